From an optimization exercise on the open Yosys and OpenROAD flow, aimed at small area; shortcuts taken in it are not production practice. The RTL was checked by simulation tests, not by an equivalence proof against the original design. Runs are listed by start time; runs that overlapped did not see each other's results, and the first one shown may already differ from the original design. Some runs may be left out. An edit can pass the tests and still lose a function that they never use. Power and IR drop assume default switching activity.

==> design.v <==
`timescale 1ns / 1ps
module crc (
    input wire [31:0]               crcIn,
    input wire [31:0]               data,
    output reg [31:0]               crcOut
);
    assign crcOut[0] = crcIn[0] ^ crcIn[1] ^ crcIn[2] ^ crcIn[3] ^ crcIn[4] ^ crcIn[6] ^ crcIn[7] ^ crcIn[8] ^ crcIn[16] ^ crcIn[20] ^ crcIn[22] ^ crcIn[23] ^ crcIn[26] ^ data[0] ^ data[1] ^ data[2] ^ data[3] ^ data[4] ^ data[6] ^ data[7] ^ data[8] ^ data[16] ^ data[20] ^ data[22] ^ data[23] ^ data[26];
    assign crcOut[1] = crcIn[1] ^ crcIn[2] ^ crcIn[3] ^ crcIn[4] ^ crcIn[5] ^ crcIn[7] ^ crcIn[8] ^ crcIn[9] ^ crcIn[17] ^ crcIn[21] ^ crcIn[23] ^ crcIn[24] ^ crcIn[27] ^ data[1] ^ data[2] ^ data[3] ^ data[4] ^ data[5] ^ data[7] ^ data[8] ^ data[9] ^ data[17] ^ data[21] ^ data[23] ^ data[24] ^ data[27];
    assign crcOut[2] = crcIn[0] ^ crcIn[2] ^ crcIn[3] ^ crcIn[4] ^ crcIn[5] ^ crcIn[6] ^ crcIn[8] ^ crcIn[9] ^ crcIn[10] ^ crcIn[18] ^ crcIn[22] ^ crcIn[24] ^ crcIn[25] ^ crcIn[28] ^ data[0] ^ data[2] ^ data[3] ^ data[4] ^ data[5] ^ data[6] ^ data[8] ^ data[9] ^ data[10] ^ data[18] ^ data[22] ^ data[24] ^ data[25] ^ data[28];
    assign crcOut[3] = crcIn[1] ^ crcIn[3] ^ crcIn[4] ^ crcIn[5] ^ crcIn[6] ^ crcIn[7] ^ crcIn[9] ^ crcIn[10] ^ crcIn[11] ^ crcIn[19] ^ crcIn[23] ^ crcIn[25] ^ crcIn[26] ^ crcIn[29] ^ data[1] ^ data[3] ^ data[4] ^ data[5] ^ data[6] ^ data[7] ^ data[9] ^ data[10] ^ data[11] ^ data[19] ^ data[23] ^ data[25] ^ data[26] ^ data[29];
    assign crcOut[4] = crcIn[2] ^ crcIn[4] ^ crcIn[5] ^ crcIn[6] ^ crcIn[7] ^ crcIn[8] ^ crcIn[10] ^ crcIn[11] ^ crcIn[12] ^ crcIn[20] ^ crcIn[24] ^ crcIn[26] ^ crcIn[27] ^ crcIn[30] ^ data[2] ^ data[4] ^ data[5] ^ data[6] ^ data[7] ^ data[8] ^ data[10] ^ data[11] ^ data[12] ^ data[20] ^ data[24] ^ data[26] ^ data[27] ^ data[30];
    assign crcOut[5] = crcIn[0] ^ crcIn[3] ^ crcIn[5] ^ crcIn[6] ^ crcIn[7] ^ crcIn[8] ^ crcIn[9] ^ crcIn[11] ^ crcIn[12] ^ crcIn[13] ^ crcIn[21] ^ crcIn[25] ^ crcIn[27] ^ crcIn[28] ^ crcIn[31] ^ data[0] ^ data[3] ^ data[5] ^ data[6] ^ data[7] ^ data[8] ^ data[9] ^ data[11] ^ data[12] ^ data[13] ^ data[21] ^ data[25] ^ data[27] ^ data[28] ^ data[31];
    assign crcOut[6] = crcIn[0] ^ crcIn[2] ^ crcIn[3] ^ crcIn[9] ^ crcIn[10] ^ crcIn[12] ^ crcIn[13] ^ crcIn[14] ^ crcIn[16] ^ crcIn[20] ^ crcIn[23] ^ crcIn[28] ^ crcIn[29] ^ data[0] ^ data[2] ^ data[3] ^ data[9] ^ data[10] ^ data[12] ^ data[13] ^ data[14] ^ data[16] ^ data[20] ^ data[23] ^ data[28] ^ data[29];
    assign crcOut[7] = crcIn[1] ^ crcIn[3] ^ crcIn[4] ^ crcIn[10] ^ crcIn[11] ^ crcIn[13] ^ crcIn[14] ^ crcIn[15] ^ crcIn[17] ^ crcIn[21] ^ crcIn[24] ^ crcIn[29] ^ crcIn[30] ^ data[1] ^ data[3] ^ data[4] ^ data[10] ^ data[11] ^ data[13] ^ data[14] ^ data[15] ^ data[17] ^ data[21] ^ data[24] ^ data[29] ^ data[30];
    assign crcOut[8] = crcIn[0] ^ crcIn[2] ^ crcIn[4] ^ crcIn[5] ^ crcIn[11] ^ crcIn[12] ^ crcIn[14] ^ crcIn[15] ^ crcIn[16] ^ crcIn[18] ^ crcIn[22] ^ crcIn[25] ^ crcIn[30] ^ crcIn[31] ^ data[0] ^ data[2] ^ data[4] ^ data[5] ^ data[11] ^ data[12] ^ data[14] ^ data[15] ^ data[16] ^ data[18] ^ data[22] ^ data[25] ^ data[30] ^ data[31];
    assign crcOut[9] = crcIn[0] ^ crcIn[2] ^ crcIn[4] ^ crcIn[5] ^ crcIn[7] ^ crcIn[8] ^ crcIn[12] ^ crcIn[13] ^ crcIn[15] ^ crcIn[17] ^ crcIn[19] ^ crcIn[20] ^ crcIn[22] ^ crcIn[31] ^ data[0] ^ data[2] ^ data[4] ^ data[5] ^ data[7] ^ data[8] ^ data[12] ^ data[13] ^ data[15] ^ data[17] ^ data[19] ^ data[20] ^ data[22] ^ data[31];
    assign crcOut[10] = crcIn[0] ^ crcIn[2] ^ crcIn[4] ^ crcIn[5] ^ crcIn[7] ^ crcIn[9] ^ crcIn[13] ^ crcIn[14] ^ crcIn[18] ^ crcIn[21] ^ crcIn[22] ^ crcIn[26] ^ data[0] ^ data[2] ^ data[4] ^ data[5] ^ data[7] ^ data[9] ^ data[13] ^ data[14] ^ data[18] ^ data[21] ^ data[22] ^ data[26];
    assign crcOut[11] = crcIn[1] ^ crcIn[3] ^ crcIn[5] ^ crcIn[6] ^ crcIn[8] ^ crcIn[10] ^ crcIn[14] ^ crcIn[15] ^ crcIn[19] ^ crcIn[22] ^ crcIn[23] ^ crcIn[27] ^ data[1] ^ data[3] ^ data[5] ^ data[6] ^ data[8] ^ data[10] ^ data[14] ^ data[15] ^ data[19] ^ data[22] ^ data[23] ^ data[27];
    assign crcOut[12] = crcIn[2] ^ crcIn[4] ^ crcIn[6] ^ crcIn[7] ^ crcIn[9] ^ crcIn[11] ^ crcIn[15] ^ crcIn[16] ^ crcIn[20] ^ crcIn[23] ^ crcIn[24] ^ crcIn[28] ^ data[2] ^ data[4] ^ data[6] ^ data[7] ^ data[9] ^ data[11] ^ data[15] ^ data[16] ^ data[20] ^ data[23] ^ data[24] ^ data[28];
    assign crcOut[13] = crcIn[0] ^ crcIn[3] ^ crcIn[5] ^ crcIn[7] ^ crcIn[8] ^ crcIn[10] ^ crcIn[12] ^ crcIn[16] ^ crcIn[17] ^ crcIn[21] ^ crcIn[24] ^ crcIn[25] ^ crcIn[29] ^ data[0] ^ data[3] ^ data[5] ^ data[7] ^ data[8] ^ data[10] ^ data[12] ^ data[16] ^ data[17] ^ data[21] ^ data[24] ^ data[25] ^ data[29];
    assign crcOut[14] = crcIn[0] ^ crcIn[1] ^ crcIn[4] ^ crcIn[6] ^ crcIn[8] ^ crcIn[9] ^ crcIn[11] ^ crcIn[13] ^ crcIn[17] ^ crcIn[18] ^ crcIn[22] ^ crcIn[25] ^ crcIn[26] ^ crcIn[30] ^ data[0] ^ data[1] ^ data[4] ^ data[6] ^ data[8] ^ data[9] ^ data[11] ^ data[13] ^ data[17] ^ data[18] ^ data[22] ^ data[25] ^ data[26] ^ data[30];
    assign crcOut[15] = crcIn[1] ^ crcIn[2] ^ crcIn[5] ^ crcIn[7] ^ crcIn[9] ^ crcIn[10] ^ crcIn[12] ^ crcIn[14] ^ crcIn[18] ^ crcIn[19] ^ crcIn[23] ^ crcIn[26] ^ crcIn[27] ^ crcIn[31] ^ data[1] ^ data[2] ^ data[5] ^ data[7] ^ data[9] ^ data[10] ^ data[12] ^ data[14] ^ data[18] ^ data[19] ^ data[23] ^ data[26] ^ data[27] ^ data[31];
    assign crcOut[16] = crcIn[1] ^ crcIn[4] ^ crcIn[7] ^ crcIn[10] ^ crcIn[11] ^ crcIn[13] ^ crcIn[15] ^ crcIn[16] ^ crcIn[19] ^ crcIn[22] ^ crcIn[23] ^ crcIn[24] ^ crcIn[26] ^ crcIn[27] ^ crcIn[28] ^ data[1] ^ data[4] ^ data[7] ^ data[10] ^ data[11] ^ data[13] ^ data[15] ^ data[16] ^ data[19] ^ data[22] ^ data[23] ^ data[24] ^ data[26] ^ data[27] ^ data[28];
    assign crcOut[17] = crcIn[2] ^ crcIn[5] ^ crcIn[8] ^ crcIn[11] ^ crcIn[12] ^ crcIn[14] ^ crcIn[16] ^ crcIn[17] ^ crcIn[20] ^ crcIn[23] ^ crcIn[24] ^ crcIn[25] ^ crcIn[27] ^ crcIn[28] ^ crcIn[29] ^ data[2] ^ data[5] ^ data[8] ^ data[11] ^ data[12] ^ data[14] ^ data[16] ^ data[17] ^ data[20] ^ data[23] ^ data[24] ^ data[25] ^ data[27] ^ data[28] ^ data[29];
    assign crcOut[18] = crcIn[0] ^ crcIn[3] ^ crcIn[6] ^ crcIn[9] ^ crcIn[12] ^ crcIn[13] ^ crcIn[15] ^ crcIn[17] ^ crcIn[18] ^ crcIn[21] ^ crcIn[24] ^ crcIn[25] ^ crcIn[26] ^ crcIn[28] ^ crcIn[29] ^ crcIn[30] ^ data[0] ^ data[3] ^ data[6] ^ data[9] ^ data[12] ^ data[13] ^ data[15] ^ data[17] ^ data[18] ^ data[21] ^ data[24] ^ data[25] ^ data[26] ^ data[28] ^ data[29] ^ data[30];
    assign crcOut[19] = crcIn[0] ^ crcIn[1] ^ crcIn[4] ^ crcIn[7] ^ crcIn[10] ^ crcIn[13] ^ crcIn[14] ^ crcIn[16] ^ crcIn[18] ^ crcIn[19] ^ crcIn[22] ^ crcIn[25] ^ crcIn[26] ^ crcIn[27] ^ crcIn[29] ^ crcIn[30] ^ crcIn[31] ^ data[0] ^ data[1] ^ data[4] ^ data[7] ^ data[10] ^ data[13] ^ data[14] ^ data[16] ^ data[18] ^ data[19] ^ data[22] ^ data[25] ^ data[26] ^ data[27] ^ data[29] ^ data[30] ^ data[31];
    assign crcOut[20] = crcIn[0] ^ crcIn[3] ^ crcIn[4] ^ crcIn[5] ^ crcIn[6] ^ crcIn[7] ^ crcIn[11] ^ crcIn[14] ^ crcIn[15] ^ crcIn[16] ^ crcIn[17] ^ crcIn[19] ^ crcIn[22] ^ crcIn[27] ^ crcIn[28] ^ crcIn[30] ^ crcIn[31] ^ data[0] ^ data[3] ^ data[4] ^ data[5] ^ data[6] ^ data[7] ^ data[11] ^ data[14] ^ data[15] ^ data[16] ^ data[17] ^ data[19] ^ data[22] ^ data[27] ^ data[28] ^ data[30] ^ data[31];
    assign crcOut[21] = crcIn[0] ^ crcIn[2] ^ crcIn[3] ^ crcIn[5] ^ crcIn[12] ^ crcIn[15] ^ crcIn[17] ^ crcIn[18] ^ crcIn[22] ^ crcIn[26] ^ crcIn[28] ^ crcIn[29] ^ crcIn[31] ^ data[0] ^ data[2] ^ data[3] ^ data[5] ^ data[12] ^ data[15] ^ data[17] ^ data[18] ^ data[22] ^ data[26] ^ data[28] ^ data[29] ^ data[31];
    assign crcOut[22] = crcIn[2] ^ crcIn[7] ^ crcIn[8] ^ crcIn[13] ^ crcIn[18] ^ crcIn[19] ^ crcIn[20] ^ crcIn[22] ^ crcIn[26] ^ crcIn[27] ^ crcIn[29] ^ crcIn[30] ^ data[2] ^ data[7] ^ data[8] ^ data[13] ^ data[18] ^ data[19] ^ data[20] ^ data[22] ^ data[26] ^ data[27] ^ data[29] ^ data[30];
    assign crcOut[23] = crcIn[0] ^ crcIn[3] ^ crcIn[8] ^ crcIn[9] ^ crcIn[14] ^ crcIn[19] ^ crcIn[20] ^ crcIn[21] ^ crcIn[23] ^ crcIn[27] ^ crcIn[28] ^ crcIn[30] ^ crcIn[31] ^ data[0] ^ data[3] ^ data[8] ^ data[9] ^ data[14] ^ data[19] ^ data[20] ^ data[21] ^ data[23] ^ data[27] ^ data[28] ^ data[30] ^ data[31];
    assign crcOut[24] = crcIn[2] ^ crcIn[3] ^ crcIn[6] ^ crcIn[7] ^ crcIn[8] ^ crcIn[9] ^ crcIn[10] ^ crcIn[15] ^ crcIn[16] ^ crcIn[21] ^ crcIn[23] ^ crcIn[24] ^ crcIn[26] ^ crcIn[28] ^ crcIn[29] ^ crcIn[31] ^ data[2] ^ data[3] ^ data[6] ^ data[7] ^ data[8] ^ data[9] ^ data[10] ^ data[15] ^ data[16] ^ data[21] ^ data[23] ^ data[24] ^ data[26] ^ data[28] ^ data[29] ^ data[31];
    assign crcOut[25] = crcIn[1] ^ crcIn[2] ^ crcIn[6] ^ crcIn[9] ^ crcIn[10] ^ crcIn[11] ^ crcIn[17] ^ crcIn[20] ^ crcIn[23] ^ crcIn[24] ^ crcIn[25] ^ crcIn[26] ^ crcIn[27] ^ crcIn[29] ^ crcIn[30] ^ data[1] ^ data[2] ^ data[6] ^ data[9] ^ data[10] ^ data[11] ^ data[17] ^ data[20] ^ data[23] ^ data[24] ^ data[25] ^ data[26] ^ data[27] ^ data[29] ^ data[30];
    assign crcOut[26] = crcIn[2] ^ crcIn[3] ^ crcIn[7] ^ crcIn[10] ^ crcIn[11] ^ crcIn[12] ^ crcIn[18] ^ crcIn[21] ^ crcIn[24] ^ crcIn[25] ^ crcIn[26] ^ crcIn[27] ^ crcIn[28] ^ crcIn[30] ^ crcIn[31] ^ data[2] ^ data[3] ^ data[7] ^ data[10] ^ data[11] ^ data[12] ^ data[18] ^ data[21] ^ data[24] ^ data[25] ^ data[26] ^ data[27] ^ data[28] ^ data[30] ^ data[31];
    assign crcOut[27] = crcIn[0] ^ crcIn[1] ^ crcIn[2] ^ crcIn[6] ^ crcIn[7] ^ crcIn[11] ^ crcIn[12] ^ crcIn[13] ^ crcIn[16] ^ crcIn[19] ^ crcIn[20] ^ crcIn[23] ^ crcIn[25] ^ crcIn[27] ^ crcIn[28] ^ crcIn[29] ^ crcIn[31] ^ data[0] ^ data[1] ^ data[2] ^ data[6] ^ data[7] ^ data[11] ^ data[12] ^ data[13] ^ data[16] ^ data[19] ^ data[20] ^ data[23] ^ data[25] ^ data[27] ^ data[28] ^ data[29] ^ data[31];
    assign crcOut[28] = crcIn[0] ^ crcIn[4] ^ crcIn[6] ^ crcIn[12] ^ crcIn[13] ^ crcIn[14] ^ crcIn[16] ^ crcIn[17] ^ crcIn[21] ^ crcIn[22] ^ crcIn[23] ^ crcIn[24] ^ crcIn[28] ^ crcIn[29] ^ crcIn[30] ^ data[0] ^ data[4] ^ data[6] ^ data[12] ^ data[13] ^ data[14] ^ data[16] ^ data[17] ^ data[21] ^ data[22] ^ data[23] ^ data[24] ^ data[28] ^ data[29] ^ data[30];
    assign crcOut[29] = crcIn[0] ^ crcIn[1] ^ crcIn[5] ^ crcIn[7] ^ crcIn[13] ^ crcIn[14] ^ crcIn[15] ^ crcIn[17] ^ crcIn[18] ^ crcIn[22] ^ crcIn[23] ^ crcIn[24] ^ crcIn[25] ^ crcIn[29] ^ crcIn[30] ^ crcIn[31] ^ data[0] ^ data[1] ^ data[5] ^ data[7] ^ data[13] ^ data[14] ^ data[15] ^ data[17] ^ data[18] ^ data[22] ^ data[23] ^ data[24] ^ data[25] ^ data[29] ^ data[30] ^ data[31];
    assign crcOut[30] = crcIn[3] ^ crcIn[4] ^ crcIn[7] ^ crcIn[14] ^ crcIn[15] ^ crcIn[18] ^ crcIn[19] ^ crcIn[20] ^ crcIn[22] ^ crcIn[24] ^ crcIn[25] ^ crcIn[30] ^ crcIn[31] ^ data[3] ^ data[4] ^ data[7] ^ data[14] ^ data[15] ^ data[18] ^ data[19] ^ data[20] ^ data[22] ^ data[24] ^ data[25] ^ data[30] ^ data[31];
    assign crcOut[31] = crcIn[0] ^ crcIn[1] ^ crcIn[2] ^ crcIn[3] ^ crcIn[5] ^ crcIn[6] ^ crcIn[7] ^ crcIn[15] ^ crcIn[19] ^ crcIn[21] ^ crcIn[22] ^ crcIn[25] ^ crcIn[31] ^ data[0] ^ data[1] ^ data[2] ^ data[3] ^ data[5] ^ data[6] ^ data[7] ^ data[15] ^ data[19] ^ data[21] ^ data[22] ^ data[25] ^ data[31];
endmodule
`timescale 1ns / 1ps
module SAL_FIFO #(
    parameter       DEPTH_LG2           = 4,
    parameter       DATA_WIDTH          = 32,
    parameter       AFULL_THRES         = ((1<<DEPTH_LG2)-1),
    parameter       AEMPTY_THRES        = 1
)
(
    input   wire                        clk,
    input   wire                        rst_n,
    output  wire                        full_o,
    output  wire                        afull_o,
    input   wire                        wren_i,
    input   wire    [DATA_WIDTH-1:0]    wdata_i,
    output  wire                        empty_o,
    output  wire                        aempty_o,
    input   wire                        rden_i,
    output  wire    [DATA_WIDTH-1:0]    rdata_o
);
    localparam  FIFO_DEPTH              = (1<<DEPTH_LG2);
    reg     [DATA_WIDTH-1:0]            data[FIFO_DEPTH];
    reg                                 full,       full_n,
                                        afull,      afull_n,
                                        empty,      empty_n,
                                        aempty,     aempty_n;
    reg     [DEPTH_LG2:0]               wrptr,      wrptr_n,
                                        rdptr,      rdptr_n;
    reg     [DEPTH_LG2-1:0]             cnt,        cnt_n;                                
    always_ff @(posedge clk)
        if (!rst_n) begin
            full                        <= 1'b0;
            afull                       <= 1'b0;
            empty                       <= 1'b1;     
            aempty                      <= 1'b1;
            wrptr                       <= {(DEPTH_LG2+1){1'b0}};
            rdptr                       <= {(DEPTH_LG2+1){1'b0}};
            cnt                         <= {DEPTH_LG2{1'b0}};
            for (int i=0; i<FIFO_DEPTH; i=i+1) begin
                data[i]                     <= {DATA_WIDTH{1'b0}};
            end
        end
        else begin
            full                        <= full_n;
            afull                       <= afull_n;
            empty                       <= empty_n;
            aempty                      <= aempty_n;
            wrptr                       <= wrptr_n;
            rdptr                       <= rdptr_n;
            cnt                         <= cnt_n;
            if (wren_i) begin
                data[wrptr[DEPTH_LG2-1:0]]  <= wdata_i;
            end
        end
    always_comb begin
        wrptr_n                     = wrptr;
        rdptr_n                     = rdptr;
        cnt_n                       = cnt;
        if (wren_i & ~full) begin
            wrptr_n                     = wrptr + 'd1;
        end
        if (rden_i & ~empty) begin
            rdptr_n                     = rdptr + 'd1;
        end
        if (wren_i & ~rden_i) begin
            cnt_n                       = cnt + 'd1;
        end
        else if (~wren_i & rden_i) begin
            cnt_n                       = cnt - 'd1;
        end
        full_n                      = (wrptr_n[DEPTH_LG2]!=rdptr_n[DEPTH_LG2])
                                     &(wrptr_n[DEPTH_LG2-1:0]==rdptr_n[DEPTH_LG2-1:0]);
        afull_n                     = (cnt_n >= AFULL_THRES);
        empty_n                     = (wrptr_n == rdptr_n);
        aempty_n                    = (cnt_n <= AEMPTY_THRES);
    end
    assign  full_o                      = full;
    assign  afull_o                     = afull;
    assign  empty_o                     = empty;
    assign  aempty_o                    = aempty;
    assign  rdata_o                     = data[rdptr[DEPTH_LG2-1:0]];
endmodule
`timescale 1ns / 1ps
module ARBITER
#(
    parameter N_MASTER          = 4,
    parameter DATA_SIZE         = 32
)
(
    input   wire                clk,
    input   wire                rst_n,   
    input   wire    [N_MASTER-1:0]      src_valid_i,
    output  reg     [N_MASTER-1:0]      src_ready_o,
    input   wire    [N_MASTER*DATA_SIZE-1:0] src_data_i,
    output  reg                 dst_valid_o,
    input   wire                dst_ready_i,
    output  reg     [DATA_SIZE-1:0] dst_data_o
);
    localparam  MASTER_CNT        = $clog2(N_MASTER);
    reg   [MASTER_CNT-1:0]        LRU,  LRU_n;
    reg                           valid,  valid_n;
    reg   [DATA_SIZE-1:0]         data,   data_n;
    reg                           cnt, cnt_n;
    always_ff @(posedge clk) begin
        if (!rst_n) begin
            valid           <= 1'b0;
            data            <= 'd0;
            LRU             <= 'd0;
            cnt             <= 'd0;
        end
        else begin
            valid           <= valid_n;
            data            <= data_n;
            LRU             <= LRU_n;
            cnt             <= cnt_n;
        end
    end
    always_comb begin
        valid_n           = valid;
        if (!valid | dst_ready_i) begin   
            if(src_valid_i[0]|src_valid_i[1]|src_valid_i[2]|src_valid_i[3]) begin
                valid_n = 1'b1;
            end
            else begin
                valid_n = 1'b0;
            end
        end
    end
    always_comb begin
        cnt_n            = cnt;
        if(!valid | dst_ready_i) cnt_n = cnt + 1'd1;
    end
    always_comb begin
        data_n                = data;
        LRU_n                 = LRU;
        {src_ready_o[0],src_ready_o[1],src_ready_o[2],src_ready_o[3]}        = 4'b0000;
        if (!valid | dst_ready_i) begin 
            if(cnt == 0) begin  
                case(LRU)
                'd0: begin
                    if (src_valid_i[1]) begin
                        data_n              = src_data_i[1*DATA_SIZE +: DATA_SIZE];
                        LRU_n               = 'd1;
                        src_ready_o[1]      = 1'b1;
                    end
                    else if (src_valid_i[2]) begin
                        data_n              = src_data_i[2*DATA_SIZE +: DATA_SIZE];
                        LRU_n               = 'd2;
                        src_ready_o[2]      = 1'b1;
                    end
                    else if (src_valid_i[3]) begin
                        data_n              = src_data_i[3*DATA_SIZE +: DATA_SIZE];
                        LRU_n               = 'd3;
                        src_ready_o[3]      = 1'b1;
                    end
                    else if (src_valid_i[0]) begin
                        data_n              = src_data_i[0*DATA_SIZE +: DATA_SIZE];
                        src_ready_o[0]      = 1'b1;
                    end
                end
                'd1 : begin
                    if (src_valid_i[2]) begin
                        data_n              = src_data_i[2*DATA_SIZE +: DATA_SIZE];
                        LRU_n               = 'd2;
                        src_ready_o[2]      = 1'b1;
                    end
                    else if (src_valid_i[3]) begin
                        data_n              = src_data_i[3*DATA_SIZE +: DATA_SIZE];
                        LRU_n               = 'd3;
                        src_ready_o[3]      = 1'b1;
                    end
                    else if (src_valid_i[0]) begin
                        data_n              = src_data_i[0*DATA_SIZE +: DATA_SIZE];
                        LRU_n               = 'd0;
                        src_ready_o[0]      = 1'b1;
                    end
                    else if (src_valid_i[1]) begin
                        data_n              = src_data_i[1*DATA_SIZE +: DATA_SIZE];
                        src_ready_o[1]      = 1'b1;
                    end
                end
                'd2 : begin
                    if (src_valid_i[3]) begin
                        data_n              = src_data_i[3*DATA_SIZE +: DATA_SIZE];
                        LRU_n               = 'd3;
                        src_ready_o[3]      = 1'b1;
                    end
                    else if (src_valid_i[0]) begin
                        data_n              = src_data_i[0*DATA_SIZE +: DATA_SIZE];
                        LRU_n               = 'd0;
                        src_ready_o[0]      = 1'b1;
                    end
                    else if (src_valid_i[1]) begin
                        data_n              = src_data_i[1*DATA_SIZE +: DATA_SIZE];
                        LRU_n               = 'd1;
                        src_ready_o[1]      = 1'b1;
                    end
                    else if (src_valid_i[2]) begin
                        data_n              = src_data_i[2*DATA_SIZE +: DATA_SIZE];
                        src_ready_o[2]      = 1'b1;
                    end
                end
                'd3 : begin
                    if (src_valid_i[0]) begin
                        data_n              = src_data_i[0*DATA_SIZE +: DATA_SIZE];
                        LRU_n               = 'd0;
                        src_ready_o[0]      = 1'b1;
                    end
                    else if (src_valid_i[1]) begin
                        data_n              = src_data_i[1*DATA_SIZE +: DATA_SIZE];
                        LRU_n               = 'd1;
                        src_ready_o[1]      = 1'b1;
                    end
                    else if (src_valid_i[2]) begin
                        data_n              = src_data_i[2*DATA_SIZE +: DATA_SIZE];
                        LRU_n               = 'd2;
                        src_ready_o[2]      = 1'b1;
                    end
                    else if (src_valid_i[3]) begin
                        data_n              = src_data_i[3*DATA_SIZE +: DATA_SIZE];
                        src_ready_o[3]      = 1'b1;
                    end
                end
                endcase
            end else begin  
                case(LRU)
                'd0: begin
                    if (src_valid_i[3]) begin
                        data_n              = src_data_i[3*DATA_SIZE +: DATA_SIZE];
                        LRU_n               = 'd1;
                        src_ready_o[3]      = 1'b1;
                    end
                    else if (src_valid_i[2]) begin
                        data_n              = src_data_i[2*DATA_SIZE +: DATA_SIZE];
                        LRU_n               = 'd2;
                        src_ready_o[2]      = 1'b1;
                    end
                    else if (src_valid_i[1]) begin
                        data_n              = src_data_i[1*DATA_SIZE +: DATA_SIZE];
                        LRU_n               = 'd3;
                        src_ready_o[1]      = 1'b1;
                    end
                    else if (src_valid_i[0]) begin
                        data_n              = src_data_i[0*DATA_SIZE +: DATA_SIZE];
                        src_ready_o[0]      = 1'b1;
                    end
                end
                'd1 : begin
                    if (src_valid_i[0]) begin
                        data_n              = src_data_i[0*DATA_SIZE +: DATA_SIZE];
                        LRU_n               = 'd2;
                        src_ready_o[0]      = 1'b1;
                    end
                    else if (src_valid_i[3]) begin
                        data_n              = src_data_i[3*DATA_SIZE +: DATA_SIZE];
                        LRU_n               = 'd3;
                        src_ready_o[3]      = 1'b1;
                    end
                    else if (src_valid_i[2]) begin
                        data_n              = src_data_i[2*DATA_SIZE +: DATA_SIZE];
                        LRU_n               = 'd0;
                        src_ready_o[2]      = 1'b1;
                    end
                    else if (src_valid_i[1]) begin
                        data_n              = src_data_i[1*DATA_SIZE +: DATA_SIZE];
                        src_ready_o[1]      = 1'b1;
                    end
                end
                'd2 : begin
                    if (src_valid_i[1]) begin
                        data_n              = src_data_i[1*DATA_SIZE +: DATA_SIZE];
                        LRU_n               = 'd3;
                        src_ready_o[1]      = 1'b1;
                    end
                    else if (src_valid_i[0]) begin
                        data_n              = src_data_i[0*DATA_SIZE +: DATA_SIZE];
                        LRU_n               = 'd0;
                        src_ready_o[0]      = 1'b1;
                    end
                    else if (src_valid_i[3]) begin
                        data_n              = src_data_i[3*DATA_SIZE +: DATA_SIZE];
                        LRU_n               = 'd1;
                        src_ready_o[3]      = 1'b1;
                    end
                    else if (src_valid_i[2]) begin
                        data_n              = src_data_i[2*DATA_SIZE +: DATA_SIZE];
                        src_ready_o[2]      = 1'b1;
                    end
                end
                'd3 : begin
                    if (src_valid_i[2]) begin
                        data_n              = src_data_i[2*DATA_SIZE +: DATA_SIZE];
                        LRU_n               = 'd0;
                        src_ready_o[2]      = 1'b1;
                    end
                    else if (src_valid_i[1]) begin
                        data_n              = src_data_i[1*DATA_SIZE +: DATA_SIZE];
                        LRU_n               = 'd1;
                        src_ready_o[1]      = 1'b1;
                    end
                    else if (src_valid_i[0]) begin
                        data_n              = src_data_i[0*DATA_SIZE +: DATA_SIZE];
                        LRU_n               = 'd2;
                        src_ready_o[0]      = 1'b1;
                    end
                    else if (src_valid_i[3]) begin
                        data_n              = src_data_i[3*DATA_SIZE +: DATA_SIZE];
                        src_ready_o[3]      = 1'b1;
                    end
                end
                endcase
            end
        end
    end
    assign  dst_valid_o             = valid;
    assign  dst_data_o              = data;
endmodule
`timescale 1ns / 1ps
module PCIE_TX_ARB (
    input   wire                clk,
    input   wire                rst_n,
    input   wire    [3:0]       in_valid,
    output  wire    [3:0]       in_ready,
    input   wire    [127:0]     in_data,
    output  wire                out_valid,
    input   wire                out_ready,
    output  wire    [31:0]      out_data,
    output  wire    [31:0]      out_crc
);
    wire    [3:0]               full;
    wire    [3:0]               empty;
    wire    [3:0]               grant;
    wire    [127:0]             q_data;
    genvar i;
    generate
        for (i = 0; i < 4; i = i + 1) begin : g_q
            SAL_FIFO #(
                .DEPTH_LG2      (4),
                .DATA_WIDTH     (32)
            ) u_fifo (
                .clk            (clk),
                .rst_n          (rst_n),
                .full_o         (full[i]),
                .afull_o        (),
                .wren_i         (in_valid[i] & ~full[i]),
                .wdata_i        (in_data[i*32 +: 32]),
                .empty_o        (empty[i]),
                .aempty_o       (),
                .rden_i         (grant[i]),
                .rdata_o        (q_data[i*32 +: 32])
            );
        end
    endgenerate
    assign  in_ready            = ~full;
    ARBITER #(
        .N_MASTER               (4),
        .DATA_SIZE              (32)
    ) u_arb (
        .clk                    (clk),
        .rst_n                  (rst_n),
        .src_valid_i            (~empty),
        .src_ready_o            (grant),
        .src_data_i             (q_data),
        .dst_valid_o            (out_valid),
        .dst_ready_i            (out_ready),
        .dst_data_o             (out_data)
    );
    reg     [31:0]              crc_q;
    wire    [31:0]              crc_next;
    crc u_crc (
        .crcIn                  (crc_q),
        .data                   (out_data),
        .crcOut                 (crc_next)
    );
    always @(posedge clk) begin
        if (!rst_n)
            crc_q               <= 32'hFFFF_FFFF;
        else if (out_valid & out_ready)
            crc_q               <= crc_next;
    end
    assign  out_crc             = crc_q;
endmodule
==> run.sh <==
#!/bin/bash
# synth_recipe.tcl (not shown) runs the flow's synth.tcl, then flattens the netlist and writes it again
# the make line also repeats each setting of config.mk as NAME=value (left out here)
make -C /OpenROAD-flow-scripts/flow DESIGN_CONFIG=/design/flow/config.mk WORK_HOME=/design/flow/orfs CLKGATE_MAP_FILE= SYNTH_SCRIPT=/design/flow/synth_recipe.tcl finish
==> config.mk <==
export PLATFORM = sky130hd
export DESIGN_NAME = PCIE_TX_ARB
export DESIGN_NICKNAME = PCIE_TX_ARB
export VERILOG_FILES = /design/flow/design.v
export SDC_FILE = /design/flow/constraint.sdc
export NUM_CORES = 4
export LEC_CHECK = 0
export CAP_MARGIN = 20
export CORE_MARGIN = 2
export CORE_UTILIZATION = 40
export SLEW_MARGIN = 20
==> constraint.sdc <==
create_clock -name core_clock -period 5.0 [get_ports {clk}]
set_input_delay 1.0000 -clock core_clock [delete_from_list [all_inputs] [get_ports {clk}]]
set_output_delay 1.0000 -clock core_clock [all_outputs]
set_load 0.01 [all_outputs]
==> results.txt, run 1 <==
status=timing/DRC/antenna clean; leading area contributor after synthesis=edfxtp_1; CP Max Fanout=29; Final Wtd Congestion=1.00; P_leak=43.6 nW; pin count of the biggest net entering global routing=62; DR vias=70,800; number of buffers created by CTS=235; initial antenna violation count=40; Least-Margin Pin Slew=about 1200 ps; dominant synthesized flop cell=edfxtp_1; Hold Crit Endpoint=crc_q[19]; Startpoint Class=flop; crit path DAT=about 4700 ps; DP Area=between 100,000 and 150,000 um2; Setup Buffers After CTS=0; Peak supply drop=0.657 mV; fin area=124,000 um2; critical path required time=between 5000 and 6000 ps; fmax=0.252 GHz; setup ws final=1030 ps; clk sink count=between 2,000 and 2,500; area grow syn2layout=14.7%; endpoints failing hold=0; setup_tns=0 ps; Starting Density=0.403; pre-CTS setup slack=~620 ps; Max Buffers Root-to-Sink=4; share of the synthesized area in the top cell type=0.569; register area share after synthesis=0.590; slew margin rel.=0.187; Final #Nets=around 8,000; worst hold path class=flop to flop; wl on met1=roughly 160,000 um; placed insts=~11,000; yosys warns=37; RSZ-0062 raised after global routing=false; All-Layer GR Usage=0.281; non-filler cells, final=about 12,000; vias in the first global route=between 70,000 and 80,000; global-route wire length before repair=about 550,000 um; Reg clk slew, reported paths=roughly 70 ps; reg2reg start=u_arb.LRU[0]; vias per std cell=5.99; ranking of synthesized cells by area=edfxtp_1 (57%), and2_1 (12%), mux4_2 (11%), xnor2_1 (2.4%), dfxtp_1 (2.1%); PwrDens=between 500 and 600 nW/um2; FF-to-FF End=u_arb.data[7]; clk_skew=109 ps; I/O Pins=between 200 and 250; 1st-pass router iterations=8; Die W=524 um; H-tree lvl count=4; Synth cell types=96; first-iteration detailed-routing DRC count=a little over 9,000; met2 wire length=roughly 180,000 um; core area=approximately 270,000 um2; period utilization=0.793; number of flops mapped to enable cells by yosys=about 2,000; FF+latch count, synth=around 2,200; IO Port Bufs=203; proportion of layout cells with a drive suffix above 1=0.180; CTS Hold Bufs=0; overall die height=~520 um; syn nets=slightly above 8,000; Clk Latency, worst-skew pair=970 ps; Routed Antenna Nets=0; Hold Path Cell Cnt=2; max cap viols=0; Total Wirelength=about 400,000 um; Util after Layout=0.462; DR WL met3=37,100 um; highest routed layer=met5; area of the mapped netlist=108,000 um2; worst reg-to-reg setup slack=between 1000 and 1500 ps; async set-reset flop share out of synthesis=0; routed len/inst=roughly 33 um; Die ar.=around 270,000 um2; R2R depth=8; Post-Syn Instances=slightly below 8,000; CTS tree=yes; Remaining DRCs=0; post-CTS sizing=0; Final HPWL DP=roughly 250,000 um; clk root buf=clkbuf_16; crit path time final=slightly below 4000 ps; CP Class=flop to flop; Slew Viols, Final=0; endpoints failing setup=0; row count=between 150 and 200; Syn Area/Cell=about 14 um2; fill count=23,400; CP startpoint=u_arb.LRU[0]; global route total overflow=0; min-delay src=crc_q[19]; endpoint class of the critical path=flop
==> cells in the mapped netlist (43+ instances only) <==
cell type  instances
nand2b_1          43
mux2_2            50
o21ai_0          192
clkbuf_1         517
nand2_1          323
mux4_2           516
xnor2_1          298
nor2_1           272
mux2i_1          161
nor3_1            46
nand3_1           63
dfxtp_1          116
o211ai_1          58
o22ai_1           48
xor2_1           109
a21oi_1          221
buf_2             57
and2_1          2088
edfxtp_1        2048
a211oi_1          47
==> routing by layer <==
layer	vias up	GRT usage
li1	29400	-
met1	36700	0.387
met2	3844	0.437
met3	831	0.0620
met4	34	0.106
met5	-	0
==> state kept, by name, summed over array words and instances (netlist names) <==
| name | count |
|---|---|
| crc_q | 32 |
| g_q.u_fifo.data | 2048 |
| g_q.u_fifo.empty | 4 |
| g_q.u_fifo.full | 4 |
| g_q.u_fifo.rdptr | 20 |
| g_q.u_fifo.wrptr | 20 |
| u_arb.LRU | 2 |
| u_arb.cnt | 1 |
| u_arb.data | 32 |
| u_arb.valid | 1 |
==> per-stage QoR <==
step	hold slack [ps]	total power, mW
after floorplan	485	39.3
after global placement	502	48.2
after detailed placement	511	48.2
after CTS	526	65.5
after global routing	555	67.8
final	520	65.7
==> power by group <==
| part | leakage (nW) | internal, mW | switching, mW |
|---|---|---|---|
| registers | 22.2 | 20.8 | 1.58 |
| clock network | 3.69 | 9.77 | 7.61 |
| logic | 17.7 | 10.9 | 15.1 |
==> critical path, cell delays in order (launching register included) <==
cell and delay [ps]:
dfxtp_2 940, and3b_1 790, nor2_1 180, nor2_1 800
o31ai_1 180, nand3_1 150, a2111oi_0 80, a2bb2oi_1 160
o22ai_1 480
==> placed cells by master, fill, tap and decap left out, drive strengths merged, types with 48 or more instances in the layout <==
cell type and instances:
a21oi 222, and2 2090, buf 387, clkbuf 295, clkdlybuf4s50 202, clkinv 115
dfxtp 116, edfxtp 2048, mux2 50, mux2i 161, mux4 540, nand2 326
nand3 63, nor2 272, o211ai 59, o21ai 200, o22ai 48, xnor2 298
xor2 109
==> worst max-delay path by stage <==
stage	cells after the start	endpoint	slack, ps
floorplan	4	g_q[2].u_fifo.data[13][0]	600
global placement	6	g_q[3].u_fifo.data[0][5]	620
detailed placement	6	g_q[3].u_fifo.data[1][7]	620
CTS	8	u_arb.data[24]	1100
global route	11	u_arb.data[7]	950
finish	8	u_arb.data[7]	1030
==> area by class of cell <==
type / instances / area (um2) / area share
diodes: 20 / 50.0 / 0.000404
well taps: 3552 / 4440 / 0.0358
clock inverters: 141 / 1420 / 0.0114
clock buffers: 294 / 6180 / 0.0499
inverters: 33 / 124 / 0.000999
flip-flops and latches: 2164 / 63900 / 0.515
multi-input cells: 5025 / 42100 / 0.340
repair buffers: 590 / 5770 / 0.0466
==> logic make-up after synthesis <==
kind of cell	share of synthesized area
multiplexers	0.133
flip-flops	0.590
AND/OR/NAND/NOR	0.157
adder cells (fa/ha/maj)	0.00241
AO/OA/AOI/OAI	0.0532
buffers and inverters	0.0300
XOR/XNOR	0.0334
==> run 2: changes to the inputs <==
==> design.v (replaced) <==
`timescale 1ns / 1ps
module crc (
    input wire [31:0]               crcIn,
    input wire [31:0]               data,
    output reg [31:0]               crcOut
);
    assign crcOut[0] = crcIn[0] ^ crcIn[1] ^ crcIn[2] ^ crcIn[3] ^ crcIn[4] ^ crcIn[6] ^ crcIn[7] ^ crcIn[8] ^ crcIn[16] ^ crcIn[20] ^ crcIn[22] ^ crcIn[23] ^ crcIn[26] ^ data[0] ^ data[1] ^ data[2] ^ data[3] ^ data[4] ^ data[6] ^ data[7] ^ data[8] ^ data[16] ^ data[20] ^ data[22] ^ data[23] ^ data[26];
    assign crcOut[1] = crcIn[1] ^ crcIn[2] ^ crcIn[3] ^ crcIn[4] ^ crcIn[5] ^ crcIn[7] ^ crcIn[8] ^ crcIn[9] ^ crcIn[17] ^ crcIn[21] ^ crcIn[23] ^ crcIn[24] ^ crcIn[27] ^ data[1] ^ data[2] ^ data[3] ^ data[4] ^ data[5] ^ data[7] ^ data[8] ^ data[9] ^ data[17] ^ data[21] ^ data[23] ^ data[24] ^ data[27];
    assign crcOut[2] = crcIn[0] ^ crcIn[2] ^ crcIn[3] ^ crcIn[4] ^ crcIn[5] ^ crcIn[6] ^ crcIn[8] ^ crcIn[9] ^ crcIn[10] ^ crcIn[18] ^ crcIn[22] ^ crcIn[24] ^ crcIn[25] ^ crcIn[28] ^ data[0] ^ data[2] ^ data[3] ^ data[4] ^ data[5] ^ data[6] ^ data[8] ^ data[9] ^ data[10] ^ data[18] ^ data[22] ^ data[24] ^ data[25] ^ data[28];
    assign crcOut[3] = crcIn[1] ^ crcIn[3] ^ crcIn[4] ^ crcIn[5] ^ crcIn[6] ^ crcIn[7] ^ crcIn[9] ^ crcIn[10] ^ crcIn[11] ^ crcIn[19] ^ crcIn[23] ^ crcIn[25] ^ crcIn[26] ^ crcIn[29] ^ data[1] ^ data[3] ^ data[4] ^ data[5] ^ data[6] ^ data[7] ^ data[9] ^ data[10] ^ data[11] ^ data[19] ^ data[23] ^ data[25] ^ data[26] ^ data[29];
    assign crcOut[4] = crcIn[2] ^ crcIn[4] ^ crcIn[5] ^ crcIn[6] ^ crcIn[7] ^ crcIn[8] ^ crcIn[10] ^ crcIn[11] ^ crcIn[12] ^ crcIn[20] ^ crcIn[24] ^ crcIn[26] ^ crcIn[27] ^ crcIn[30] ^ data[2] ^ data[4] ^ data[5] ^ data[6] ^ data[7] ^ data[8] ^ data[10] ^ data[11] ^ data[12] ^ data[20] ^ data[24] ^ data[26] ^ data[27] ^ data[30];
    assign crcOut[5] = crcIn[0] ^ crcIn[3] ^ crcIn[5] ^ crcIn[6] ^ crcIn[7] ^ crcIn[8] ^ crcIn[9] ^ crcIn[11] ^ crcIn[12] ^ crcIn[13] ^ crcIn[21] ^ crcIn[25] ^ crcIn[27] ^ crcIn[28] ^ crcIn[31] ^ data[0] ^ data[3] ^ data[5] ^ data[6] ^ data[7] ^ data[8] ^ data[9] ^ data[11] ^ data[12] ^ data[13] ^ data[21] ^ data[25] ^ data[27] ^ data[28] ^ data[31];
    assign crcOut[6] = crcIn[0] ^ crcIn[2] ^ crcIn[3] ^ crcIn[9] ^ crcIn[10] ^ crcIn[12] ^ crcIn[13] ^ crcIn[14] ^ crcIn[16] ^ crcIn[20] ^ crcIn[23] ^ crcIn[28] ^ crcIn[29] ^ data[0] ^ data[2] ^ data[3] ^ data[9] ^ data[10] ^ data[12] ^ data[13] ^ data[14] ^ data[16] ^ data[20] ^ data[23] ^ data[28] ^ data[29];
    assign crcOut[7] = crcIn[1] ^ crcIn[3] ^ crcIn[4] ^ crcIn[10] ^ crcIn[11] ^ crcIn[13] ^ crcIn[14] ^ crcIn[15] ^ crcIn[17] ^ crcIn[21] ^ crcIn[24] ^ crcIn[29] ^ crcIn[30] ^ data[1] ^ data[3] ^ data[4] ^ data[10] ^ data[11] ^ data[13] ^ data[14] ^ data[15] ^ data[17] ^ data[21] ^ data[24] ^ data[29] ^ data[30];
    assign crcOut[8] = crcIn[0] ^ crcIn[2] ^ crcIn[4] ^ crcIn[5] ^ crcIn[11] ^ crcIn[12] ^ crcIn[14] ^ crcIn[15] ^ crcIn[16] ^ crcIn[18] ^ crcIn[22] ^ crcIn[25] ^ crcIn[30] ^ crcIn[31] ^ data[0] ^ data[2] ^ data[4] ^ data[5] ^ data[11] ^ data[12] ^ data[14] ^ data[15] ^ data[16] ^ data[18] ^ data[22] ^ data[25] ^ data[30] ^ data[31];
    assign crcOut[9] = crcIn[0] ^ crcIn[2] ^ crcIn[4] ^ crcIn[5] ^ crcIn[7] ^ crcIn[8] ^ crcIn[12] ^ crcIn[13] ^ crcIn[15] ^ crcIn[17] ^ crcIn[19] ^ crcIn[20] ^ crcIn[22] ^ crcIn[31] ^ data[0] ^ data[2] ^ data[4] ^ data[5] ^ data[7] ^ data[8] ^ data[12] ^ data[13] ^ data[15] ^ data[17] ^ data[19] ^ data[20] ^ data[22] ^ data[31];
    assign crcOut[10] = crcIn[0] ^ crcIn[2] ^ crcIn[4] ^ crcIn[5] ^ crcIn[7] ^ crcIn[9] ^ crcIn[13] ^ crcIn[14] ^ crcIn[18] ^ crcIn[21] ^ crcIn[22] ^ crcIn[26] ^ data[0] ^ data[2] ^ data[4] ^ data[5] ^ data[7] ^ data[9] ^ data[13] ^ data[14] ^ data[18] ^ data[21] ^ data[22] ^ data[26];
    assign crcOut[11] = crcIn[1] ^ crcIn[3] ^ crcIn[5] ^ crcIn[6] ^ crcIn[8] ^ crcIn[10] ^ crcIn[14] ^ crcIn[15] ^ crcIn[19] ^ crcIn[22] ^ crcIn[23] ^ crcIn[27] ^ data[1] ^ data[3] ^ data[5] ^ data[6] ^ data[8] ^ data[10] ^ data[14] ^ data[15] ^ data[19] ^ data[22] ^ data[23] ^ data[27];
    assign crcOut[12] = crcIn[2] ^ crcIn[4] ^ crcIn[6] ^ crcIn[7] ^ crcIn[9] ^ crcIn[11] ^ crcIn[15] ^ crcIn[16] ^ crcIn[20] ^ crcIn[23] ^ crcIn[24] ^ crcIn[28] ^ data[2] ^ data[4] ^ data[6] ^ data[7] ^ data[9] ^ data[11] ^ data[15] ^ data[16] ^ data[20] ^ data[23] ^ data[24] ^ data[28];
    assign crcOut[13] = crcIn[0] ^ crcIn[3] ^ crcIn[5] ^ crcIn[7] ^ crcIn[8] ^ crcIn[10] ^ crcIn[12] ^ crcIn[16] ^ crcIn[17] ^ crcIn[21] ^ crcIn[24] ^ crcIn[25] ^ crcIn[29] ^ data[0] ^ data[3] ^ data[5] ^ data[7] ^ data[8] ^ data[10] ^ data[12] ^ data[16] ^ data[17] ^ data[21] ^ data[24] ^ data[25] ^ data[29];
    assign crcOut[14] = crcIn[0] ^ crcIn[1] ^ crcIn[4] ^ crcIn[6] ^ crcIn[8] ^ crcIn[9] ^ crcIn[11] ^ crcIn[13] ^ crcIn[17] ^ crcIn[18] ^ crcIn[22] ^ crcIn[25] ^ crcIn[26] ^ crcIn[30] ^ data[0] ^ data[1] ^ data[4] ^ data[6] ^ data[8] ^ data[9] ^ data[11] ^ data[13] ^ data[17] ^ data[18] ^ data[22] ^ data[25] ^ data[26] ^ data[30];
    assign crcOut[15] = crcIn[1] ^ crcIn[2] ^ crcIn[5] ^ crcIn[7] ^ crcIn[9] ^ crcIn[10] ^ crcIn[12] ^ crcIn[14] ^ crcIn[18] ^ crcIn[19] ^ crcIn[23] ^ crcIn[26] ^ crcIn[27] ^ crcIn[31] ^ data[1] ^ data[2] ^ data[5] ^ data[7] ^ data[9] ^ data[10] ^ data[12] ^ data[14] ^ data[18] ^ data[19] ^ data[23] ^ data[26] ^ data[27] ^ data[31];
    assign crcOut[16] = crcIn[1] ^ crcIn[4] ^ crcIn[7] ^ crcIn[10] ^ crcIn[11] ^ crcIn[13] ^ crcIn[15] ^ crcIn[16] ^ crcIn[19] ^ crcIn[22] ^ crcIn[23] ^ crcIn[24] ^ crcIn[26] ^ crcIn[27] ^ crcIn[28] ^ data[1] ^ data[4] ^ data[7] ^ data[10] ^ data[11] ^ data[13] ^ data[15] ^ data[16] ^ data[19] ^ data[22] ^ data[23] ^ data[24] ^ data[26] ^ data[27] ^ data[28];
    assign crcOut[17] = crcIn[2] ^ crcIn[5] ^ crcIn[8] ^ crcIn[11] ^ crcIn[12] ^ crcIn[14] ^ crcIn[16] ^ crcIn[17] ^ crcIn[20] ^ crcIn[23] ^ crcIn[24] ^ crcIn[25] ^ crcIn[27] ^ crcIn[28] ^ crcIn[29] ^ data[2] ^ data[5] ^ data[8] ^ data[11] ^ data[12] ^ data[14] ^ data[16] ^ data[17] ^ data[20] ^ data[23] ^ data[24] ^ data[25] ^ data[27] ^ data[28] ^ data[29];
    assign crcOut[18] = crcIn[0] ^ crcIn[3] ^ crcIn[6] ^ crcIn[9] ^ crcIn[12] ^ crcIn[13] ^ crcIn[15] ^ crcIn[17] ^ crcIn[18] ^ crcIn[21] ^ crcIn[24] ^ crcIn[25] ^ crcIn[26] ^ crcIn[28] ^ crcIn[29] ^ crcIn[30] ^ data[0] ^ data[3] ^ data[6] ^ data[9] ^ data[12] ^ data[13] ^ data[15] ^ data[17] ^ data[18] ^ data[21] ^ data[24] ^ data[25] ^ data[26] ^ data[28] ^ data[29] ^ data[30];
    assign crcOut[19] = crcIn[0] ^ crcIn[1] ^ crcIn[4] ^ crcIn[7] ^ crcIn[10] ^ crcIn[13] ^ crcIn[14] ^ crcIn[16] ^ crcIn[18] ^ crcIn[19] ^ crcIn[22] ^ crcIn[25] ^ crcIn[26] ^ crcIn[27] ^ crcIn[29] ^ crcIn[30] ^ crcIn[31] ^ data[0] ^ data[1] ^ data[4] ^ data[7] ^ data[10] ^ data[13] ^ data[14] ^ data[16] ^ data[18] ^ data[19] ^ data[22] ^ data[25] ^ data[26] ^ data[27] ^ data[29] ^ data[30] ^ data[31];
    assign crcOut[20] = crcIn[0] ^ crcIn[3] ^ crcIn[4] ^ crcIn[5] ^ crcIn[6] ^ crcIn[7] ^ crcIn[11] ^ crcIn[14] ^ crcIn[15] ^ crcIn[16] ^ crcIn[17] ^ crcIn[19] ^ crcIn[22] ^ crcIn[27] ^ crcIn[28] ^ crcIn[30] ^ crcIn[31] ^ data[0] ^ data[3] ^ data[4] ^ data[5] ^ data[6] ^ data[7] ^ data[11] ^ data[14] ^ data[15] ^ data[16] ^ data[17] ^ data[19] ^ data[22] ^ data[27] ^ data[28] ^ data[30] ^ data[31];
    assign crcOut[21] = crcIn[0] ^ crcIn[2] ^ crcIn[3] ^ crcIn[5] ^ crcIn[12] ^ crcIn[15] ^ crcIn[17] ^ crcIn[18] ^ crcIn[22] ^ crcIn[26] ^ crcIn[28] ^ crcIn[29] ^ crcIn[31] ^ data[0] ^ data[2] ^ data[3] ^ data[5] ^ data[12] ^ data[15] ^ data[17] ^ data[18] ^ data[22] ^ data[26] ^ data[28] ^ data[29] ^ data[31];
    assign crcOut[22] = crcIn[2] ^ crcIn[7] ^ crcIn[8] ^ crcIn[13] ^ crcIn[18] ^ crcIn[19] ^ crcIn[20] ^ crcIn[22] ^ crcIn[26] ^ crcIn[27] ^ crcIn[29] ^ crcIn[30] ^ data[2] ^ data[7] ^ data[8] ^ data[13] ^ data[18] ^ data[19] ^ data[20] ^ data[22] ^ data[26] ^ data[27] ^ data[29] ^ data[30];
    assign crcOut[23] = crcIn[0] ^ crcIn[3] ^ crcIn[8] ^ crcIn[9] ^ crcIn[14] ^ crcIn[19] ^ crcIn[20] ^ crcIn[21] ^ crcIn[23] ^ crcIn[27] ^ crcIn[28] ^ crcIn[30] ^ crcIn[31] ^ data[0] ^ data[3] ^ data[8] ^ data[9] ^ data[14] ^ data[19] ^ data[20] ^ data[21] ^ data[23] ^ data[27] ^ data[28] ^ data[30] ^ data[31];
    assign crcOut[24] = crcIn[2] ^ crcIn[3] ^ crcIn[6] ^ crcIn[7] ^ crcIn[8] ^ crcIn[9] ^ crcIn[10] ^ crcIn[15] ^ crcIn[16] ^ crcIn[21] ^ crcIn[23] ^ crcIn[24] ^ crcIn[26] ^ crcIn[28] ^ crcIn[29] ^ crcIn[31] ^ data[2] ^ data[3] ^ data[6] ^ data[7] ^ data[8] ^ data[9] ^ data[10] ^ data[15] ^ data[16] ^ data[21] ^ data[23] ^ data[24] ^ data[26] ^ data[28] ^ data[29] ^ data[31];
    assign crcOut[25] = crcIn[1] ^ crcIn[2] ^ crcIn[6] ^ crcIn[9] ^ crcIn[10] ^ crcIn[11] ^ crcIn[17] ^ crcIn[20] ^ crcIn[23] ^ crcIn[24] ^ crcIn[25] ^ crcIn[26] ^ crcIn[27] ^ crcIn[29] ^ crcIn[30] ^ data[1] ^ data[2] ^ data[6] ^ data[9] ^ data[10] ^ data[11] ^ data[17] ^ data[20] ^ data[23] ^ data[24] ^ data[25] ^ data[26] ^ data[27] ^ data[29] ^ data[30];
    assign crcOut[26] = crcIn[2] ^ crcIn[3] ^ crcIn[7] ^ crcIn[10] ^ crcIn[11] ^ crcIn[12] ^ crcIn[18] ^ crcIn[21] ^ crcIn[24] ^ crcIn[25] ^ crcIn[26] ^ crcIn[27] ^ crcIn[28] ^ crcIn[30] ^ crcIn[31] ^ data[2] ^ data[3] ^ data[7] ^ data[10] ^ data[11] ^ data[12] ^ data[18] ^ data[21] ^ data[24] ^ data[25] ^ data[26] ^ data[27] ^ data[28] ^ data[30] ^ data[31];
    assign crcOut[27] = crcIn[0] ^ crcIn[1] ^ crcIn[2] ^ crcIn[6] ^ crcIn[7] ^ crcIn[11] ^ crcIn[12] ^ crcIn[13] ^ crcIn[16] ^ crcIn[19] ^ crcIn[20] ^ crcIn[23] ^ crcIn[25] ^ crcIn[27] ^ crcIn[28] ^ crcIn[29] ^ crcIn[31] ^ data[0] ^ data[1] ^ data[2] ^ data[6] ^ data[7] ^ data[11] ^ data[12] ^ data[13] ^ data[16] ^ data[19] ^ data[20] ^ data[23] ^ data[25] ^ data[27] ^ data[28] ^ data[29] ^ data[31];
    assign crcOut[28] = crcIn[0] ^ crcIn[4] ^ crcIn[6] ^ crcIn[12] ^ crcIn[13] ^ crcIn[14] ^ crcIn[16] ^ crcIn[17] ^ crcIn[21] ^ crcIn[22] ^ crcIn[23] ^ crcIn[24] ^ crcIn[28] ^ crcIn[29] ^ crcIn[30] ^ data[0] ^ data[4] ^ data[6] ^ data[12] ^ data[13] ^ data[14] ^ data[16] ^ data[17] ^ data[21] ^ data[22] ^ data[23] ^ data[24] ^ data[28] ^ data[29] ^ data[30];
    assign crcOut[29] = crcIn[0] ^ crcIn[1] ^ crcIn[5] ^ crcIn[7] ^ crcIn[13] ^ crcIn[14] ^ crcIn[15] ^ crcIn[17] ^ crcIn[18] ^ crcIn[22] ^ crcIn[23] ^ crcIn[24] ^ crcIn[25] ^ crcIn[29] ^ crcIn[30] ^ crcIn[31] ^ data[0] ^ data[1] ^ data[5] ^ data[7] ^ data[13] ^ data[14] ^ data[15] ^ data[17] ^ data[18] ^ data[22] ^ data[23] ^ data[24] ^ data[25] ^ data[29] ^ data[30] ^ data[31];
    assign crcOut[30] = crcIn[3] ^ crcIn[4] ^ crcIn[7] ^ crcIn[14] ^ crcIn[15] ^ crcIn[18] ^ crcIn[19] ^ crcIn[20] ^ crcIn[22] ^ crcIn[24] ^ crcIn[25] ^ crcIn[30] ^ crcIn[31] ^ data[3] ^ data[4] ^ data[7] ^ data[14] ^ data[15] ^ data[18] ^ data[19] ^ data[20] ^ data[22] ^ data[24] ^ data[25] ^ data[30] ^ data[31];
    assign crcOut[31] = crcIn[0] ^ crcIn[1] ^ crcIn[2] ^ crcIn[3] ^ crcIn[5] ^ crcIn[6] ^ crcIn[7] ^ crcIn[15] ^ crcIn[19] ^ crcIn[21] ^ crcIn[22] ^ crcIn[25] ^ crcIn[31] ^ data[0] ^ data[1] ^ data[2] ^ data[3] ^ data[5] ^ data[6] ^ data[7] ^ data[15] ^ data[19] ^ data[21] ^ data[22] ^ data[25] ^ data[31];
endmodule
`timescale 1ns / 1ps
module PCIE_TX_ARB (
    input   wire                clk,
    input   wire                rst_n,
    input   wire    [3:0]       in_valid,
    output  wire    [3:0]       in_ready,
    input   wire    [127:0]     in_data,
    output  wire                out_valid,
    input   wire                out_ready,
    output  wire    [31:0]      out_data,
    output  wire    [31:0]      out_crc
);
    reg     [4:0]   wptr [0:3];
    reg     [4:0]   rptr [0:3];
    wire    [3:0]   full, empty, wen;
    wire    [3:0]   grant;
    genvar q, k;
    generate
        for (q = 0; q < 4; q = q + 1) begin : g_ptr
            wire [4:0] x = wptr[q] ^ rptr[q];
            assign empty[q] = ~|x;
            assign full[q]  = x[4] & ~|x[3:0];
            assign wen[q]   = in_valid[q] & ~full[q];
            always @(posedge clk) begin
                if (!rst_n) begin
                    wptr[q] <= 5'd0;
                    rptr[q] <= 5'd0;
                end else begin
                    wptr[q] <= wptr[q] + {4'd0, wen[q]};
                    rptr[q] <= rptr[q] + {4'd0, grant[q]};
                end
            end
        end
    endgenerate
    assign in_ready = ~full;
    reg             valid;
    reg     [1:0]   lru;
    reg             dir;
    reg     [31:0]  data;
    wire            load = ~valid | out_ready;
    wire    [3:0]   ne   = ~empty;
    wire            any  = |ne;
    wire    [1:0]   s1 = dir ? lru - 2'd1 : lru + 2'd1;
    wire    [1:0]   s2 = lru + 2'd2;
    wire    [1:0]   s3 = dir ? lru + 2'd1 : lru - 2'd1;
    wire            h1 = ne[s1];
    wire            h2 = ne[s2];
    wire            h3 = ne[s3];
    wire            h4 = ne[lru];
    reg     [1:0]   gidx;
    reg     [1:0]   step;
    always @(*) begin
        if (h1)      begin gidx = s1;  step = 2'd1; end
        else if (h2) begin gidx = s2;  step = 2'd2; end
        else if (h3) begin gidx = s3;  step = 2'd3; end
        else         begin gidx = lru; step = 2'd0; end
    end
    wire            take_new = load & any;
    assign grant[0] = take_new & (gidx == 2'd0);
    assign grant[1] = take_new & (gidx == 2'd1);
    assign grant[2] = take_new & (gidx == 2'd2);
    assign grant[3] = take_new & (gidx == 2'd3);
    wire    [31:0]  rd_term [0:64];
    generate
        for (q = 0; q < 4; q = q + 1) begin : g_q
            wire [31:0] wd = in_data[q*32 +: 32];
            for (k = 0; k < 16; k = k + 1) begin : g_e
                wire we  = wen[q] & rst_n & (wptr[q][3:0] == k);
                wire sel = grant[q] & (rptr[q][3:0] == k);
                wire hd  = ~sel & rst_n;
                reg  [31:0] m;
                always @(posedge clk)
                    m <= (m & {32{hd}}) | (wd & {32{we}});
                assign rd_term[q*16+k] = m & {32{sel}};
            end
        end
    endgenerate
    assign rd_term[64] = data & {32{~take_new}};
    reg     [31:0]  data_n;
    integer j;
    always @(*) begin
        data_n = 32'd0;
        for (j = 0; j < 65; j = j + 1)
            data_n = data_n | rd_term[j];
    end
    always @(posedge clk) begin
        data <= data_n;
        if (!rst_n) begin
            valid <= 1'b0;
            lru   <= 2'd0;
            dir   <= 1'b0;
        end else if (load) begin
            valid <= any;
            lru   <= lru + step;
            dir   <= ~dir;
        end
    end
    assign out_valid = valid;
    assign out_data  = data;
    reg     [31:0]  crc_q;
    wire    [31:0]  crc_next;
    crc u_crc (
        .crcIn  (crc_q),
        .data   (data),
        .crcOut (crc_next)
    );
    always @(posedge clk) begin
        if (!rst_n)
            crc_q <= 32'hFFFF_FFFF;
        else if (valid & out_ready)
            crc_q <= crc_next;
    end
    assign out_crc = crc_q;
endmodule
==> results.txt, run 2 <==
proportion of layout cells with a drive suffix above 1=0.153 (-0.0265); All-Layer GR Usage=0.432 (+0.150); IO Port Bufs=203 (unchanged); clk root buf=clkbuf_16; vias in the first global route=72,200 (+2.2%); Synth top cells by count=dfxtp_1 (2,156), a22o_1 (2,131), clkbuf_1 (619); number of buffers created by CTS=224 (-4.7%); Setup Buffers After CTS=0 (unchanged); DR vias=80,100 (+13%); endpoints failing setup=1 (+1); Post-Synth XOR/XNOR Area=0.0421 (+0.00871); worst hold path class=flop to flop; fmax=0.199 GHz (-21%); Starting Density=0.402 (-0.000973); simple-gate share of the synthesized area=0.0587 (-0.0984); 1st-pass router iterations=9 (+1); async set-reset flop share out of synthesis=0 (unchanged); initial antenna violation count=43 (+7.5%); leading area contributor after synthesis=dfxtp_1; Remaining DRCs=0 (unchanged); Top Registers=g_q.g_e.m: 2048 flops, crc_q: 32 flops, data: 32 flops; most frequent cell after synthesis=dfxtp_1; Synth cell types=86 (-10%); global-route wire length before repair=648,000 um (+18%); FF+latch count, synth=2,156 (-0.37%); CTS tree=yes; setup ws final=-21.4 ps (-1050 ps); max FFs per register=2,048 (unchanged); syn nets=8,074 (+0.14%); commonest non-fill, non-tap cells in the layout=dfxtp_1 (2,156), a22o_1 (2,131), buf_4 (526), xnor2_1 (305), a22oi_1 (305); CP Class=flop to flop; endpoints failing hold=0 (unchanged); clk_skew=39.6 ps (-69.3 ps); Peak supply drop=0.530 mV (-19%); endpoint class of the critical path=flop; global route total overflow=0 (unchanged); Startpoint Class=flop; Total Power Consumption=66.8 mW (+1.7%); fill count=18,800 (-20%); Die W=462 um (-12%); Final HPWL DP=325,000 um (+31%); crit path time final=5020 ps (+1050 ps); crit path DAT=5820 ps (+1120 ps); pre-CTS setup slack=-113 ps (-737 ps); register area share after synthesis=0.514 (-0.0768); fin area=101,000 um2 (-18%); critical path required time=5800 ps (+70 ps); dominant synthesized flop cell=dfxtp_1; share of the synthesized area in the top cell type=0.514 (-0.0553); yosys warns=35 (-5.4%); CP startpoint=wptr[3][1]; Top delay family on crit path=compound AO/OA/AOI/OAI gates; Syn Area/Cell=10.6 um2 (-22%); vias per std cell=7.27 (+21%); P_leak=37.5 nW (-14%); min-delay src=g_q[2].g_e[14].m[11]; Slowest-stage cell, CP=dfxtp_1; row count=168 (-12%); area of the mapped netlist=84,000 um2 (-22%); crit path buf inv count=3 (+3); area grow syn2layout=20.3%; most used cell, CP=buf_4; Least-Margin Pin Slew=1270 ps (+56.8 ps); slowest stage delay, CP=570 ps (-370 ps); CP Max Fanout=16 (-45%); routed len/inst=43.9 um (+33%); first-iteration detailed-routing DRC count=15,600 (+66%); compound-cell area share of the yosys netlist=0.332 (+0.278); Routed Antenna Nets=0 (unchanged); SO Viols=negative setup slack; PwrDens=661 nW/um2 (+25%); Final Wtd Congestion=1.03 (+2.4%); core area=209,000 um2 (-22%); CTS Hold Bufs=0 (unchanged); Clk Latency, worst-skew pair=920 ps (-50 ps); Final #Nets=8,160 (-0.54%); setup_tns=-21.4 ps (-21.4 ps); mux contribution to synthesized area=0.00293 (-0.131); max cap viols=0 (unchanged); Die ar.=214,000 um2 (-22%); RSZ-0062 raised after global routing=true; status=complete, but fails checks; reg2reg start=wptr[3][1]; Post-Syn Instances=7,922 (+0.18%); number of flops mapped to enable cells by yosys=0 (-100%); period utilization=1.00 (+0.211); Max Buffers Root-to-Sink=3 (-1); clk sink count=2,156 (-0.37%); Synth Area in Adders=0.00253 (+0.000124); CP Cell Sequence=xnor2_1, and4_1, nand2_1, buf_4, o31ai_4, a211oi_4, buf_4, and2_2, buf_4, a22o_1, a2111oi_2, nand4_1, a2111o_1; most common cell after layout, fill and taps aside=dfxtp_1; Total Wirelength=484,000 um (+24%); register with the most flip-flops=g_q.g_e.m; pin count of the biggest net entering global routing=45 (-27%); Slew Viols, Final=0 (unchanged); ranking of synthesized cells by area=dfxtp_1 (51%), a22o_1 (22%), xnor2_1 (3.2%), clkbuf_1 (2.8%), a22oi_1 (2.7%); overall die height=462 um (-12%); main combinational cell family by area after synthesis=compound AO/OA/AOI/OAI gates; DP Area=93,400 um2 (-20%); slew margin rel.=0.129 (-0.0579); Reg clk slew, reported paths=70 ps (about the same); Util after Layout=0.483 (+0.0212); I/O Pins=204 (unchanged); H-tree lvl count=4 (unchanged)
-- run 2: changes by cell type after synthesis, moves of 276 or more --
cell      delta
and2_1    -2049
a22oi_1    +276
dfxtp_1   +2040
a22o_1    +2121
mux4_2     -516
edfxtp_1  -2048
-- run 2: worst paths after layout --
kind | endpoint | slack (ps) | cells past startpoint
hold reg to reg | g_q[2].g_e[14].m[11] | 470 | 1
setup reg to reg | data[26] | -20 | 13
hold / removal | g_q[2].g_e[14].m[11] | 470 | 1
setup / recovery | data[26] | -20 | 13
-- run 2: stage by stage --
step                hold slack [ps]  instances
floorplan                       434       7922
global placement                448      10600
detailed placement              447      10600
CTS                             466      11000
global route                    479      11000
finish                          467      11000
-- run 2: cell type report --
| type | count | area (um2) | area share |
|---|---|---|---|
| flip-flops and latches | 2156 | 43200 | 0.427 |
| multi-input cells | 4771 | 38500 | 0.381 |
| repair buffers | 843 | 8200 | 0.0811 |
| clock buffers | 328 | 6580 | 0.0651 |
| well taps | 2805 | 3510 | 0.0347 |
| clock inverters | 84 | 997 | 0.00987 |
| inverters | 12 | 52.6 | 0.000520 |
| diodes | 20 | 50.0 | 0.000495 |
-- run 2: report_power, final --
part / internal, mW / total, mW / switching [mW]
clock network: 10.0 / 17.6 / 7.57
logic: 10.3 / 30.8 / 20.4
registers: 17.7 / 18.5 / 0.759
-- run 2: kinds of logic (layout without fill, tap and decap cells) --
logic type                 count (synthesis)  count (layout)
AOI/OAI and AO/OA                       3329            3329
buffers and inverters                    995            1267
xor gates and xnor gates                 404             404
other                                      0              20
adders and majority gates                 17              17
muxes                                     24              24
DFF                                     2156            2156
and+or+nand+nor                          997             997
-- run 2: metal layers --
metal / global-route usage / routed length [um]
met1: 0.568 / 183000
met2: 0.590 / 189000
met3: 0.190 / 79600
met4: 0.224 / 31300
met5: 0 / 335
-- run 2: timing repair --
item                                    4_1_cts  5_1_grt
cloned                                        0        0
resized for setup                             1        3
endpoints found under the setup margin        1        3
==> run 3: changes to the inputs <==
==> design.v (replaced) <==
`timescale 1ns / 1ps
module crc (
    input wire [31:0]               crcIn,
    input wire [31:0]               data,
    output wire [31:0]              crcOut
);
    wire [31:0] u = crcIn ^ data;
    wire t32 = u[2] ^ u[7];
    wire t33 = u[0] ^ u[22];
    wire t34 = u[3] ^ u[5];
    wire t35 = u[4] ^ t33;
    wire t36 = u[1] ^ u[23];
    wire t37 = u[10] ^ u[26];
    wire t38 = u[11] ^ u[27];
    wire t39 = u[17] ^ u[24];
    wire t40 = u[6] ^ u[25];
    wire t41 = u[14] ^ u[30];
    wire t42 = u[12] ^ u[28];
    wire t43 = u[13] ^ u[29];
    wire t44 = u[19] ^ u[31];
    wire t45 = u[8] ^ u[20];
    wire t46 = u[9] ^ t40;
    wire t47 = u[18] ^ u[26];
    wire t48 = u[18] ^ u[25];
    wire t49 = u[6] ^ u[16];
    wire t50 = u[3] ^ u[21];
    wire t51 = u[8] ^ t34;
    wire t52 = u[9] ^ t32;
    wire t53 = u[15] ^ t41;
    wire t54 = t36 ^ t37;
    wire t55 = u[5] ^ u[12];
    wire t56 = t39 ^ t43;
    wire t57 = u[0] ^ t42;
    wire t58 = t32 ^ t45;
    wire t59 = u[4] ^ u[24];
    wire t60 = u[7] ^ t38;
    wire t61 = u[21] ^ t51;
    wire t62 = u[30] ^ t38;
    wire t63 = u[13] ^ t35;
    wire t64 = u[19] ^ u[22];
    wire t65 = t48 ^ t53;
    wire t66 = u[23] ^ t49;
    wire t67 = u[2] ^ u[29];
    wire t68 = u[30] ^ t47;
    wire t69 = u[16] ^ t43;
    wire t70 = u[27] ^ t44;
    wire t71 = u[15] ^ u[28];
    wire t72 = t39 ^ t61;
    wire t73 = u[31] ^ t33;
    wire t74 = u[1] ^ u[11];
    wire t75 = u[15] ^ u[17];
    wire t76 = t52 ^ t66;
    wire t77 = t40 ^ t44;
    wire t78 = t41 ^ t70;
    wire t79 = u[24] ^ t50;
    wire t80 = u[20] ^ t57;
    wire t81 = u[2] ^ t35;
    wire t82 = u[14] ^ t52;
    wire t83 = u[14] ^ u[23];
    wire t84 = t55 ^ t58;
    wire t85 = u[20] ^ t59;
    wire t86 = t46 ^ t54;
    wire t87 = u[7] ^ t65;
    wire t88 = t35 ^ t49;
    wire t89 = t50 ^ t56;
    wire t90 = u[31] ^ t79;
    wire t91 = t37 ^ t48;
    wire t92 = t46 ^ t57;
    wire t93 = u[13] ^ t60;
    wire t94 = u[16] ^ u[25];
    wire t95 = t39 ^ t67;
    wire t96 = t32 ^ t77;
    wire t97 = t69 ^ t80;
    wire t98 = u[10] ^ t51;
    wire t99 = t71 ^ t76;
    wire t100 = u[27] ^ t64;
    wire t101 = u[7] ^ u[29];
    assign crcOut[0] = u[3] ^ u[26] ^ t36 ^ t58 ^ t88;
    assign crcOut[1] = u[4] ^ u[27] ^ t36 ^ t52 ^ t72;
    assign crcOut[2] = u[18] ^ u[24] ^ u[28] ^ t46 ^ t81 ^ t98;
    assign crcOut[3] = u[4] ^ u[11] ^ u[19] ^ t34 ^ t86 ^ t101;
    assign crcOut[4] = u[6] ^ t37 ^ t59 ^ t62 ^ t84;
    assign crcOut[5] = u[31] ^ t61 ^ t92 ^ t93;
    assign crcOut[6] = u[2] ^ u[3] ^ u[9] ^ u[10] ^ t83 ^ t97;
    assign crcOut[7] = u[4] ^ u[10] ^ t53 ^ t74 ^ t89;
    assign crcOut[8] = u[11] ^ u[16] ^ u[31] ^ t55 ^ t65 ^ t81;
    assign crcOut[9] = t44 ^ t63 ^ t75 ^ t84;
    assign crcOut[10] = u[5] ^ u[21] ^ t47 ^ t63 ^ t82;
    assign crcOut[11] = u[6] ^ u[14] ^ u[15] ^ t36 ^ t98 ^ t100;
    assign crcOut[12] = u[11] ^ t85 ^ t99;
    assign crcOut[13] = u[0] ^ u[10] ^ u[12] ^ t72 ^ t94 ^ t101;
    assign crcOut[14] = u[8] ^ u[17] ^ t46 ^ t63 ^ t68 ^ t74;
    assign crcOut[15] = u[18] ^ t54 ^ t55 ^ t70 ^ t82;
    assign crcOut[16] = u[16] ^ t54 ^ t59 ^ t64 ^ t71 ^ t93;
    assign crcOut[17] = u[5] ^ t38 ^ t42 ^ t45 ^ t83 ^ t94 ^ t95;
    assign crcOut[18] = u[15] ^ t68 ^ t89 ^ t92;
    assign crcOut[19] = u[1] ^ u[7] ^ t35 ^ t69 ^ t78 ^ t91;
    assign crcOut[20] = u[17] ^ u[28] ^ t34 ^ t44 ^ t53 ^ t60 ^ t88;
    assign crcOut[21] = t34 ^ t42 ^ t47 ^ t67 ^ t73 ^ t75;
    assign crcOut[22] = t43 ^ t58 ^ t68 ^ t100;
    assign crcOut[23] = u[0] ^ u[9] ^ u[23] ^ u[28] ^ t45 ^ t50 ^ t78;
    assign crcOut[24] = u[8] ^ u[29] ^ t37 ^ t90 ^ t99;
    assign crcOut[25] = u[20] ^ t62 ^ t86 ^ t95;
    assign crcOut[26] = t32 ^ t42 ^ t62 ^ t90 ^ t91;
    assign crcOut[27] = t36 ^ t38 ^ t96 ^ t97;
    assign crcOut[28] = u[21] ^ t35 ^ t41 ^ t42 ^ t56 ^ t66;
    assign crcOut[29] = u[5] ^ t36 ^ t56 ^ t73 ^ t87;
    assign crcOut[30] = u[3] ^ u[22] ^ t44 ^ t85 ^ t87;
    assign crcOut[31] = u[1] ^ u[15] ^ u[21] ^ t33 ^ t34 ^ t96;
endmodule
`timescale 1ns / 1ps
module PCIE_TX_ARB (
    input   wire                clk,
    input   wire                rst_n,
    input   wire    [3:0]       in_valid,
    output  wire    [3:0]       in_ready,
    input   wire    [127:0]     in_data,
    output  wire                out_valid,
    input   wire                out_ready,
    output  wire    [31:0]      out_data,
    output  wire    [31:0]      out_crc
);
    reg             valid;
    reg     [1:0]   lru;
    reg             dir;
    reg     [3:0]   cand;        
    reg     [31:0]  data;
    wire            load = ~valid | out_ready;
    wire            any  = |cand;
    wire    [3:0]   grant = cand & {4{load}};
    reg     [4:0]   wptr [0:3];
    reg     [4:0]   rptr [0:3];
    wire    [3:0]   full, wen, ne_n;
    genvar q, k;
    generate
        for (q = 0; q < 4; q = q + 1) begin : g_ptr
            wire [4:0] x  = wptr[q] ^ rptr[q];
            wire [4:0] r1 = rptr[q] + 5'd1;
            wire       ne   = |x;
            wire       one  = (wptr[q] == r1);
            assign full[q] = x[4] & ~|x[3:0];
            assign wen[q]  = in_valid[q] & ~full[q];
            assign ne_n[q] = wen[q] | (ne & ~(grant[q] & one));
            always @(posedge clk) begin
                if (!rst_n) begin
                    wptr[q] <= 5'd0;
                    rptr[q] <= 5'd0;
                end else begin
                    wptr[q] <= wptr[q] + {4'd0, wen[q]};
                    rptr[q] <= rptr[q] + {4'd0, grant[q]};
                end
            end
        end
    endgenerate
    assign in_ready = ~full;
    wire    [1:0]   g = {cand[3] | cand[2], cand[3] | cand[1]};
    wire    [1:0]   lru_g = dir ? {lru[0], 1'b0} - g : g;
    wire    [1:0]   lru_n = (load & any) ? lru_g : lru;
    wire            dir_n = load ? ~dir : dir;
    wire    [1:0]   s1 = dir_n ? lru_n - 2'd1 : lru_n + 2'd1;
    wire    [1:0]   s2 = lru_n + 2'd2;
    wire    [1:0]   s3 = dir_n ? lru_n + 2'd1 : lru_n - 2'd1;
    reg     [1:0]   gi;
    always @(*) begin
        if (ne_n[s1])      gi = s1;
        else if (ne_n[s2]) gi = s2;
        else if (ne_n[s3]) gi = s3;
        else               gi = lru_n;
    end
    wire            any_n = |ne_n;
    wire    [3:0]   cand_n = {4{any_n}} & (4'b0001 << gi);
    always @(posedge clk) begin
        if (!rst_n) begin
            valid <= 1'b0;
            lru   <= 2'd0;
            dir   <= 1'b0;
            cand  <= 4'd0;
        end else begin
            if (load)
                valid <= any;
            lru   <= lru_n;
            dir   <= dir_n;
            cand  <= cand_n;
        end
    end
    reg     [3:0]   rd_prev;
    always @(posedge clk)
        rd_prev <= grant & {4{rst_n}};
    wire    [31:0]  rd_term [0:63];
    generate
        for (q = 0; q < 4; q = q + 1) begin : g_q
            wire [31:0] wd = in_data[q*32 +: 32];
            wire [15:0] rdec;
            wire [15:0] wdec;
            for (k = 0; k < 16; k = k + 1) begin : g_dec
                assign rdec[k] = (rptr[q][3:0] == k);
                assign wdec[k] = (wptr[q][3:0] == k);
            end
            for (k = 0; k < 16; k = k + 1) begin : g_e
                wire we  = wen[q] & rst_n & wdec[k];
                wire hd  = ~(rd_prev[q] & rdec[(k+1)%16]) & rst_n;
                wire sel = cand[q] & rdec[k];
                reg  [31:0] m;
                always @(posedge clk)
                    m <= (m & {32{hd}}) | (wd & {32{we}});
                assign rd_term[q*16+k] = m & {32{sel}};
            end
        end
    endgenerate
    reg     [31:0]  rd_word;
    integer j;
    always @(*) begin
        rd_word = 32'd0;
        for (j = 0; j < 64; j = j + 1)
            rd_word = rd_word | rd_term[j];
    end
    always @(posedge clk)
        if (load & any)
            data <= rd_word;
    assign out_valid = valid;
    assign out_data  = data;
    reg     [31:0]  crc_q;
    wire    [31:0]  crc_next;
    crc u_crc (
        .crcIn  (crc_q),
        .data   (data),
        .crcOut (crc_next)
    );
    always @(posedge clk) begin
        if (!rst_n)
            crc_q <= 32'hFFFF_FFFF;
        else if (valid & out_ready)
            crc_q <= crc_next;
    end
    assign out_crc = crc_q;
endmodule
--- a/config.mk
+++ b/config.mk
@@ -6,6 +6,8 @@
 export NUM_CORES = 4
 export LEC_CHECK = 0
-export CAP_MARGIN = 20
+export CAP_MARGIN = 0
 export CORE_MARGIN = 2
-export CORE_UTILIZATION = 40
-export SLEW_MARGIN = 20
+export CORE_UTILIZATION = 60
+export CTS_CLUSTER_DIAMETER = 60
+export CTS_CLUSTER_SIZE = 30
+export SLEW_MARGIN = 0
==> results.txt, run 3 <==
status=timing/DRC/antenna clean; CTS tree=yes; internal power=30.4 mW (-20%); H-tree lvl count=4 (unchanged); DP Area=85,700 um2 (-8.3%); endpoints failing setup=0 (-1); yosys warns=3 (-91%); dominant synthesized flop cell=dfxtp_1; max FFs per register=2,048 (unchanged); Routed Antenna Nets=0 (unchanged); setup_tns=0 ps (+21.4 ps); crit path time final=4820 ps (-202 ps); share of the synthesized area in the top cell type=0.526 (+0.0124); area grow syn2layout=11.6%; endpoints failing hold=0 (unchanged); Synth cell types=65 (-24%); crit path buf inv count=2 (-1); Clk pwr share=0.274 (+0.011); Syn Area/Cell=11.2 um2 (+5.3%); Starting Density=0.606 (+0.205); DR vias=74,800 (-6.6%); fill count=10,100 (-46%); core area=134,000 um2 (-36%); Slew Viols, Final=0 (unchanged); P_leak=34.3 nW (-8.7%); Top Registers=g_q.g_e.m: 2048 flops, crc_q: 32 flops, data: 32 flops; Top delay family on crit path=simple AND/OR/NAND/NOR gates; pin count of the biggest net entering global routing=70 (+56%); first-iteration detailed-routing DRC count=14,800 (-4.7%); global-route wire length before repair=551,000 um (-15%); post-CTS sizing=0 (-1); worst hold path class=flop to flop; Flop pwr share=0.394 (+0.118); FF+latch count, synth=2,164 (+0.37%); wl on met1=135,000 um (-26%); clk sink count=2,164 (+0.37%); Final Wtd Congestion=1.00 (-2.4%); Die ar.=138,000 um2 (-35%); fmax=0.208 GHz (+4.2%); number of flops mapped to enable cells by yosys=32 (+32); syn nets=7,432 (-8.0%); sw frac=0.358 (-0.0724); routed len/inst=45.4 um (+3.5%); area of the mapped netlist=81,100 um2 (-3.4%); global route total overflow=0 (unchanged); slew margin rel.=0.0380 (-0.0909); non-filler cells, final=8,882 (-19%); most common cell after layout, fill and taps aside=a22o_1; most used cell, CP=nand4_1; placed insts=8,611 (-19%); Die W=372 um (-20%); Reg clk slew, reported paths=100 ps (+30 ps); I/O Pins=204 (unchanged); most frequent cell after synthesis=a22o_1; NetSw=17.0 mW (-41%); critical path required time=5460 ps (-340 ps); vias in the first global route=68,500 (-5.1%); Setup Buffers After CTS=0 (unchanged); Remaining DRCs=0 (unchanged); CTS Hold Bufs=0 (unchanged); commonest non-fill, non-tap cells in the layout=a22o_1 (2,311), dfxtp_1 (2,132), a22oi_1 (407), buf_4 (264), a221oi_1 (261); Final #Nets=7,148 (-12%); DR WL met3=75,100 um (-5.6%); Max Buffers Root-to-Sink=3 (unchanged); period utilization=0.964 (-0.0405); CP Max Fanout=15 (-1); Total Wirelength=404,000 um (-17%); All-Layer GR Usage=0.566 (+0.135); Startpoint Class=flop; RSZ-0062 raised after global routing=false; Comb pwr share=0.332 (-0.128); pre-CTS setup slack=868 ps (+981 ps); endpoint class of the critical path=flop; register area share after synthesis=0.538 (+0.0242); proportion of layout cells with a drive suffix above 1=0.105 (-0.0487); async set-reset flop share out of synthesis=0 (unchanged); fin area=90,600 um2 (-10%); met2 wire length=150,000 um (-21%); register with the most flip-flops=g_q.g_e.m; Util after Layout=0.677 (+0.194); Final HPWL DP=248,000 um (-24%); row count=134 (-20%); crit path DAT=5280 ps (-540 ps); Clk Latency, worst-skew pair=870 ps (-50 ps); Slowest-stage cell, CP=nor4_1; Least-Margin Pin Slew=1440 ps (+166 ps); highest routed layer=met5; 1st-pass router iterations=8 (-1); leading area contributor after synthesis=dfxtp_1; clk_skew=60.6 ps (+21.0 ps); CP Cell Sequence=inv_1, ha_1, nand2_1, nor2_4, buf_4, a22o_1, a221oi_1, nand4_1, nor4_1, nand4_1; IO Port Bufs=203 (unchanged); initial antenna violation count=37 (-14%); slowest stage delay, CP=910 ps (+340 ps); Peak supply drop=0.910 mV (+72%); vias per std cell=8.42 (+16%); max cap viols=0 (unchanged); CP Class=flop to flop; clk root buf=clkbuf_16; PwrDens=523 nW/um2 (-21%); overall die height=372 um (-20%); setup ws final=181 ps (+202 ps); ranking of synthesized cells by area=dfxtp_1 (53%), a22o_1 (25%), a22oi_1 (3.8%), clkbuf_1 (3.0%), a221oi_1 (2.8%); Synth top cells by count=a22o_1 (2,311), dfxtp_1 (2,132), clkbuf_1 (653); number of buffers created by CTS=136 (-39%); Post-Syn Instances=7,265 (-8.3%)
[run 3: power by group through the flow]
stage / Sequential (mW) / Combinational (mW) / Clock [mW]
2_1_floorplan: 18.6 / 10.7 / 0
3_3_place_gp: 19.0 / 15.4 / 0
3_5_place_dp: 19.0 / 15.3 / 0
4_1_cts: 18.6 / 15.4 / 12.7
5_1_grt: 18.7 / 16.5 / 13.4
6_report: 18.7 / 15.7 / 13.0
[run 3: cell type report]
class	instances	area [um2]	share of cell area
antenna	22	55.1	0.000608
clock buffer	152	3650	0.0403
clock inverter	97	1200	0.0132
inverter	15	56.3	0.000622
multi-input combinational	4178	35300	0.390
sequential	2164	43600	0.482
tap	1768	2210	0.0244
timing repair buffer	486	4400	0.0486
[run 3: cell families after synthesis]
group,after synthesis,synth area share
AO/OA/AOI/OAI,3183,0.336
flip-flops,2164,0.538
buffers and inverters,923,0.0442
AND/OR/NAND/NOR,666,0.0439
XOR/XNOR,297,0.0330
adder cells (fa/ha/maj),32,0.00493
[run 3: worst paths after layout]
path              slack (ps)  cells after the start                from                 end
setup / recovery         180                     10          rptr[0][0]            data[31]
hold / removal           480                      1  g_q[0].g_e[1].m[2]  g_q[0].g_e[1].m[2]
setup reg to reg         180                     10          rptr[0][0]            data[31]
hold reg to reg          480                      1  g_q[0].g_e[1].m[2]  g_q[0].g_e[1].m[2]
[run 3: layer usage]
layer,vias to the layer above,global-route usage
met2,8306,0.744
met5,-,0
li1,28000,-
met4,48,0.450
met1,35900,0.692
met3,2650,0.285
[run 3: metrics by stage]
stage,hold slack [ps],power [mW]
3_5_place_dp,454,34.3
3_3_place_gp,455,34.4
4_1_cts,479,46.8
2_1_floorplan,441,29.3
6_report,479,47.4
5_1_grt,488,48.5
==> run 4: changes to the inputs <==
==> flow/run.sh (new file) <==
#!/bin/bash
# Layout flow: the standard ORFS flow with two changes:
#  - port buffers use the smallest buffer cell (buf_1) instead of the default pick;
#  - clock tree synthesis runs without dummy loads.
# Each tool's output goes to a log file in this folder.
set -o pipefail
cp standard.sh standard_sh_copy.txt
export BUFFER_PORTS_ARGS="-buffer_cell sky130_fd_sc_hd__buf_1"
export CTS_ARGS="-sink_clustering_enable -repair_clock_nets -sink_clustering_size 22 -sink_clustering_max_diameter 70 -dont_use_dummy_load"
bash standard.sh > standard_flow.log 2>&1
==> standard.sh (new file) <==
#!/bin/bash
# synth_recipe.tcl (not shown) runs the flow's synth.tcl, then flattens the netlist and writes it again
# the make line also repeats each setting of config.mk as NAME=value (left out here)
make -C /OpenROAD-flow-scripts/flow DESIGN_CONFIG=/design/flow/config.mk WORK_HOME=/design/flow/orfs CLKGATE_MAP_FILE= SYNTH_SCRIPT=/design/flow/synth_recipe.tcl "${@:-finish}"
--- a/config.mk
+++ b/config.mk
@@ -9,5 +9,5 @@
 export CORE_MARGIN = 2
 export CORE_UTILIZATION = 60
-export CTS_CLUSTER_DIAMETER = 60
-export CTS_CLUSTER_SIZE = 30
+export CTS_CLUSTER_DIAMETER = 70
+export CTS_CLUSTER_SIZE = 22
 export SLEW_MARGIN = 0
removed: run.sh
==> results.txt, run 4 <==
Final HPWL DP=247,000 um (-0.18%); number of flops mapped to enable cells by yosys=32 (unchanged); routed len/inst=46.2 um (+1.7%); crit path time final=5070 ps (+251 ps); worst hold path class=flop to flop; DR vias=74,900 (+0.048%); status=complete, but fails checks; Syn Area/Cell=11.2 um2 (unchanged); Total Power Consumption=44.6 mW (-5.9%); period utilization=1.01 (+0.0502); endpoints failing hold=0 (unchanged); Util after Layout=0.657 (-0.0197); overall die height=372 um (unchanged); Least-Margin Pin Slew=1500 ps (+61.0 ps); Die W=372 um (unchanged); PwrDens=507 nW/um2 (-3.0%); Peak supply drop=0.831 mV (-8.6%); Setup Buffers After CTS=0 (unchanged); H-tree lvl count=4 (unchanged); clk sink count=2,164 (unchanged); async set-reset flop share out of synthesis=0 (unchanged); share of the synthesized area in the top cell type=0.526 (unchanged); Final #Nets=7,160 (+0.17%); CTS tree=yes; CP Max Fanout=17 (+2); yosys warns=3 (unchanged); clk_skew=94.5 ps (+33.9 ps); Startpoint Class=flop; global route total overflow=0 (unchanged); slew margin rel.=-0.00278 (-0.0407); Clk Latency, worst-skew pair=830 ps (-40 ps); Final Wtd Congestion=0.987 (-1.4%); dominant synthesized flop cell=dfxtp_1; Hold Crit Endpoint=g_q[3].g_e[4].m[21]; I/O Pins=204 (unchanged); register with the most flip-flops=g_q.g_e.m; endpoints failing setup=1 (+1); pin count of the biggest net entering global routing=64 (-8.6%); syn nets=7,432 (unchanged); row count=134 (unchanged); vias in the first global route=68,300 (-0.30%); area of the mapped netlist=81,100 um2 (unchanged); CP Class=flop to flop; first-iteration detailed-routing DRC count=15,000 (+1.4%); Max Buffers Root-to-Sink=3 (unchanged); FF+latch count, synth=2,164 (unchanged); most frequent cell after synthesis=a22o_1; RSZ-0062 raised after global routing=false; Starting Density=0.606 (unchanged); CTS Hold Bufs=0 (unchanged); Remaining DRCs=0 (unchanged); reg2reg start=rptr[0][2]; Reg clk slew, reported paths=90 ps (about the same); ranking of synthesized cells by area=dfxtp_1 (53%), a22o_1 (25%), a22oi_1 (3.8%), clkbuf_1 (3.0%), a221oi_1 (2.8%); Die ar.=138,000 um2 (unchanged); worst reg-to-reg setup slack=-70 ps (-250 ps); post-CTS sizing=0 (unchanged); All-Layer GR Usage=0.570 (+0.00367); number of buffers created by CTS=130 (-4.4%); 1st-pass router iterations=13 (+5); P_leak=33.0 nW (-3.6%); setup ws final=-69.9 ps (-251 ps); Synth cell types=65 (unchanged); critical path required time=5370 ps (-90 ps); vias per std cell=8.52 (+1.2%); min-delay src=g_q[3].g_e[4].m[21]; commonest non-fill, non-tap cells in the layout=a22o_1 (2,311), dfxtp_1 (2,132), a22oi_1 (407), buf_4 (275), a221oi_1 (261); Slew Viols, Final=24 (+24); Total Wirelength=406,000 um (+0.57%); setup_tns=-69.9 ps (-69.9 ps); area grow syn2layout=8.36%; R2R depth=8 (-2); max FFs per register=2,048 (unchanged); FF-to-FF End=data[7]; clk root buf=clkbuf_16; Synth top cells by count=a22o_1 (2,311), dfxtp_1 (2,132), clkbuf_1 (653); max cap viols=1 (+1); proportion of layout cells with a drive suffix above 1=0.0924 (-0.0122); Hold Path Cell Cnt=1 (unchanged); global-route wire length before repair=553,000 um (+0.34%); most common cell after layout, fill and taps aside=a22o_1; initial antenna violation count=39 (+5.4%); core area=134,000 um2 (unchanged); crit path DAT=5440 ps (+160 ps); endpoint class of the critical path=flop; leading area contributor after synthesis=dfxtp_1; IO Port Bufs=203 (unchanged); fill count=10,300 (+2.0%); Top Registers=g_q.g_e.m: 2048 flops, crc_q: 32 flops, data: 32 flops; Post-Syn Instances=7,265 (unchanged); fmax=0.197 GHz (-4.9%); Routed Antenna Nets=0 (unchanged); pre-CTS setup slack=656 ps (-212 ps); SO Viols=max-capacitance violations, max-slew violations, negative setup slack; register area share after synthesis=0.538 (unchanged)
run 4: cell counts after synthesis:
No cell type changed its count.
run 4: cells by family (layout without fill, tap and decap cells):
kind of cell / count (synthesis) / in the layout / synth area share
AOI/OAI and AO/OA: 3183 / 3183 / 0.336
DFF: 2164 / 2164 / 0.538
buffers and inverters: 923 / 649 / 0.0442
and+or+nand+nor: 666 / 666 / 0.0439
xor gates and xnor gates: 297 / 297 / 0.0330
adders and majority gates: 32 / 32 / 0.00493
other: 0 / 26 / 0
run 4: power breakdown:
| part | switching, mW | total (mW) | internal [mW] |
|---|---|---|---|
| clock | 5.83 | 10.5 | 4.63 |
| combinational | 9.27 | 15.5 | 6.18 |
| sequential | 0.864 | 18.7 | 17.8 |
| total | 16.0 | 44.6 | 28.6 |
run 4: per-layer routing:
layer  global-route usage  vias to the layer above  routed length [um]
met5              0.00210                        -                 405
met3                0.320                     2511               78500
li1                     -                    27800                   -
met4                0.413                       48               39700
met2                0.738                     8400              150000
met1                0.699                    36100              138000
run 4: critical path: stages (launching register included):
cell and delay [ps]:
dfxtp_1 760, nand2b_1 490, nor2_4 320, buf_4 380, a22o_1 300, a221oi_1 370
nand4_1 320, nor4_1 990, nand4_1 680
run 4: per-stage QoR:
step	instance area [um2]	hold slack (ps)	instances
final	87900	476	8785
after global routing	87900	485	8763
after CTS	87900	474	8759
after detailed placement	84600	455	8629
after global placement	84600	455	8629
after floorplan	81100	441	7265
run 4: cell type report:
| class | instances | area [um2] | share of cell area |
|---|---|---|---|
| sequential | 2164 | 43600 | 0.496 |
| clock buffer | 130 | 3250 | 0.0370 |
| inverter | 15 | 56.3 | 0.000640 |
| tap | 1768 | 2210 | 0.0252 |
| timing repair buffer | 504 | 3350 | 0.0381 |
| multi-input combinational | 4178 | 35300 | 0.402 |
| antenna | 26 | 65.1 | 0.000740 |
run 4: worst max-delay path by stage:
stage / depth (start not counted) / slack [ps] / from / endpoint
5_1_grt: 10 / 180 / rptr[2][1] / data[7]
3_3_place_gp: 9 / 630 / rptr[1][1] / data[15]
4_1_cts: 10 / 660 / rptr[2][0] / data[7]
6_report: 8 / -70 / rptr[0][2] / data[7]
2_1_floorplan: 9 / 1850 / out_ready / cand[1]
3_5_place_dp: 10 / 660 / rptr[2][0] / data[7]
==> run 5: changes to the inputs <==
==> flow/run.sh (replaced) <==
#!/bin/bash
# Layout flow: the standard ORFS flow with two changes:
#  - (port buffers as in the standard flow)
#  - clock tree synthesis runs without dummy loads, with clkbuf_8 buffers.
# Each tool's output goes to a log file in this folder.
set -o pipefail
cp standard.sh standard_sh_copy.txt
export CTS_ARGS="-sink_clustering_enable -repair_clock_nets -sink_clustering_size 14 -sink_clustering_max_diameter 50 -dont_use_dummy_load -buf_list sky130_fd_sc_hd__clkbuf_8"
bash standard.sh > standard_flow.log 2>&1
--- a/config.mk
+++ b/config.mk
@@ -6,8 +6,9 @@
 export NUM_CORES = 4
 export LEC_CHECK = 0
-export CAP_MARGIN = 0
+export CAP_MARGIN = 10
 export CORE_MARGIN = 2
 export CORE_UTILIZATION = 60
-export CTS_CLUSTER_DIAMETER = 70
-export CTS_CLUSTER_SIZE = 22
-export SLEW_MARGIN = 0
+export CTS_CLUSTER_DIAMETER = 50
+export CTS_CLUSTER_SIZE = 14
+export SETUP_SLACK_MARGIN = 0.3
+export SLEW_MARGIN = 10
==> results.txt, run 5 <==
area grow syn2layout=8.84%; max FFs per register=2,048 (unchanged); register area share after synthesis=0.538 (unchanged); Synth top cells by count=a22o_1 (2,311), dfxtp_1 (2,132), clkbuf_1 (653); Starting Density=0.606 (unchanged); Startpoint Class=flop; Die W=372 um (unchanged); GRT met3 Usage=0.284 (-0.0359); CTS Hold Bufs=0 (unchanged); pin count of the biggest net entering global routing=70 (+9.4%); placed insts=8,611 (-0.21%); crit path time final=4810 ps (-261 ps); core area=134,000 um2 (unchanged); I/O Pins=204 (unchanged); share of the synthesized area in the top cell type=0.526 (unchanged); crit path DAT=5390 ps (-50 ps); routed len/inst=45.8 um (-0.78%); GRT met2 Usage=0.744 (+0.00661); register with the most flip-flops=g_q.g_e.m; Reg clk slew, reported paths=90 ps (about the same); async set-reset flop share out of synthesis=0 (unchanged); CTS tree=yes; endpoints failing setup=0 (-1); M1 GR Usage=0.691 (-0.00877); syn nets=7,432 (unchanged); vias in the first global route=68,700 (+0.59%); post-CTS sizing=0 (unchanged); Slew Viols, Final=0 (-100%); clk_skew=88.9 ps (-5.51 ps); Die ar.=138,000 um2 (unchanged); global route total overflow=0 (unchanged); Syn Area/Cell=11.2 um2 (unchanged); clk root buf=clkbuf_8; FF+latch count, synth=2,164 (unchanged); yosys warns=3 (unchanged); non-filler cells, final=8,825 (+0.46%); commonest non-fill, non-tap cells in the layout=a22o_1 (2,311), dfxtp_1 (2,132), a22oi_1 (407), buf_4 (264), a221oi_1 (261); CP Class=flop to flop; H-tree lvl count=4 (unchanged); Post-Syn Instances=7,265 (unchanged); number of flops mapped to enable cells by yosys=32 (unchanged); row count=134 (unchanged); Total Power Consumption=43.7 mW (-2.0%); period utilization=0.962 (-0.0523); initial antenna violation count=33 (-15%); 1st-pass router iterations=14 (+1); setup_tns=0 ps (+69.9 ps); busiest grt layer=met2; Synth cell types=65 (unchanged); DR vias=74,800 (-0.063%); area of the mapped netlist=81,100 um2 (unchanged); Final Wtd Congestion=1.00 (+1.5%); worst hold path class=flop to flop; critical path required time=5580 ps (+210 ps); most common cell after layout, fill and taps aside=a22o_1; clk sink count=2,164 (unchanged); fmax=0.208 GHz (+5.4%); overall die height=372 um (unchanged); endpoints failing hold=0 (unchanged); number of buffers created by CTS=189 (+45%); proportion of layout cells with a drive suffix above 1=0.0976 (+0.00515); Clk Latency, worst-skew pair=1000 ps (+170 ps); slew margin rel.=0.0145 (+0.0173); RSZ-0062 raised after global routing=false; status=timing/DRC/antenna clean; P_leak=33.3 nW (+0.65%); Least-Margin Pin Slew=1470 ps (-25.9 ps); Setup Buffers After CTS=0 (unchanged); PwrDens=495 nW/um2 (-2.4%); most frequent cell after synthesis=a22o_1; vias per std cell=8.48 (-0.52%); leading area contributor after synthesis=dfxtp_1; Final HPWL DP=248,000 um (+0.19%); first-iteration detailed-routing DRC count=14,800 (-1.7%); dominant synthesized flop cell=dfxtp_1; worst reg-to-reg setup slack=190 ps (+260 ps); endpoint class of the critical path=flop; Total Wirelength=405,000 um (-0.33%); global-route wire length before repair=551,000 um (-0.41%); All-Layer GR Usage=0.566 (-0.00417); Top Registers=g_q.g_e.m: 2048 flops, crc_q: 32 flops, data: 32 flops; Max Buffers Root-to-Sink=3 (unchanged); Remaining DRCs=0 (unchanged); Final #Nets=7,201 (+0.57%); WHS=477 ps (+1.21 ps); Routed Antenna Nets=0 (unchanged); IO Port Bufs=203 (unchanged); CP Max Fanout=15 (-2); ranking of synthesized cells by area=dfxtp_1 (53%), a22o_1 (25%), a22oi_1 (3.8%), clkbuf_1 (3.0%), a221oi_1 (2.8%); Peak supply drop=0.895 mV (+7.7%); max cap viols=0 (-1)
run 5: worst max-delay path, cell delays in order (launching register included):
cell      delay [ps]
dfxtp_1          460
inv_1            100
ha_1             370
nand2_1          340
nor2_4           280
buf_4            330
a22o_1           210
a221oi_1         540
nand4_1          390
nor4_1           940
nand4_1          470
run 5: final timing paths:
kind	endpoint	startpoint	depth (start not counted)
max	data[31]	rptr[0][0]	10
min	g_q[3].g_e[5].m[29]	g_q[3].g_e[5].m[29]	1
min reg2reg	g_q[3].g_e[5].m[29]	g_q[3].g_e[5].m[29]	1
max reg2reg	data[31]	rptr[0][0]	10
run 5: cells by family (layout without fill, tap and decap cells):
group | Yosys count | in the layout | share of synthesized area
AND/OR/NAND/NOR | 666 | 666 | 0.0439
other | 0 | 25 | 0
XOR/XNOR | 297 | 297 | 0.0330
adder cells (fa/ha/maj) | 32 | 32 | 0.00493
AO/OA/AOI/OAI | 3183 | 3183 | 0.336
flip-flops | 2164 | 2164 | 0.538
buffers and inverters | 923 | 690 | 0.0442
run 5: metal layers:
layer	up-vias	routed length (um)
li1	27900	-
met1	35800	137000
met2	8444	151000
met3	2639	75000
met4	32	42200
met5	-	204
run 5: report_power, final:
part	total, mW	leakage [nW]	internal (mW)	switching (mW)
Clock	9.21	1.36	3.36	5.86
Combinational	15.8	14.4	6.58	9.21
Sequential	18.7	17.5	17.8	0.878
run 5: cell type report:
class / instances / area, um2
fillers: 10400 / 45500
repair buffers: 486 / 4400
well taps: 1768 / 2210
diodes: 25 / 62.6
inverters: 15 / 56.3
clock buffers: 189 / 2600
multi-input cells: 4178 / 35300
flip-flops and latches: 2164 / 43600
run 5: stage by stage:
step,area [um2],util,worst slack [ps]
after floorplan,81100,-,1850
final,88300,0.660,191
after CTS,88300,0.660,571
after detailed placement,85700,0.640,868
after global routing,88300,0.660,374
after global placement,85700,0.640,894
==> run 6: changes to the inputs <==
--- a/flow/run.sh
+++ b/flow/run.sh
@@ -1,5 +1,4 @@
 #!/bin/bash
-# Layout flow: the standard ORFS flow with two changes:
-#  - (port buffers as in the standard flow)
+# Layout flow: the standard ORFS flow with one change:
 #  - clock tree synthesis runs without dummy loads, with clkbuf_8 buffers.
 # Each tool's output goes to a log file in this folder.
--- a/config.mk
+++ b/config.mk
@@ -8,5 +8,5 @@
 export CAP_MARGIN = 10
 export CORE_MARGIN = 2
-export CORE_UTILIZATION = 60
+export CORE_UTILIZATION = 65
 export CTS_CLUSTER_DIAMETER = 50
 export CTS_CLUSTER_SIZE = 14
==> results.txt, run 6 <==
status=timing/DRC/antenna clean; FF+latch count, synth=2,164 (unchanged); CP Class=flop to flop; Slowest-stage cell, CP=nor4_1; slowest stage delay, CP=880 ps (-60 ps); non-filler cells, final=8,675 (-1.7%); P_leak=33.2 nW (-0.26%); number of buffers created by CTS=187 (-1.1%); Post-Syn Instances=7,265 (unchanged); fin area=87,900 um2 (-0.43%); DR WL met3=80,200 um (+6.9%); proportion of layout cells with a drive suffix above 1=0.0960 (-0.00153); register with the most flip-flops=g_q.g_e.m; main combinational cell family by area after synthesis=compound AO/OA/AOI/OAI gates; crit path time final=4610 ps (-201 ps); endpoint class of the critical path=flop; setup_tns=0 ps (unchanged); simple-gate share of the synthesized area=0.0439 (unchanged); Peak supply drop=1.08 mV (+21%); clk_skew=128 ps (+39.3 ps); most frequent cell after synthesis=a22o_1; CTS Hold Bufs=0 (unchanged); endpoints failing hold=0 (unchanged); Final #Nets=7,188 (-0.18%); H-tree lvl count=4 (unchanged); global-route wire length before repair=541,000 um (-1.8%); PwrDens=501 nW/um2 (+1.4%); DR vias=75,100 (+0.35%); Synth cell types=65 (unchanged); crit path DAT=5200 ps (-190 ps); area of the mapped netlist=81,100 um2 (unchanged); Final Wtd Congestion=1.02 (+2.2%); max FFs per register=2,048 (unchanged); 1st-pass router iterations=12 (-2); Routed Antenna Nets=0 (unchanged); async set-reset flop share out of synthesis=0 (unchanged); Die ar.=128,000 um2 (-7.6%); compound-cell area share of the yosys netlist=0.336 (unchanged); syn nets=7,432 (unchanged); clk root buf=clkbuf_8; CP Cell Sequence=inv_1, ha_1, nand2_1, nor2_4, buf_4, a22o_1, a221oi_1, nand4_1, nor4_1, nand4_1; Die W=357 um (-3.9%); vias in the first global route=69,300 (+0.85%); first-iteration detailed-routing DRC count=16,100 (+9.3%); Util after Layout=0.710 (+0.0502); register area share after synthesis=0.538 (unchanged); Clk Latency, worst-skew pair=1030 ps (+30 ps); Remaining DRCs=0 (unchanged); wl on met1=129,000 um (-5.8%); Setup Buffers After CTS=0 (unchanged); Max Buffers Root-to-Sink=3 (unchanged); All-Layer GR Usage=0.596 (+0.0304); met2 wire length=141,000 um (-6.6%); Syn Area/Cell=11.2 um2 (unchanged); commonest non-fill, non-tap cells in the layout=a22o_1 (2,311), dfxtp_1 (2,132), a22oi_1 (407), buf_4 (261), a221oi_1 (260); Synth Area in Adders=0.00493 (unchanged); global route total overflow=0 (unchanged); Post-Synth XOR/XNOR Area=0.0330 (unchanged); Final HPWL DP=238,000 um (-3.9%); placed insts=8,468 (-1.7%); IO Port Bufs=203 (unchanged); I/O Pins=204 (unchanged); Slew Viols, Final=0 (unchanged); Starting Density=0.655 (+0.0490); critical path required time=5590 ps (about the same); worst hold path class=flop to flop; share of the synthesized area in the top cell type=0.526 (unchanged); yosys warns=3 (unchanged); post-CTS sizing=0 (unchanged); dominant synthesized flop cell=dfxtp_1; leading area contributor after synthesis=dfxtp_1; pin count of the biggest net entering global routing=64 (-8.6%); highest routed layer=met5; most used cell, CP=nand4_1; vias per std cell=8.65 (+2.1%); Least-Margin Pin Slew=1400 ps (-70.6 ps); most common cell after layout, fill and taps aside=a22o_1; max cap viols=0 (unchanged); Top delay family on crit path=simple AND/OR/NAND/NOR gates; routed len/inst=45.3 um (-1.1%); CTS tree=yes; DP Area=85,300 um2 (-0.43%); number of flops mapped to enable cells by yosys=32 (unchanged); Total Power Consumption=44.1 mW (+0.94%); row count=129 (-3.7%); fmax=0.217 GHz (+4.4%); CP Max Fanout=17 (+2); initial antenna violation count=36 (+9.1%); mux contribution to synthesized area=0 (unchanged); overall die height=357 um (-3.9%); core area=124,000 um2 (-7.5%); Reg clk slew, reported paths=80 ps (about the same); crit path buf inv count=2 (unchanged); Total Wirelength=393,000 um (-2.8%); clk sink count=2,164 (unchanged); area grow syn2layout=8.38%; endpoints failing setup=0 (unchanged); Synth top cells by count=a22o_1 (2,311), dfxtp_1 (2,132), clkbuf_1 (653); Startpoint Class=flop; period utilization=0.921 (-0.0403); ranking of synthesized cells by area=dfxtp_1 (53%), a22o_1 (25%), a22oi_1 (3.8%), clkbuf_1 (3.0%), a221oi_1 (2.8%); slew margin rel.=0.0630 (+0.0485); RSZ-0062 raised after global routing=false; Top Registers=g_q.g_e.m: 2048 flops, crc_q: 32 flops, data: 32 flops
run 6: cell counts after synthesis:
No cell type changed its count.
run 6: logic make-up after synthesis:
family	Yosys count
AOI/OAI and AO/OA	3183
DFF	2164
buffers and inverters	923
adders and majority gates	32
and+or+nand+nor	666
xor gates and xnor gates	297
run 6: final cells by class:
class / instances / area [um2]
timing repair buffer: 475 / 4230
multi-input combinational: 4178 / 35300
fill: 8947 / 35900
tap: 1637 / 2050
inverter: 15 / 56.3
clock buffer: 187 / 2570
antenna: 19 / 47.5
sequential: 2164 / 43600
run 6: layer usage:
| metal | GRT usage | vias up |
|---|---|---|
| li1 | - | 27800 |
| met1 | 0.719 | 35400 |
| met3 | 0.350 | 3015 |
| met5 | 0.0141 | - |
| met4 | 0.457 | 45 |
| met2 | 0.764 | 8811 |
run 6: worst paths after layout:
kind | start | slack [ps] | endpoint | cells after the start
worst max-delay path | rptr[0][0] | 390 | data[31] | 10
worst min-delay path | g_q[1].g_e[11].m[31] | 480 | g_q[1].g_e[11].m[31] | 1
worst max register to register | rptr[0][0] | 390 | data[31] | 10
worst min register to register | g_q[1].g_e[11].m[31] | 480 | g_q[1].g_e[11].m[31] | 1
run 6: through the flow:
stage	worst slack [ps]	hold WS (ps)
floorplan	1850	441
global placement	919	455
detailed placement	902	454
CTS	740	476
global route	503	489
finish	393	479
run 6: power breakdown:
group | total (mW) | switching (mW) | internal (mW) | leakage [nW]
sequential | 18.7 | 0.850 | 17.8 | 17.5
combinational | 16.3 | 9.82 | 6.52 | 14.3
clock | 9.11 | 5.78 | 3.32 | 1.34
total | 44.1 | 16.4 | 27.6 | 33.2

what the ideal ports hide:
The flow's constraints put no driver on any port. The routed layouts listed below were extracted and timed again, unchanged, in two steps. Step 1 sets driving cells, clkbuf_16 on the clock port and buf_2 on the other inputs (assumed; they add their load-dependent delay and slew). Step 2 times the ports against the registers' clock, not the clock port: input delays grow and output delays shrink by t, the midpoint of the rising clock arrivals with the driver on. Three values: ideal, step 1, step 2; two values: the first two.
run | shift t [ns] | setup slack, ns | worst setup path at the end
run 1 | 1.026 | 1.033 / 1.033 / 0.697 | input to register
run 2 | 0.998 | -0.021 / -0.021 / -0.116 | input to register
run 3 | 0.931 | 0.181 / 0.181 / 0.181 | register to register
run 4 | 0.871 | -0.070 / -0.070 / -0.070 | register to register
run 5 | 1.038 | 0.191 / 0.191 / 0.191 | register to register
run 6 | 1.048 | 0.393 / 0.393 / 0.393 | register to register
For run 1, which loses most, drivers alone change the setup slack by 0.000 ns; drivers and shift together by -0.336 ns.
